This is an optimization exercise on Yosys and OpenROAD, whose aim is small area, not a production implementation. The RTL was checked by simulation tests, not by an equivalence proof against the original design. The runs stand in the order in which they began. Some may have run side by side, so a run need not build on the results above it, and the first need not be the original design. Not every run is shown, and edits may drop behaviour that the tests do not exercise. Power is estimated from default activity; no workload was simulated.

**flow/design.v**
```verilog
module dual_port_ram #(
  parameter DATA_WIDTH = 8,
  parameter ADDR_WIDTH = 6
)(
  input logic clk,
  input logic rst,
  input logic [DATA_WIDTH-1 : 0] data1,
  input logic [ADDR_WIDTH-1 : 0] addr1,
  input logic enable1,
  input logic [DATA_WIDTH-1 : 0] data2,
  input logic [ADDR_WIDTH-1 : 0] addr2,
  input logic enable2,
  output logic [DATA_WIDTH-1 : 0] q1,
  output logic [DATA_WIDTH-1 : 0] q2
);
  logic [DATA_WIDTH-1 : 0] ram[0 : 2**(ADDR_WIDTH)-1];
  always@(posedge clk) begin
    if(rst) begin
      q1 <= 0;
      q2 <= 0;
    end else begin
      if (enable1) begin
        ram[addr1] <= data1;
      end else begin
        q1 <= ram[addr1];
      end 
      if (enable2) begin
        ram[addr2] <= data2;
      end else begin
        q2 <= ram[addr2];
      end 
    end 
  end
endmodule
```
**flow/run.sh**
```bash
#!/bin/bash
# synth_recipe.tcl (not shown) runs the flow's synth.tcl, then flattens the netlist and writes it again
# the make line also repeats each setting of config.mk as NAME=value (left out here)
make -C /OpenROAD-flow-scripts/flow DESIGN_CONFIG=/design/flow/config.mk WORK_HOME=/design/flow/orfs CLKGATE_MAP_FILE= SYNTH_SCRIPT=/design/flow/synth_recipe.tcl finish
```
**flow/config.mk**
```make
export PLATFORM = sky130hd
export DESIGN_NAME = dual_port_ram
export DESIGN_NICKNAME = dual_port_ram
export VERILOG_FILES = /design/flow/design.v
export SDC_FILE = /design/flow/constraint.sdc
export NUM_CORES = 4
export LEC_CHECK = 0
export CAP_MARGIN = 20
export CORE_MARGIN = 2
export CORE_UTILIZATION = 30
export SLEW_MARGIN = 20
```
**flow/constraint.sdc**
```tcl
create_clock -name core_clock -period 10.0 [get_ports {clk}]
set_input_delay 2.0000 -clock core_clock [delete_from_list [all_inputs] [get_ports {clk}]]
set_output_delay 2.0000 -clock core_clock [all_outputs]
set_load 0.01 [all_outputs]
```
==> metrics.log, run 1 <==
[metrics] status: complete, no violations
[metrics] CTS tree: built
[metrics] peak supply drop: 135 uV
[metrics] hold path cells: 2
[metrics] Ys Warns: 1
[metrics] DR WL/cell: 36.4 microns
[metrics] worst clock skew: 0.0227 ns
[metrics] endpoint of the lowest-slack register-to-register path: q1[5]
[metrics] area added between synthesis and finish: 10.3%
[metrics] setup repair after global routing missed its margin: no
[metrics] RR Startpoint: ram[8][5]
[metrics] proportion of layout cells with a drive suffix above 1: 36.7%
[metrics] Placed Cells incl. Taps: 3676
[metrics] via count of the first global-routing pass: 23600
[metrics] leakage: 11.1 nW
[metrics] die boundary width: 330 microns
[metrics] fmax: 0.188 GHz
[metrics] DRC errors left: 0
[metrics] logic depth of the worst register-to-register path: 6
[metrics] synthesized netlist cell count: 2444
[metrics] Final Setup Violations: 0
[metrics] hold endpoint: q2[7]
[metrics] count of cell types in the netlist: 77
[metrics] worst-case register-to-register setup slack: 7.36 ns
[metrics] Hold Vio Cnt, Final: 0
[metrics] maximum fanout count along the critical path: 56
[metrics] primary flip-flop cell chosen by synthesis mapping: edfxtp_1
[metrics] clock latency on the worst-skew pair: 0.65 ns
[metrics] fraction of the cycle the final worst path needs: 53.1%
[metrics] clock input transition at the sequential cells of the worst setup and hold paths: 0.07 ns
[metrics] Vias/cell: 6.70
[metrics] post-route ant nets: 0
[metrics] FF+latch count, synth: 528
[metrics] starting utilization of the core area: 30.3%
[metrics] ranking of synthesized cells by area: edfxtp_1 48%, mux2_2 20%, mux4_2 4.7%
[metrics] fraction of the yosys area taken by sequential cells: 49.3%
[metrics] count of non-filler cells in the finished layout: 3786
[metrics] data required time at the worst endpoint: 10.26 ns
[metrics] count of final max-slew check failures: 0
[metrics] post-CTS setup buffer count: 0
[metrics] count of pins on the block boundary: 48
[metrics] area of the core region: 105000 sq um
[metrics] class of the tightest hold or removal check: reg -> reg
[metrics] number of violations of the max-capacitance limit: 0
[metrics] area of the die: 109000 sq um
[metrics] initial antenna violation count: 17
[metrics] final WL: 138000 microns
[metrics] Slew headroom: 17.9%
[metrics] maximum level of the CTS H-tree: 2
[metrics] crit path launch type: input port
[metrics] PwrDens: 151 nW/um^2
[metrics] Setup WS post-layout: 4.69 ns
[metrics] category of the most critical setup path: in -> reg
[metrics] via count: 25400
[metrics] Die Y: 330 microns
[metrics] number of port buffers: 47
[metrics] First DRT Iteration DRCs: 5380
[metrics] Tmin final: 5.31 ns
[metrics] global-route congestion overflow total: 0
[metrics] pin slew with the least headroom to its limit: 1.23 ns
[metrics] number of clock sinks: 528
[metrics] hold path startpoint: q2[7]
[metrics] top cell type by total area after synthesis: edfxtp_1
[metrics] post-synthesis async set-or-reset flop share: 0%
[metrics] portion of synthesized cell area occupied by the leading cell type: 48.3%
[metrics] netlist area before placement: 31800 sq um
[metrics] Hold WS: 0.637 ns
[metrics] post-cts sizing count: 0
[metrics] deepest clock path buffer count: 3
[metrics] Pre-antenna DRT Iters: 9
[metrics] hold_buf cts: 0
[metrics] number of buffers inserted during clock tree synthesis: 59
[metrics] Design Power: 5.32 mW
[metrics] first-pass GRT wire length: 190000 microns
[metrics] global router's overall resource usage: 24.6%
[metrics] number of nets in the finished design: 2380
[metrics] summed negative setup slack over all endpoints: 0 ns
[metrics] largest net degree at the start of global routing: 65
[metrics] Data arrival, critical path: 5.56 ns
[metrics] total number of placement rows: 119
[metrics] Post-DP HPWL: 86100 microns
[metrics] final weighted congestion in routability-driven placement: 1.01
[metrics] mean instance size in the synthesized netlist: 13.0 sq um
[metrics] worst setup slack before clock tree synthesis: 4.18 ns
[metrics] Root Buffer: clkbuf_16
[metrics] Worst Setup End Kind: flop
[metrics] EDFF count, synth: 512
layer usage:
layer / track usage (%) / vias up / wire [microns]
met3: 9.16 / 551 / 21600
met4: 11.6 / 16 / 8060
met1: 32.7 / 12700 / 50600
met2: 35.4 / 2455 / 57500
met5: 0 / - / 95
li1: - / 9640 / -
where the power goes:
group	switching, mW	internal, mW	leakage [nW]
combinational	0.464	0.238	5.47
sequential	0.0284	2.45	4.74
clock	0.933	1.20	0.882
total	1.43	3.89	11.1
flip-flops by register name, indices dropped and copies added (netlist names):
name,cells
q2,8
ram,512
q1,8
stage by stage:
step / utilization, % / area [sq um]
floorplan: - / 31800
global placement: 31.6 / 33300
detailed placement: 31.6 / 33300
CTS: 33.3 / 35100
global route: 33.4 / 35100
finish: 33.4 / 35100
synthesized netlist by cell type, drive strengths merged (7+ instances only):
master,number
a21oi,70
a221o,24
a221oi,131
a22o,22
a22oi,71
a31oi,7
and2,9
buf,125
clkbuf,156
dfxtp,16
edfxtp,512
inv,16
mux2,587
mux2i,93
mux4,67
nand2,103
nand3,23
nor2,106
nor2b,18
nor3,12
o2111ai,8
o211ai,11
o21ai,84
o221ai,12
o22ai,62
o2bb2ai,10
o31a,7
worst max-delay path by stage:
| stage | from | endpoint | slack [ns] | cells past startpoint |
|---|---|---|---|---|
| after floorplan | enable1 | ram[3][0] | 5.89 | 5 |
| after global placement | addr2[2] | ram[46][1] | 4.24 | 6 |
| after detailed placement | addr2[2] | ram[54][2] | 4.18 | 6 |
| after CTS | addr2[2] | ram[22][6] | 4.82 | 6 |
| after global routing | enable1 | ram[23][3] | 4.68 | 5 |
| final | addr2[2] | ram[62][7] | 4.69 | 6 |
logic make-up (layout without fill, tap and decap cells):
logic type | count (synthesis) | in the layout | share of synthesized area [%]
mux | 747 | 747 | 28.4
compound gates | 573 | 573 | 13.2
flops | 528 | 528 | 49.3
simple gates | 298 | 298 | 4.78
buf+inv | 298 | 245 | 4.31
other cells | 0 | 4 | 0
cells in the final DEF, fill, tap and decap left out, types with 6 or more instances in the layout:
| master | instances |
|---|---|
| nand3_1 | 22 |
| clkinv_2 | 7 |
| inv_1 | 11 |
| mux2_2 | 561 |
| o21ai_0 | 61 |
| a2bb2oi_1 | 6 |
| o22ai_1 | 62 |
| buf_2 | 17 |
| and3_1 | 6 |
| o31a_1 | 7 |
| nor2_2 | 30 |
| a22o_1 | 22 |
| a221oi_1 | 130 |
| nor2b_2 | 9 |
| o211ai_1 | 11 |
| nor2b_1 | 7 |
| buf_4 | 78 |
| o2111ai_1 | 8 |
| edfxtp_1 | 512 |
| clkinv_1 | 16 |
| o221ai_1 | 12 |
| nor2_1 | 69 |
| mux2i_1 | 93 |
| and2_1 | 7 |
| a22oi_1 | 71 |
| nor2_4 | 7 |
| clkdlybuf4s50_1 | 25 |
| a21oi_1 | 70 |
| mux2_1 | 26 |
| a31oi_1 | 7 |
| nand2_4 | 8 |
| clkbuf_1 | 12 |
| o2bb2ai_1 | 10 |
| clkbuf_16 | 61 |
| mux4_2 | 67 |
| a221o_1 | 24 |
| nor3_1 | 10 |
| dfxtp_1 | 16 |
| o21ai_1 | 23 |
| nand2_1 | 94 |
critical path, stage by stage:
cell and delay (ns):
buf_6 0.49, buf_4 0.74, inv_2 0.47, nor3_4 1.02
nand2_4 0.23, o21ai_0 0.49
area by class of cell:
class	count	area, sq um
fill	10300	70100
sequential	528	15700
multi-input combinational	1618	14800
tap	1391	1740
clock buffer	73	1570
timing repair buffer	124	960
clock inverter	31	251
inverter	17	63.8
antenna	4	10.0
==> run 2: changes to the inputs <==
==> flow/design.v (replaced) <==
module dpram_wbit (
  input  logic s1, a1,
  input  logic s2, a2,
  input  logic h,  q,
  output logic n
);
  assign n = ~((s1 & a1) | (s2 & a2) | (h & q));
endmodule
module dpram_rsel3 (
  input  logic a, qa,
  input  logic b, qb,
  input  logic c, qc,
  output logic n
);
  assign n = ~((a & qa) | (b & qb) | (c & qc));
endmodule
module dpram_rsel2 (
  input  logic a, qa,
  input  logic b, qb,
  output logic n
);
  assign n = ~((a & qa) | (b & qb));
endmodule
module dpram_pre3 (
  input  logic [2:0] a,
  input  logic       en,
  output logic [7:0] n
);
  always_comb
    for (int i = 0; i < 8; i++)
      n[i] = ~(en & (a == 3'(i)));
endmodule
module dpram_nor2 (
  input  logic a, b,
  output logic y
);
  assign y = ~(a | b);
endmodule
module dual_port_ram #(
  parameter DATA_WIDTH = 8,
  parameter ADDR_WIDTH = 6
)(
  input logic clk,
  input logic rst,
  input logic [DATA_WIDTH-1 : 0] data1,
  input logic [ADDR_WIDTH-1 : 0] addr1,
  input logic enable1,
  input logic [DATA_WIDTH-1 : 0] data2,
  input logic [ADDR_WIDTH-1 : 0] addr2,
  input logic enable2,
  output logic [DATA_WIDTH-1 : 0] q1,
  output logic [DATA_WIDTH-1 : 0] q2
);
  localparam DEPTH = 64;
  localparam N3 = 20;           
  logic [DATA_WIDTH-1 : 0] ram [0 : DEPTH-1];
  logic [DATA_WIDTH-1 : 0] ram_n [0 : DEPTH-1];
  logic we1, we2, nrst;
  assign nrst = ~rst;
  assign we2  = enable2 & nrst;
  assign we1  = enable1 & nrst & ~(enable2 & (addr1 == addr2));
  logic [7:0] lo1_n, lo2_n, rhi1_n, rhi2_n, whi1_n, whi2_n;
  dpram_pre3 u_lo1  (.a(addr1[2:0]), .en(1'b1), .n(lo1_n));
  dpram_pre3 u_lo2  (.a(addr2[2:0]), .en(1'b1), .n(lo2_n));
  dpram_pre3 u_rhi1 (.a(addr1[5:3]), .en(1'b1), .n(rhi1_n));
  dpram_pre3 u_rhi2 (.a(addr2[5:3]), .en(1'b1), .n(rhi2_n));
  dpram_pre3 u_whi1 (.a(addr1[5:3]), .en(we1),  .n(whi1_n));
  dpram_pre3 u_whi2 (.a(addr2[5:3]), .en(we2),  .n(whi2_n));
  logic [DEPTH-1:0] r1, r2, s1, s2, h;
  for (genvar w = 0; w < DEPTH; w++) begin : g_line
    dpram_nor2 u_r1 (.a(rhi1_n[w/8]), .b(lo1_n[w%8]), .y(r1[w]));
    dpram_nor2 u_r2 (.a(rhi2_n[w/8]), .b(lo2_n[w%8]), .y(r2[w]));
    dpram_nor2 u_s1 (.a(whi1_n[w/8]), .b(lo1_n[w%8]), .y(s1[w]));
    dpram_nor2 u_s2 (.a(whi2_n[w/8]), .b(lo2_n[w%8]), .y(s2[w]));
    dpram_nor2 u_h  (.a(s1[w]),       .b(s2[w]),      .y(h[w]));
  end
  logic ph;
  always_ff @(posedge clk) begin
    if (ph) ph <= 1'b0;
    else    ph <= 1'b1;
  end
  logic [DATA_WIDTH-1:0] a1, a2;
  assign a1 = data1 ^ {DATA_WIDTH{ph}};
  assign a2 = data2 ^ {DATA_WIDTH{ph}};
  for (genvar w = 0; w < DEPTH; w++) begin : g_word
    for (genvar b = 0; b < DATA_WIDTH; b++) begin : g_bit
      dpram_wbit u_wbit (
        .s1(s1[w]), .a1(a1[b]),
        .s2(s2[w]), .a2(a2[b]),
        .h(h[w]),   .q(ram[w][b]),
        .n(ram_n[w][b])
      );
    end
  end
  always_ff @(posedge clk) begin
    for (int w = 0; w < DEPTH; w++)
      ram[w] <= ram_n[w];
  end
  logic [DATA_WIDTH-1:0] g1 [0 : N3+1];
  logic [DATA_WIDTH-1:0] g2 [0 : N3+1];
  for (genvar b = 0; b < DATA_WIDTH; b++) begin : g_rbit
    for (genvar g = 0; g < N3; g++) begin : g_grp
      dpram_rsel3 u_r1 (
        .a(r1[3*g]),   .qa(ram[3*g][b]),
        .b(r1[3*g+1]), .qb(ram[3*g+1][b]),
        .c(r1[3*g+2]), .qc(ram[3*g+2][b]),
        .n(g1[g][b])
      );
      dpram_rsel3 u_r2 (
        .a(r2[3*g]),   .qa(ram[3*g][b]),
        .b(r2[3*g+1]), .qb(ram[3*g+1][b]),
        .c(r2[3*g+2]), .qc(ram[3*g+2][b]),
        .n(g2[g][b])
      );
    end
    for (genvar g = 0; g < 2; g++) begin : g_grp2
      dpram_rsel2 u_r1 (
        .a(r1[3*N3+2*g]),   .qa(ram[3*N3+2*g][b]),
        .b(r1[3*N3+2*g+1]), .qb(ram[3*N3+2*g+1][b]),
        .n(g1[N3+g][b])
      );
      dpram_rsel2 u_r2 (
        .a(r2[3*N3+2*g]),   .qa(ram[3*N3+2*g][b]),
        .b(r2[3*N3+2*g+1]), .qb(ram[3*N3+2*g+1][b]),
        .n(g2[N3+g][b])
      );
    end
  end
  logic [DATA_WIDTH-1:0] rd1, rd2;
  always_comb begin
    rd1 = '1;
    rd2 = '1;
    for (int g = 0; g < N3+2; g++) begin
      rd1 = rd1 & g1[g];
      rd2 = rd2 & g2[g];
    end
    rd1 = ~rd1 ^ {DATA_WIDTH{ph}};
    rd2 = ~rd2 ^ {DATA_WIDTH{ph}};
  end
  always_ff @(posedge clk) begin
    if (rst) begin
      q1 <= '0;
      q2 <= '0;
    end else begin
      if (!enable1) q1 <= rd1;
      if (!enable2) q2 <= rd2;
    end
  end
endmodule
--- a/flow/config.mk
+++ b/flow/config.mk
@@ -10,2 +10,4 @@
 export CORE_UTILIZATION = 30
 export SLEW_MARGIN = 20
+export SYNTH_HIERARCHICAL = 1
+export SYNTH_MINIMUM_KEEP_SIZE = 0
==> run 2 against run 1 <==
Still clean on timing, DRC and antenna. Wire length is 16% lower. Register-to-register slack worse by 0.55 ns. Final area is 24% lower. Cell count is 16% lower. Sequential power is 8.1% higher. Critical path type unchanged. Critical endpoint is now q1[1]. Largest cell class is now multi-input combinational cells.
==> metrics.log, run 2 <==
[metrics] status: complete, no violations (unchanged)
[metrics] hold path startpoint: ram[37][0] (was q2[7])
[metrics] max FFs per register: 512 (unchanged)
[metrics] post-cts sizing count: 0 (unchanged)
[metrics] Tmin final: 5.94 ns (was 5.31 ns)
[metrics] pin slew with the least headroom to its limit: 1.25 ns (was 1.23 ns)
[metrics] most numerous cell types in the synthesized netlist: 832 x a222oi_1, 529 x dfxtp_1, 320 x nor2_1, 87 x nand4_1, 48 x nand2_1 (was 561 x mux2_2, 512 x edfxtp_1, 156 x clkbuf_1, 130 x a221oi_1, 94 x nand2_1)
[metrics] most instantiated library cell after synthesis: a222oi_1 (was mux2_2)
[metrics] via count of the first global-routing pass: 23600 (about the same)
[metrics] post-route ant nets: 0 (unchanged)
[metrics] final weighted congestion in routability-driven placement: 1.00 (was 1.01)
[metrics] count of pins on the block boundary: 48 (unchanged)
[metrics] Hold Vio Cnt, Final: 0 (unchanged)
[metrics] area added between synthesis and finish: 18.6% (was 10.3%)
[metrics] most common cell after layout, fill and taps aside: a222oi_1 (was mux2_2)
[metrics] worst clock skew: 0.0133 ns (was 0.0227 ns)
[metrics] Ys Warns: 13 (was 1)
[metrics] fraction of the yosys area taken by sequential cells: 47.2% (was 49.3%)
[metrics] data required time at the worst endpoint: 10.54 ns (was 10.26 ns)
[metrics] primary flip-flop cell chosen by synthesis mapping: dfxtp_1 (was edfxtp_1)
[metrics] first-pass GRT wire length: 163000 microns (was 190000 microns)
[metrics] final WL: 115000 microns (was 138000 microns)
[metrics] number of violations of the max-capacitance limit: 0 (unchanged)
[metrics] total number of placement rows: 100 (was 119)
[metrics] number of nets in the finished design: 2186 (was 2380)
[metrics] synthesized netlist cell count: 1993 (was 2444)
[metrics] xor-xnor portion of the synthesized cell area: 0.860% (was 0%)
[metrics] area of the die: 76900 sq um (was 109000 sq um)
[metrics] post-synthesis async set-or-reset flop share: 0% (unchanged)
[metrics] Pre-antenna DRT Iters: 17 (was 9)
[metrics] clock latency on the worst-skew pair: 0.63 ns (was 0.65 ns)
[metrics] peak supply drop: 124 uV (was 135 uV)
[metrics] Vias/cell: 8.14 (was 6.70)
[metrics] category of the most critical setup path: in -> reg (unchanged)
[metrics] Data arrival, critical path: 6.47 ns (was 5.56 ns)
[metrics] worst setup slack before clock tree synthesis: 3.72 ns (was 4.18 ns)
[metrics] setup repair after global routing missed its margin: no (unchanged)
[metrics] number of clock sinks: 529 (was 528)
[metrics] Die Y: 277 microns (was 330 microns)
[metrics] FF+latch count, synth: 529 (was 528)
[metrics] mean instance size in the synthesized netlist: 11.2 sq um (was 13.0 sq um)
[metrics] EDFF count, synth: 0 (was 512)
[metrics] initial antenna violation count: 4 (was 17)
[metrics] logic depth of the worst register-to-register path: 3 (was 6)
[metrics] maximum fanout count along the critical path: 17 (was 56)
[metrics] hold_buf cts: 0 (unchanged)
[metrics] proportion of layout cells with a drive suffix above 1: 7.91% (was 36.7%)
[metrics] portion of synthesized cell area occupied by the leading cell type: 47.2% (was 48.3%)
[metrics] number of port buffers: 47 (unchanged)
[metrics] mux contribution to synthesized area: 0% (was 28.4%)
[metrics] Post-DP HPWL: 71200 microns (was 86100 microns)
[metrics] Slew headroom: 16.8% (was 17.9%)
[metrics] crit path launch type: input port (unchanged)
[metrics] count of cell types in the netlist: 24 (was 77)
[metrics] Setup WS post-layout: 4.06 ns (was 4.69 ns)
[metrics] count of final max-slew check failures: 0 (unchanged)
[metrics] endpoint of the lowest-slack register-to-register path: ram[62][1] (was q1[5])
[metrics] post-synthesis share of cell area spent on and, or, nand and nor gates: 11.8% (was 4.78%)
[metrics] via count: 25800 (was 25400)
[metrics] hold path cells: 1 (was 2)
[metrics] post-CTS setup buffer count: 0 (unchanged)
[metrics] post-layout utilization of the core: 35.8% (was 33.4%)
[metrics] hold endpoint: ram[37][0] (was q2[7])
[metrics] summed negative setup slack over all endpoints: 0 ns (unchanged)
[metrics] CTS tree: built (unchanged)
[metrics] synthesized-area fraction occupied by ao, oa, aoi and oai cells: 39.9% (was 13.2%)
[metrics] count of non-filler cells in the finished layout: 3170 (was 3786)
[metrics] RR Startpoint: ph (was ram[8][5])
[metrics] largest net degree at the start of global routing: 65 (unchanged)
[metrics] Placed Cells incl. Taps: 3065 (was 3676)
[metrics] Root Buffer: clkbuf_16 (unchanged)
[metrics] number of buffers inserted during clock tree synthesis: 56 (was 59)
[metrics] leakage: 8.38 nW (was 11.1 nW)
[metrics] DRC errors left: 0 (unchanged)
[metrics] area of the core region: 74200 sq um (was 105000 sq um)
[metrics] top register by number of flip-flops: ram (unchanged)
[metrics] starting utilization of the core area: 30.2% (was 30.3%)
[metrics] global router's overall resource usage: 28.0% (was 24.6%)
[metrics] fraction of the cycle the final worst path needs: 59.4% (was 53.1%)
[metrics] First DRT Iteration DRCs: 8994 (was 5380)
[metrics] DR WL/cell: 36.4 microns (about the same)
[metrics] top cell type by total area after synthesis: dfxtp_1 (was edfxtp_1)
[metrics] class of the tightest hold or removal check: reg -> reg (unchanged)
[metrics] ranking of synthesized cells by area: dfxtp_1 47%, a222oi_1 37%, nor2_1 5.4% (was edfxtp_1 48%, mux2_2 20%, mux4_2 4.7%)
[metrics] netlist area before placement: 22400 sq um (was 31800 sq um)
[metrics] maximum level of the CTS H-tree: 2 (unchanged)
[metrics] post-synthesis share of cell area spent on full adders, half adders and majority gates: 0% (unchanged)
[metrics] deepest clock path buffer count: 3 (unchanged)
[metrics] highest-count cells in the layout ignoring fill and taps: 832 x a222oi_1, 528 x dfxtp_1, 320 x nor2_1, 87 x nand4_1, 57 x clkbuf_16 (was 561 x mux2_2, 512 x edfxtp_1, 130 x a221oi_1, 94 x nand2_1, 93 x mux2i_1)
[metrics] worst-case register-to-register setup slack: 6.81 ns (was 7.36 ns)
[metrics] main combinational cell family by area after synthesis: compound AO/OA/AOI/OAI gates (was multiplexers)
[metrics] PwrDens: 200 nW/um^2 (was 151 nW/um^2)
[metrics] Worst Setup End Kind: flop (unchanged)
[metrics] global-route congestion overflow total: 0 (unchanged)
[metrics] clock input transition at the sequential cells of the worst setup and hold paths: 0.06 ns (was 0.07 ns)
[metrics] fmax: 0.168 GHz (was 0.188 GHz)
[metrics] Final Setup Violations: 0 (unchanged)
[metrics] die boundary width: 277 microns (was 330 microns)
[metrics] largest registers in the final layout: ram x512, q1 x8, q2 x8 (unchanged)
-- run 2: worst max path at each step --
stage / start / end / slack [ns] / cells after the start
CTS: addr2[4] / ram[35][4] / 4.34 / 9
global placement: addr2[4] / ram[32][1] / 3.87 / 9
finish: addr1[4] / q1[1] / 4.06 / 8
floorplan: data1[7] / ram[0][7] / 5.33 / 2
global route: addr2[5] / ram[42][2] / 4.03 / 9
detailed placement: addr2[5] / ram[37][1] / 3.72 / 9
-- run 2: modules after synthesis, one instance, submodules excluded --
module	copies in the design	cells inside	area (sq um)	flops+latches
dpram_rsel3	320	1	10.0	0
dpram_wbit	512	1	10.0	0
dpram_rsel2	32	1	12.5	0
dpram_pre3	6	8	76.3	0
dual_port_ram	1	761	12000	529
dpram_nor2	320	1	3.75	0
-- run 2: through the flow --
stage          hold WS (ns)  power (mW)  instance area, sq um
3_5_place_dp          0.475        3.17                 24700
5_1_grt               0.499        5.43                 26600
4_1_cts               0.484        5.27                 26600
2_1_floorplan         0.456        2.87                 22500
6_report              0.491        5.31                 26600
3_3_place_gp          0.463        3.13                 24700
-- run 2: metal layers --
| layer | track usage (%) | vias to the layer above | part of all wire [%] |
|---|---|---|---|
| met5 | 0 | - | 0.050 |
| met4 | 17.0 | 8 | 7.0 |
| met3 | 7.03 | 543 | 14 |
| met2 | 42.9 | 2529 | 43 |
| met1 | 35.2 | 12500 | 36 |
| li1 | - | 10200 | - |
-- run 2: worst max-delay path, cell delays in order --
cell	delay, ns
clkdlybuf4s50_1	0.73
nand4b_1	0.72
nor2_1	0.29
a222oi_1	0.90
nand4_1	0.40
or4_1	0.75
or4_1	0.55
o2111ai_1	0.10
-- run 2: power by group --
group	internal [mW]	switching, mW	leakage [nW]
Combinational	0.219	0.269	2.76
Clock	1.22	0.916	0.904
Sequential	2.39	0.292	4.71
-- run 2: logic make-up after synthesis --
group | after synthesis
other cells | 1
xor+xnor | 22
simple gates | 536
compound gates | 896
flops | 529
buf+inv | 9
-- run 2: layout make-up --
type / instances / area, sq um
Multi-Input combinational cell: 1486 / 12200
Fill cell: 7266 / 47600
Clock buffer: 82 / 1610
Sequential cell: 529 / 10600
Antenna cell: 1 / 2.50
Tap cell: 969 / 1210
Inverter: 1 / 3.75
Timing Repair Buffer: 80 / 718
Clock inverter: 22 / 244
==> run 3: changes to the inputs <==
==> flow/design.v (replaced) <==
module dpram_wbit (
  input  logic s1, a1,
  input  logic s2, a2,
  input  logic h,  q,
  output logic n
);
  assign n = ~((s1 & a1) | (s2 & a2) | (h & q));
endmodule
module dpram_rsel3 (
  input  logic a, qa,
  input  logic b, qb,
  input  logic c, qc,
  output logic n
);
  assign n = ~((a & qa) | (b & qb) | (c & qc));
endmodule
module dpram_rsel1 (
  input  logic a, qa,
  output logic n
);
  assign n = ~(a & qa);
endmodule
module dpram_hold (
  input  logic hi1_n, lo1_n,
  input  logic hi2_n, lo2_n,
  output logic h
);
  assign h = (hi1_n | lo1_n) & (hi2_n | lo2_n);
endmodule
module dpram_pre3 (
  input  logic [2:0] a,
  input  logic       en,
  output logic [7:0] n
);
  always_comb
    for (int i = 0; i < 8; i++)
      n[i] = ~(en & (a == 3'(i)));
endmodule
module dpram_pre3n (
  input  logic [2:0] a,
  output logic [7:0] n
);
  always_comb
    for (int i = 0; i < 8; i++)
      n[i] = ~(a == 3'(i));
endmodule
module dpram_nor2 (
  input  logic a, b,
  output logic y
);
  assign y = ~(a | b);
endmodule
module dual_port_ram #(
  parameter DATA_WIDTH = 8,
  parameter ADDR_WIDTH = 6
)(
  input logic clk,
  input logic rst,
  input logic [DATA_WIDTH-1 : 0] data1,
  input logic [ADDR_WIDTH-1 : 0] addr1,
  input logic enable1,
  input logic [DATA_WIDTH-1 : 0] data2,
  input logic [ADDR_WIDTH-1 : 0] addr2,
  input logic enable2,
  output logic [DATA_WIDTH-1 : 0] q1,
  output logic [DATA_WIDTH-1 : 0] q2
);
  localparam DEPTH = 64;
  localparam N3 = 21;           
  logic [DATA_WIDTH-1 : 0] ram [0 : DEPTH-1];
  logic [DATA_WIDTH-1 : 0] ram_n [0 : DEPTH-1];
  logic we1, we2;
  assign we2 = enable2 & ~rst;
  assign we1 = enable1 & ~rst & ~(enable2 & (addr1 == addr2));
  logic [7:0] lo1_n, lo2_n, hi1_n, hi2_n;
  dpram_pre3n u_lo1 (.a(addr1[2:0]), .n(lo1_n));
  dpram_pre3n u_lo2 (.a(addr2[2:0]), .n(lo2_n));
  dpram_pre3n u_hi1 (.a(addr1[5:3]), .n(hi1_n));
  dpram_pre3n u_hi2 (.a(addr2[5:3]), .n(hi2_n));
  logic [7:0] whi1_n, whi2_n;
  dpram_pre3 u_whi1 (.a(addr1[5:3]), .en(we1), .n(whi1_n));
  dpram_pre3 u_whi2 (.a(addr2[5:3]), .en(we2), .n(whi2_n));
  logic [DEPTH-1:0] r1, r2, h;
  for (genvar w = 0; w < DEPTH; w++) begin : g_line
    dpram_nor2 u_r1 (.a(hi1_n[w/8]), .b(lo1_n[w%8]), .y(r1[w]));
    dpram_nor2 u_r2 (.a(hi2_n[w/8]), .b(lo2_n[w%8]), .y(r2[w]));
    dpram_hold u_h  (.hi1_n(whi1_n[w/8]), .lo1_n(lo1_n[w%8]),
                     .hi2_n(whi2_n[w/8]), .lo2_n(lo2_n[w%8]), .h(h[w]));
  end
  logic ph;
  always_ff @(posedge clk) begin
    if (ph) ph <= 1'b0;
    else    ph <= 1'b1;
  end
  logic [DATA_WIDTH-1:0] a1, a2;
  assign a1 = (data1 ^ {DATA_WIDTH{ph}}) & {DATA_WIDTH{we1}};
  assign a2 = (data2 ^ {DATA_WIDTH{ph}}) & {DATA_WIDTH{we2}};
  for (genvar w = 0; w < DEPTH; w++) begin : g_word
    for (genvar b = 0; b < DATA_WIDTH; b++) begin : g_bit
      dpram_wbit u_wbit (
        .s1(r1[w]), .a1(a1[b]),
        .s2(r2[w]), .a2(a2[b]),
        .h(h[w]),   .q(ram[w][b]),
        .n(ram_n[w][b])
      );
    end
  end
  always_ff @(posedge clk) begin
    for (int w = 0; w < DEPTH; w++)
      ram[w] <= ram_n[w];
  end
  logic [DATA_WIDTH-1:0] g1 [0 : N3];
  logic [DATA_WIDTH-1:0] g2 [0 : N3];
  for (genvar b = 0; b < DATA_WIDTH; b++) begin : g_rbit
    for (genvar g = 0; g < N3; g++) begin : g_grp
      dpram_rsel3 u_r1 (
        .a(r1[3*g]),   .qa(ram[3*g][b]),
        .b(r1[3*g+1]), .qb(ram[3*g+1][b]),
        .c(r1[3*g+2]), .qc(ram[3*g+2][b]),
        .n(g1[g][b])
      );
      dpram_rsel3 u_r2 (
        .a(r2[3*g]),   .qa(ram[3*g][b]),
        .b(r2[3*g+1]), .qb(ram[3*g+1][b]),
        .c(r2[3*g+2]), .qc(ram[3*g+2][b]),
        .n(g2[g][b])
      );
    end
    dpram_rsel1 u_r1 (.a(r1[DEPTH-1]), .qa(ram[DEPTH-1][b]), .n(g1[N3][b]));
    dpram_rsel1 u_r2 (.a(r2[DEPTH-1]), .qa(ram[DEPTH-1][b]), .n(g2[N3][b]));
  end
  logic [DATA_WIDTH-1:0] rd1, rd2;
  always_comb begin
    rd1 = '1;
    rd2 = '1;
    for (int g = 0; g < N3+1; g++) begin
      rd1 = rd1 & g1[g];
      rd2 = rd2 & g2[g];
    end
    rd1 = ~rd1 ^ {DATA_WIDTH{ph}};
    rd2 = ~rd2 ^ {DATA_WIDTH{ph}};
  end
  always_ff @(posedge clk) begin
    if (rst) begin
      q1 <= '0;
      q2 <= '0;
    end else begin
      if (!enable1) q1 <= rd1;
      if (!enable2) q2 <= rd2;
    end
  end
endmodule
==> flow/flow/run.sh (new file) <==
#!/bin/bash
# The standard layout, with two changes: the port buffers are the smallest
# buffer cell, and clock tree synthesis inserts no dummy loads.
set -euo pipefail
bash standard.sh \
  "BUFFER_PORTS_ARGS=-buffer_cell sky130_fd_sc_hd__buf_1" \
  "CTS_ARGS=-sink_clustering_enable -repair_clock_nets -sink_clustering_size 16 -sink_clustering_max_diameter 60 -buf_list sky130_fd_sc_hd__clkbuf_8 -dont_use_dummy_load" \
  finish > standard.log 2>&1
==> flow/standard.sh (new file) <==
#!/bin/bash
# synth_recipe.tcl (not shown) runs the flow's synth.tcl, then flattens the netlist and writes it again
# the make line also repeats each setting of config.mk as NAME=value (left out here)
make -C /OpenROAD-flow-scripts/flow DESIGN_CONFIG=/design/flow/config.mk WORK_HOME=/design/flow/orfs CLKGATE_MAP_FILE= SYNTH_SCRIPT=/design/flow/synth_recipe.tcl "${@:-finish}"
--- a/flow/config.mk
+++ b/flow/config.mk
@@ -8,5 +8,9 @@
 export CAP_MARGIN = 20
 export CORE_MARGIN = 2
-export CORE_UTILIZATION = 30
+export CORE_UTILIZATION = 45
+export CTS_BUF_LIST = sky130_fd_sc_hd__clkbuf_8
+export CTS_CLUSTER_DIAMETER = 60
+export CTS_CLUSTER_SIZE = 16
+export PLACE_DENSITY = 0.62
 export SLEW_MARGIN = 20
 export SYNTH_HIERARCHICAL = 1
removed: flow/run.sh
==> run 3 against run 2 <==
Non-clock buffer count increased by 68. Count of clock-buffer cells in the layout is 39 lower. Via count is 5.1% lower. Largest power group unchanged.
==> metrics.log, run 3 <==
[metrics] post-synthesis async set-or-reset flop share: 0% (unchanged)
[metrics] count of final max-slew check failures: 0 (unchanged)
[metrics] PwrDens: 189 nW/um^2 (was 200 nW/um^2)
[metrics] Slew headroom: 8.48% (was 16.8%)
[metrics] via count: 24500 (was 25800)
[metrics] post-placement cell area: 23900 sq um (was 24700 sq um)
[metrics] Placed Cells incl. Taps: 2680 (was 3065)
[metrics] top cell type by total area after synthesis: dfxtp_1 (unchanged)
[metrics] worst clock skew: 0.0487 ns (was 0.0133 ns)
[metrics] most prevalent standard cell on the critical path: or4_1 (unchanged)
[metrics] Ys Warns: 14 (was 13)
[metrics] data required time at the worst endpoint: 10.58 ns (was 10.54 ns)
[metrics] cells along the critical path: buf_1 -> nand3b_1 -> nor2_1 -> a222oi_1 -> nand4_1 -> or4_1 -> or4_1 -> o2111ai_1 (was clkdlybuf4s50_1 -> nand4b_1 -> nor2_1 -> a222oi_1 -> nand4_1 -> or4_1 -> or4_1 -> o2111ai_1)
[metrics] EDFF count, synth: 0 (unchanged)
[metrics] area added between synthesis and finish: 11.5% (was 18.6%)
[metrics] Die Y: 226 microns (was 277 microns)
[metrics] maximum fanout count along the critical path: 16 (was 17)
[metrics] synthesized netlist cell count: 1883 (was 1993)
[metrics] fraction of the cycle the final worst path needs: 57.3% (was 59.4%)
[metrics] post-CTS setup buffer count: 0 (unchanged)
[metrics] DRC errors left: 0 (unchanged)
[metrics] top register by number of flip-flops: ram (unchanged)
[metrics] RR Startpoint: ram[51][0] (was ph)
[metrics] fraction of the yosys area taken by sequential cells: 47.9% (was 47.2%)
[metrics] gate family responsible for the most delay along the worst path: simple AND/OR/NAND/NOR gates (unchanged)
[metrics] netlist area before placement: 22100 sq um (was 22400 sq um)
[metrics] setup repair after global routing missed its margin: no (unchanged)
[metrics] number of clock sinks: 529 (unchanged)
[metrics] sequential cell area in the final layout: 10600 sq um (about the same)
[metrics] global-route congestion overflow total: 0 (unchanged)
[metrics] fillers: 4507 (was 7266)
[metrics] fmax: 0.174 GHz (was 0.168 GHz)
[metrics] hold path startpoint: ram[63][3] (was ram[37][0])
[metrics] Root Buffer: clkbuf_8 (was clkbuf_16)
[metrics] number of violations of the max-capacitance limit: 0 (unchanged)
[metrics] summed negative setup slack over all endpoints: 0 ns (unchanged)
[metrics] final WL: 101000 microns (was 115000 microns)
[metrics] global router's overall resource usage: 37.5% (was 28.0%)
[metrics] maximum level of the CTS H-tree: 2 (unchanged)
[metrics] count of pins on the block boundary: 48 (unchanged)
[metrics] clock input transition at the sequential cells of the worst setup and hold paths: 0.10 ns (was 0.06 ns)
[metrics] number of buffers inserted during clock tree synthesis: 43 (was 56)
[metrics] DR WL/cell: 36.8 microns (was 36.4 microns)
[metrics] Critical Path Start: addr2[0] (was addr1[4])
[metrics] delay of the slowest cell on the worst path: 1.02 ns (was 0.90 ns)
[metrics] most instantiated library cell after synthesis: a222oi_1 (unchanged)
[metrics] largest registers in the final layout: ram x512, q1 x8, q2 x8 (unchanged)
[metrics] FF+latch count, synth: 529 (unchanged)
[metrics] mean instance size in the synthesized netlist: 11.7 sq um (was 11.2 sq um)
[metrics] primary flip-flop cell chosen by synthesis mapping: dfxtp_1 (unchanged)
[metrics] Pre-antenna DRT Iters: 17 (unchanged)
[metrics] post-layout utilization of the core: 50.6% (was 35.8%)
[metrics] count of buffering cells on the critical path with inverters included: 1 (unchanged)
[metrics] most common cell after layout, fill and taps aside: a222oi_1 (unchanged)
[metrics] via count of the first global-routing pass: 21500 (was 23600)
[metrics] status: complete, no violations (unchanged)
[metrics] area of the die: 50900 sq um (was 76900 sq um)
[metrics] Hold Vio Cnt, Final: 0 (unchanged)
[metrics] CTS tree: built (unchanged)
[metrics] category of the most critical setup path: in -> reg (unchanged)
[metrics] Vias/cell: 8.96 (was 8.14)
[metrics] pin slew with the least headroom to its limit: 1.37 ns (was 1.25 ns)
[metrics] crit path launch type: input port (unchanged)
[metrics] Post-DP HPWL: 62800 microns (was 71200 microns)
[metrics] First DRT Iteration DRCs: 8586 (was 8994)
[metrics] deepest clock path buffer count: 3 (unchanged)
[metrics] critical path's slowest cell: nand3b_1 (was a222oi_1)
[metrics] die boundary width: 226 microns (was 277 microns)
[metrics] count of non-filler cells in the finished layout: 2735 (was 3170)
[metrics] hold_buf cts: 0 (unchanged)
[metrics] Final Setup Violations: 0 (unchanged)
[metrics] number of port buffers: 47 (unchanged)
[metrics] total number of placement rows: 81 (was 100)
[metrics] first-pass GRT wire length: 146000 microns (was 163000 microns)
[metrics] highest-count cells in the layout ignoring fill and taps: 848 x a222oi_1, 529 x dfxtp_1, 101 x nor2_1, 100 x buf_4, 83 x nand4_1 (was 832 x a222oi_1, 528 x dfxtp_1, 320 x nor2_1, 87 x nand4_1, 57 x clkbuf_16)
[metrics] starting utilization of the core area: 45.4% (was 30.2%)
[metrics] largest net degree at the start of global routing: 65 (unchanged)
[metrics] portion of synthesized cell area occupied by the leading cell type: 47.9% (was 47.2%)
[metrics] number of nets in the finished design: 2099 (was 2186)
[metrics] peak supply drop: 142 uV (was 124 uV)
[metrics] ranking of synthesized cells by area: dfxtp_1 48%, a222oi_1 38%, o22a_1 2.5% (was dfxtp_1 47%, a222oi_1 37%, nor2_1 5.4%)
[metrics] clock latency on the worst-skew pair: 0.68 ns (was 0.63 ns)
[metrics] final weighted congestion in routability-driven placement: 0.980 (was 1.00)
[metrics] proportion of layout cells with a drive suffix above 1: 9.39% (was 7.91%)
[metrics] area of the core region: 48700 sq um (was 74200 sq um)
[metrics] post-cts sizing count: 0 (unchanged)
[metrics] leakage: 7.70 nW (was 8.38 nW)
[metrics] Data arrival, critical path: 6.32 ns (was 6.47 ns)
[metrics] class of the tightest hold or removal check: reg -> reg (unchanged)
[metrics] Hold WS: 0.488 ns (was 0.491 ns)
[metrics] Worst Setup End Kind: flop (unchanged)
[metrics] Tmin final: 5.73 ns (was 5.94 ns)
[metrics] max FFs per register: 512 (unchanged)
[metrics] area of all placed cells without fillers: 24700 sq um (was 26600 sq um)
[metrics] count of cell types in the netlist: 31 (was 24)
[metrics] most numerous cell types in the synthesized netlist: 848 x a222oi_1, 529 x dfxtp_1, 144 x nor2_1, 83 x nand4_1, 64 x o22a_1 (was 832 x a222oi_1, 529 x dfxtp_1, 320 x nor2_1, 87 x nand4_1, 48 x nand2_1)
[metrics] initial antenna violation count: 9 (was 4)
[metrics] post-route ant nets: 0 (unchanged)
[metrics] area taken by multi-input logic gates: 11700 sq um (was 12200 sq um)
## run 3: modules after synthesis (local to each module, per instance)
module         flip-flops and latches  area (sq um)
dual_port_ram                     529         12100
dpram_rsel3                         0          10.0
dpram_rsel1                         0          3.75
dpram_nor2                          0          3.75
dpram_hold                          0          8.76
dpram_wbit                          0          10.0
dpram_pre3                          0          76.3
dpram_pre3n                         0          60.1
## run 3: power by group
| part | switching, mW | leakage (nW) | internal (mW) |
|---|---|---|---|
| Sequential | 0.362 | 4.63 | 2.54 |
| Clock | 0.714 | 0.309 | 0.386 |
| Combinational | 0.327 | 2.77 | 0.321 |
## run 3: path summary, 6_finish.rpt
path	slack, ns	depth (start not counted)	end
setup / recovery	4.27	8	q2[5]
setup reg to reg	7.06	5	q1[0]
hold reg to reg	0.49	1	ram[63][3]
hold / removal	0.49	1	ram[63][3]
## run 3: kinds of logic (layout without fill, tap and decap cells)
| family | Yosys count | in the layout | share of synthesized area, % |
|---|---|---|---|
| flip-flops | 529 | 529 | 47.9 |
| other | 0 | 6 | 0 |
| AND/OR/NAND/NOR | 375 | 375 | 9.05 |
| buffers and inverters | 12 | 194 | 0.232 |
| AO/OA/AOI/OAI | 945 | 945 | 42.0 |
| XOR/XNOR | 22 | 22 | 0.871 |
## run 3: cell type report
class	instances	share of cell area (%)
flip-flops and latches	529	42.9
inverters	3	0.0457
diodes	6	0.0609
multi-input cells	1342	47.4
repair buffers	148	3.82
clock buffers	43	2.40
well taps	664	3.37
## run 3: layer usage
| metal | vias to the layer above | wire (microns) | GRT usage [%] |
|---|---|---|---|
| met1 | 12000 | 37500 | 50.4 |
| met4 | 2 | 5000 | 16.2 |
| met5 | - | 15 | 0 |
| met3 | 303 | 14000 | 8.14 |
| met2 | 2193 | 44200 | 58.0 |
| li1 | 9962 | - | - |
## run 3: per-stage QoR
step           total power, mW  setup WS (ns)
6_report                  4.65           4.27
3_5_place_dp              3.55           3.82
4_1_cts                   4.61           4.51
3_3_place_gp              3.51           3.85
5_1_grt                   4.81           4.32
2_1_floorplan             3.26           4.95
==> run 4: changes to the inputs <==
==> flow/flow/run.sh (replaced) <==
#!/bin/bash
# The standard layout, with two changes: the port buffers are the smallest
# buffer cell, and clock tree synthesis inserts no dummy loads.
set -euo pipefail
bash standard.sh \
  "BUFFER_PORTS_ARGS=-buffer_cell sky130_fd_sc_hd__buf_1" \
  "CTS_ARGS=-sink_clustering_enable -repair_clock_nets -sink_clustering_size 12 -sink_clustering_max_diameter 50 -buf_list sky130_fd_sc_hd__clkbuf_8 -dont_use_dummy_load" \
  finish > standard.log 2>&1
--- a/flow/config.mk
+++ b/flow/config.mk
@@ -10,6 +10,6 @@
 export CORE_UTILIZATION = 45
 export CTS_BUF_LIST = sky130_fd_sc_hd__clkbuf_8
-export CTS_CLUSTER_DIAMETER = 60
-export CTS_CLUSTER_SIZE = 16
+export CTS_CLUSTER_DIAMETER = 50
+export CTS_CLUSTER_SIZE = 12
 export PLACE_DENSITY = 0.62
 export SLEW_MARGIN = 20
==> run 4 against run 3 <==
Still clean. Area after synthesis unchanged. First-iteration DRC count fell by 2.0%. Utilization grew 0.36 points. Hold slack got worse by 0.0056 ns. Setup slack better by 0.46 ns. Final area increased by 0.71%. Critical path depth increased by 1. Count of clock-buffer cells in the layout up 13. Fmax is 8.6% higher. Synthesized cell count is the same. Clock skew grew 0.0020 ns. Power grew 3.1%. Largest cell class unchanged.
==> metrics.log, run 4 <==
[metrics] status: complete, no violations (unchanged)
[metrics] Post-DP HPWL: 62800 microns (unchanged)
[metrics] Design Power: 4.80 mW (was 4.65 mW)
[metrics] post-route ant nets: 0 (unchanged)
[metrics] area added between synthesis and finish: 12.3% (was 11.5%)
[metrics] gate family responsible for the most delay along the worst path: simple AND/OR/NAND/NOR gates (unchanged)
[metrics] Pre-antenna DRT Iters: 17 (unchanged)
[metrics] Flop pwr share: 60.6% (was 62.4%)
[metrics] global-route congestion overflow total: 0 (unchanged)
[metrics] post-synthesis share of cell area spent on full adders, half adders and majority gates: 0% (unchanged)
[metrics] mux contribution to synthesized area: 0% (unchanged)
[metrics] primary flip-flop cell chosen by synthesis mapping: dfxtp_1 (unchanged)
[metrics] portion of synthesized cell area occupied by the leading cell type: 47.9% (unchanged)
[metrics] die boundary width: 226 microns (unchanged)
[metrics] post-synthesis async set-or-reset flop share: 0% (unchanged)
[metrics] initial antenna violation count: 9 (unchanged)
[metrics] most prevalent standard cell on the critical path: or4_1 (unchanged)
[metrics] synthesized-area fraction occupied by ao, oa, aoi and oai cells: 42.0% (unchanged)
[metrics] starting utilization of the core area: 45.4% (unchanged)
[metrics] share of total power consumed by net switching: 29.9% (was 30.2%)
[metrics] top cell type by total area after synthesis: dfxtp_1 (unchanged)
[metrics] post-CTS setup buffer count: 0 (unchanged)
[metrics] area of the core region: 48700 sq um (unchanged)
[metrics] final weighted congestion in routability-driven placement: 0.980 (unchanged)
[metrics] max FFs per register: 512 (unchanged)
[metrics] post-synthesis share of cell area spent on and, or, nand and nor gates: 9.05% (unchanged)
[metrics] count of final max-slew check failures: 0 (unchanged)
[metrics] Tmin final: 5.28 ns (was 5.73 ns)
[metrics] xor-xnor portion of the synthesized cell area: 0.871% (unchanged)
[metrics] design internal power: 3.36 mW (was 3.25 mW)
[metrics] crit path launch type: input port (unchanged)
[metrics] synthesized netlist cell count: 1883 (unchanged)
[metrics] Final Setup Violations: 0 (unchanged)
[metrics] first-pass GRT wire length: 147000 microns (was 146000 microns)
[metrics] Hold Vio Cnt, Final: 0 (unchanged)
[metrics] area of the die: 50900 sq um (unchanged)
[metrics] number of nets in the finished design: 2111 (was 2099)
[metrics] setup repair after global routing missed its margin: no (unchanged)
[metrics] leakage: 7.79 nW (was 7.70 nW)
[metrics] clock input transition at the sequential cells of the worst setup and hold paths: 0.05 ns (was 0.10 ns)
[metrics] Combinational Power Share: 13.5% (was 13.9%)
[metrics] main combinational cell family by area after synthesis: compound AO/OA/AOI/OAI gates (unchanged)
[metrics] post-cts sizing count: 0 (unchanged)
[metrics] via count: 24600 (was 24500)
[metrics] cells along the critical path: buf_1 -> nand3b_1 -> buf_8 -> nor2_1 -> a222oi_1 -> nand4_1 -> or4_1 -> or4_1 -> o2111ai_1 (was buf_1 -> nand3b_1 -> nor2_1 -> a222oi_1 -> nand4_1 -> or4_1 -> or4_1 -> o2111ai_1)
[metrics] delay of the slowest cell on the worst path: 0.73 ns (was 1.02 ns)
[metrics] Root Buffer: clkbuf_8 (unchanged)
[metrics] netlist area before placement: 22100 sq um (unchanged)
[metrics] class of the tightest hold or removal check: reg -> reg (unchanged)
[metrics] fraction of the yosys area taken by sequential cells: 47.9% (unchanged)
[metrics] most instantiated library cell after synthesis: a222oi_1 (unchanged)
[metrics] ranking of synthesized cells by area: dfxtp_1 48%, a222oi_1 38%, o22a_1 2.5% (unchanged)
[metrics] DRC errors left: 0 (unchanged)
[metrics] First DRT Iteration DRCs: 8412 (was 8586)
[metrics] proportion of layout cells with a drive suffix above 1: 9.92% (was 9.39%)
[metrics] data required time at the worst endpoint: 10.62 ns (was 10.58 ns)
[metrics] mean instance size in the synthesized netlist: 11.7 sq um (unchanged)
[metrics] count of cell types in the netlist: 31 (unchanged)
[metrics] Worst Setup End Kind: flop (unchanged)
[metrics] deepest clock path buffer count: 3 (unchanged)
[metrics] highest-count cells in the layout ignoring fill and taps: 848 x a222oi_1, 529 x dfxtp_1, 101 x nor2_1, 98 x buf_4, 83 x nand4_1 (was 848 x a222oi_1, 529 x dfxtp_1, 101 x nor2_1, 100 x buf_4, 83 x nand4_1)
[metrics] fraction of the cycle the final worst path needs: 52.8% (was 57.3%)
[metrics] maximum level of the CTS H-tree: 2 (unchanged)
[metrics] Data arrival, critical path: 5.90 ns (was 6.32 ns)
[metrics] sw power: 1.44 mW (was 1.40 mW)
[metrics] Ys Warns: 14 (unchanged)
[metrics] top register by number of flip-flops: ram (unchanged)
[metrics] peak supply drop: 133 uV (was 142 uV)
[metrics] via count of the first global-routing pass: 21700 (was 21500)
[metrics] Die Y: 226 microns (unchanged)
[metrics] summed negative setup slack over all endpoints: 0 ns (unchanged)
[metrics] most numerous cell types in the synthesized netlist: 848 x a222oi_1, 529 x dfxtp_1, 144 x nor2_1, 83 x nand4_1, 64 x o22a_1 (unchanged)
[metrics] EDFF count, synth: 0 (unchanged)
[metrics] power share of the clock group: 25.9% (was 23.6%)
[metrics] global router's overall resource usage: 37.6% (was 37.5%)
[metrics] largest net degree at the start of global routing: 65 (unchanged)
[metrics] most common cell after layout, fill and taps aside: a222oi_1 (unchanged)
[metrics] pin slew with the least headroom to its limit: 1.19 ns (was 1.37 ns)
[metrics] hold_buf cts: 0 (unchanged)
[metrics] clock latency on the worst-skew pair: 0.71 ns (was 0.68 ns)
[metrics] DR WL/cell: 36.7 microns (was 36.8 microns)
[metrics] area of all placed cells without fillers: 24800 sq um (was 24700 sq um)
[metrics] largest registers in the final layout: ram x512, q1 x8, q2 x8 (unchanged)
[metrics] count of buffering cells on the critical path with inverters included: 2 (was 1)
[metrics] worst clock skew: 0.0507 ns (was 0.0487 ns)
[metrics] final WL: 101000 microns (about the same)
[metrics] total number of placement rows: 81 (unchanged)
[metrics] CTS tree: built (unchanged)
[metrics] post-placement cell area: 23900 sq um (unchanged)
[metrics] Slew headroom: 20.2% (was 8.48%)
[metrics] PwrDens: 193 nW/um^2 (was 189 nW/um^2)
[metrics] number of buffers inserted during clock tree synthesis: 56 (was 43)
[metrics] count of pins on the block boundary: 48 (unchanged)
[metrics] Vias/cell: 8.97 (was 8.96)
[metrics] number of violations of the max-capacitance limit: 0 (unchanged)
[metrics] FF+latch count, synth: 529 (unchanged)
[metrics] maximum fanout count along the critical path: 16 (unchanged)
[metrics] number of clock sinks: 529 (unchanged)
[metrics] critical path's slowest cell: a222oi_1 (was nand3b_1)
[metrics] fmax: 0.189 GHz (was 0.174 GHz)
[metrics] number of port buffers: 47 (unchanged)
[metrics] category of the most critical setup path: in -> reg (unchanged)
[run 4: cell counts after synthesis]
No cell type changed its count.
[run 4: power groups by stage]
| stage | Combinational, mW | Clock, mW | Sequential [mW] |
|---|---|---|---|
| global placement | 0.605 | 0 | 2.90 |
| finish | 0.648 | 1.24 | 2.91 |
| floorplan | 0.439 | 0 | 2.82 |
| CTS | 0.630 | 1.25 | 2.88 |
| detailed placement | 0.630 | 0 | 2.92 |
| global route | 0.689 | 1.34 | 2.94 |
[run 4: routing by layer]
| layer | routed length, microns | track usage (%) |
|---|---|---|
| met2 | 44300 | 58.1 |
| met5 | 91 | 0 |
| met3 | 14100 | 8.24 |
| met1 | 37400 | 50.3 |
| met4 | 4920 | 16.6 |
[run 4: cell families (layout without fill, tap and decap cells)]
family                 after synthesis  after routing
AO/OA/AOI/OAI                      945            945
flip-flops                         529            529
AND/OR/NAND/NOR                    375            375
XOR/XNOR                            22             22
buffers and inverters               12            206
other                                0              6
[run 4: layout make-up]
cell class	instances	area, sq um
Antenna cell	6	15.0
Clock buffer	56	771
Fill cell	4507	23900
Inverter	3	11.3
Multi-Input combinational cell	1342	11700
Sequential cell	529	10600
Tap cell	664	831
Timing Repair Buffer	147	938
[run 4: path summary, 6_finish.rpt]
| check | endpoint | depth (start not counted) | slack, ns | start |
|---|---|---|---|---|
| hold / removal | ram[25][2] | 1 | 0.48 | ram[25][2] |
| setup / recovery | q1[5] | 9 | 4.72 | addr1[0] |
| hold reg to reg | ram[25][2] | 1 | 0.48 | ram[25][2] |
| setup reg to reg | q1[1] | 5 | 7.14 | ram[51][1] |
[run 4: stage by stage]
step / std cells / utilization [%] / hold slack [ns] / setup slack (ns)
3_3_place_gp: 2680 / 49.1 / 0.463 / 3.85
3_5_place_dp: 2680 / 49.1 / 0.474 / 3.82
6_report: 2747 / 50.9 / 0.482 / 4.72
2_1_floorplan: 1883 / - / 0.456 / 4.95
5_1_grt: 2744 / 50.9 / 0.497 / 4.62
4_1_cts: 2736 / 50.7 / 0.482 / 4.53
[run 4: modules after synthesis, one instance, submodules excluded]
| module | times used | area, sq um | flip-flops and latches | cells inside |
|---|---|---|---|---|
| dpram_hold | 64 | 8.76 | 0 | 1 |
| dual_port_ram | 1 | 12100 | 529 | 779 |
| dpram_rsel1 | 16 | 3.75 | 0 | 1 |
| dpram_nor2 | 128 | 3.75 | 0 | 1 |
| dpram_pre3n | 4 | 60.1 | 0 | 8 |
| dpram_rsel3 | 336 | 10.0 | 0 | 1 |
| dpram_wbit | 512 | 10.0 | 0 | 1 |
| dpram_pre3 | 2 | 76.3 | 0 | 8 |
[run 4: worst register-to-register path: stages, from the launching register on]
cell and delay (ns):
dfxtp_1 0.34, a222oi_1 0.77, nand4_1 0.38, or4_1 0.67
or4_1 0.53, o2111ai_1 0.10
==> run 5: changes to the inputs <==
--- a/flow/design.v
+++ b/flow/design.v
@@ -5,5 +5,5 @@
   output logic n
 );
-  assign n = ~((s1 & a1) | (s2 & a2) | (h & q));
+  assign n = ~((s1 & a1) | (s2 & a2) | (h & ~q));
 endmodule
 module dpram_rsel3 (
@@ -88,12 +88,7 @@
                      .hi2_n(whi2_n[w/8]), .lo2_n(lo2_n[w%8]), .h(h[w]));
   end
-  logic ph;
-  always_ff @(posedge clk) begin
-    if (ph) ph <= 1'b0;
-    else    ph <= 1'b1;
-  end
   logic [DATA_WIDTH-1:0] a1, a2;
-  assign a1 = (data1 ^ {DATA_WIDTH{ph}}) & {DATA_WIDTH{we1}};
-  assign a2 = (data2 ^ {DATA_WIDTH{ph}}) & {DATA_WIDTH{we2}};
+  assign a1 = ~data1 & {DATA_WIDTH{we1}};
+  assign a2 = ~data2 & {DATA_WIDTH{we2}};
   for (genvar w = 0; w < DEPTH; w++) begin : g_word
     for (genvar b = 0; b < DATA_WIDTH; b++) begin : g_bit
@@ -138,6 +133,6 @@
       rd2 = rd2 & g2[g];
     end
-    rd1 = ~rd1 ^ {DATA_WIDTH{ph}};
-    rd2 = ~rd2 ^ {DATA_WIDTH{ph}};
+    rd1 = ~rd1;
+    rd2 = ~rd2;
   end
   always_ff @(posedge clk) begin
==> flow/run.sh (new file) <==
#!/bin/bash
# synth_recipe.tcl (not shown) runs the flow's synth.tcl, then flattens the netlist and writes it again
# the make line also repeats each setting of config.mk as NAME=value (left out here)
make -C /OpenROAD-flow-scripts/flow DESIGN_CONFIG=/design/flow/config.mk WORK_HOME=/design/flow/orfs CLKGATE_MAP_FILE= SYNTH_SCRIPT=/design/flow/synth_recipe.tcl finish
--- a/flow/config.mk
+++ b/flow/config.mk
@@ -10,6 +10,6 @@
 export CORE_UTILIZATION = 45
 export CTS_BUF_LIST = sky130_fd_sc_hd__clkbuf_8
-export CTS_CLUSTER_DIAMETER = 50
-export CTS_CLUSTER_SIZE = 12
+export CTS_CLUSTER_DIAMETER = 60
+export CTS_CLUSTER_SIZE = 16
 export PLACE_DENSITY = 0.62
 export SLEW_MARGIN = 20
removed: flow/flow/run.sh
removed: flow/standard.sh
==> run 5 against run 4 <==
First-iteration DRC count grew 15%. Via count grew 6.4%. Global-route usage shrank 0.52 points. Critical path type unchanged. Highest routed layer unchanged.
==> metrics.log, run 5 <==
[metrics] PwrDens: 181 nW/um^2 (was 193 nW/um^2)
[metrics] deepest clock path buffer count: 3 (unchanged)
[metrics] hold endpoint: ram[34][0] (was ram[25][2])
[metrics] Pre-antenna DRT Iters: 17 (unchanged)
[metrics] largest registers in the final layout: ram x512, q1 x8, q2 x8 (unchanged)
[metrics] largest net degree at the start of global routing: 65 (unchanged)
[metrics] category of the most critical setup path: in -> reg (unchanged)
[metrics] initial antenna violation count: 4 (was 9)
[metrics] die boundary width: 234 microns (was 226 microns)
[metrics] portion of synthesized cell area occupied by the leading cell type: 44.6% (was 47.9%)
[metrics] data required time at the worst endpoint: 10.54 ns (was 10.62 ns)
[metrics] area of the core region: 52300 sq um (was 48700 sq um)
[metrics] Slew headroom: 17.3% (was 20.2%)
[metrics] post-cts sizing count: 0 (unchanged)
[metrics] number of clock sinks: 528 (was 529)
[metrics] primary flip-flop cell chosen by synthesis mapping: dfxtp_1 (unchanged)
[metrics] clock latency on the worst-skew pair: 0.68 ns (was 0.71 ns)
[metrics] netlist area before placement: 23700 sq um (was 22100 sq um)
[metrics] count of pins on the block boundary: 48 (unchanged)
[metrics] Die Y: 234 microns (was 226 microns)
[metrics] pin slew with the least headroom to its limit: 1.24 ns (was 1.19 ns)
[metrics] count of final max-slew check failures: 0 (unchanged)
[metrics] number of nets in the finished design: 2542 (was 2111)
[metrics] hold path cells: 2 (was 1)
[metrics] post-route ant nets: 0 (unchanged)
[metrics] proportion of layout cells with a drive suffix above 1: 8.20% (was 9.92%)
[metrics] most numerous cell types in the synthesized netlist: 848 x a222oi_1, 529 x inv_1, 528 x dfxtp_1, 152 x nor2_1, 66 x nand4_1 (was 848 x a222oi_1, 529 x dfxtp_1, 144 x nor2_1, 83 x nand4_1, 64 x o22a_1)
[metrics] via count: 26200 (was 24600)
[metrics] most instantiated library cell after synthesis: a222oi_1 (unchanged)
[metrics] summed negative setup slack over all endpoints: 0 ns (unchanged)
[metrics] crit path launch type: input port (unchanged)
[metrics] most common cell after layout, fill and taps aside: a222oi_1 (unchanged)
[metrics] status: complete, no violations (unchanged)
[metrics] final weighted congestion in routability-driven placement: 0.943 (was 0.980)
[metrics] Final Setup Violations: 0 (unchanged)
[metrics] maximum level of the CTS H-tree: 2 (unchanged)
[metrics] Placed Cells incl. Taps: 3146 (was 2680)
[metrics] worst clock skew: 0.0355 ns (was 0.0507 ns)
[metrics] count of cell types in the netlist: 30 (was 31)
[metrics] clock input transition at the sequential cells of the worst setup and hold paths: 0.09 ns (was 0.05 ns)
[metrics] post-CTS setup buffer count: 0 (unchanged)
[metrics] highest-count cells in the layout ignoring fill and taps: 848 x a222oi_1, 532 x inv_1, 528 x dfxtp_1, 111 x nor2_1, 83 x buf_4 (was 848 x a222oi_1, 529 x dfxtp_1, 101 x nor2_1, 98 x buf_4, 83 x nand4_1)
[metrics] fraction of the yosys area taken by sequential cells: 44.6% (was 47.9%)
[metrics] Data arrival, critical path: 6.14 ns (was 5.90 ns)
[metrics] global router's overall resource usage: 37.1% (was 37.6%)
[metrics] hold_buf cts: 0 (unchanged)
[metrics] Ys Warns: 14 (unchanged)
[metrics] logic depth of the worst register-to-register path: 4 (was 5)
[metrics] setup repair after global routing missed its margin: no (unchanged)
[metrics] DR WL/cell: 33.2 microns (was 36.7 microns)
[metrics] starting utilization of the core area: 45.3% (was 45.4%)
[metrics] max FFs per register: 512 (unchanged)
[metrics] Hold Vio Cnt, Final: 0 (unchanged)
[metrics] DRC errors left: 0 (unchanged)
[metrics] area added between synthesis and finish: 13.2% (was 12.3%)
[metrics] number of violations of the max-capacitance limit: 0 (unchanged)
[metrics] peak supply drop: 78.1 uV (was 133 uV)
[metrics] FF+latch count, synth: 528 (was 529)
[metrics] mean instance size in the synthesized netlist: 10.1 sq um (was 11.7 sq um)
[metrics] First DRT Iteration DRCs: 9633 (was 8412)
[metrics] Tmin final: 5.60 ns (was 5.28 ns)
[metrics] fillers: 4750 (was 4507)
[metrics] Vias/cell: 8.13 (was 8.97)
[metrics] Design Power: 4.86 mW (was 4.80 mW)
[metrics] area of the die: 54600 sq um (was 50900 sq um)
[metrics] count of non-filler cells in the finished layout: 3225 (was 2747)
[metrics] Worst Setup End Kind: flop (unchanged)
[metrics] synthesized netlist cell count: 2339 (was 1883)
[metrics] fraction of the cycle the final worst path needs: 56.0% (was 52.8%)
[metrics] worst setup slack before clock tree synthesis: 4.01 ns (was 3.82 ns)
[metrics] total number of placement rows: 84 (was 81)
[metrics] fmax: 0.179 GHz (was 0.189 GHz)
[metrics] Root Buffer: clkbuf_8 (unchanged)
[metrics] top register by number of flip-flops: ram (unchanged)
[metrics] number of port buffers: 47 (unchanged)
[metrics] number of buffers inserted during clock tree synthesis: 44 (was 56)
[metrics] ranking of synthesized cells by area: dfxtp_1 45%, a222oi_1 36%, inv_1 8.4% (was dfxtp_1 48%, a222oi_1 38%, o22a_1 2.5%)
[metrics] leakage: 12.2 nW (was 7.79 nW)
[metrics] Post-DP HPWL: 65200 microns (was 62800 microns)
[metrics] final WL: 107000 microns (was 101000 microns)
[metrics] first-pass GRT wire length: 153000 microns (was 147000 microns)
[metrics] via count of the first global-routing pass: 23000 (was 21700)
[metrics] CTS tree: built (unchanged)
[metrics] Setup WS post-layout: 4.40 ns (was 4.72 ns)
[metrics] RR Startpoint: ram[39][6] (was ram[51][1])
[metrics] hold path startpoint: ram[34][0] (was ram[25][2])
[metrics] top cell type by total area after synthesis: dfxtp_1 (unchanged)
[metrics] class of the tightest hold or removal check: reg -> reg (unchanged)
[metrics] EDFF count, synth: 0 (unchanged)
[metrics] post-synthesis async set-or-reset flop share: 0% (unchanged)
[metrics] post-layout utilization of the core: 51.3% (was 50.9%)
[metrics] global-route congestion overflow total: 0 (unchanged)
[metrics] endpoint of the lowest-slack register-to-register path: q2[6] (was q1[1])
[metrics] maximum fanout count along the critical path: 17 (was 16)
[metrics] worst-case register-to-register setup slack: 7.52 ns (was 7.14 ns)
[run 5: cell types whose count changed after synthesis, sizes merged, moves of 16 or more]
cell / change
o2111ai: -16
or4: -32
nor4: +16
nand2: -48
o21ai: -16
nand3: +16
xnor2: -16
a221oi: +16
nand4b: +16
nand4: -17
inv: +526
[run 5: per-stage QoR]
stage | hold slack (ns) | cell area (sq um)
floorplan | 0.469 | 23700
global placement | 0.475 | 25700
detailed placement | 0.482 | 25800
CTS | 0.495 | 26700
global route | 0.511 | 26800
finish | 0.499 | 26800
[run 5: worst max path at each step]
stage          startpoint    endpoint  slack, ns  depth (start not counted)
6_report         addr2[3]  ram[27][1]       4.40                          7
5_1_grt           enable1  ram[40][6]       4.40                          6
4_1_cts               rst  ram[27][1]       4.73                          6
3_5_place_dp     addr2[3]  ram[27][1]       4.01                          7
3_3_place_gp          rst  ram[40][0]       4.21                          6
2_1_floorplan         rst   ram[0][0]       3.54                          5
[run 5: critical path, cell delays in order]
cell	delay, ns
clkdlybuf4s50_1	0.85
xnor2_1	0.32
and4_1	0.48
a21oi_1	0.66
nand4b_1	0.77
o22a_1	0.64
a222oi_1	0.39
[run 5: kinds of logic (layout without fill, tap and decap cells)]
kind of cell	after synthesis	after routing	share of synthesized area (%)
flops	528	528	44.6
other cells	0	1	0
buf+inv	536	733	8.58
xor+xnor	6	6	0.222
compound gates	937	937	39.0
simple gates	332	332	7.58
[run 5: modules after synthesis (local to each module, per instance)]
module	flip-flops and latches	area, sq um	copies in the design	cells inside
dual_port_ram	528	11800	1	723
dpram_pre3	0	76.3	2	8
dpram_pre3n	0	60.1	4	8
dpram_wbit	0	13.8	512	2
dpram_rsel3	0	10.0	336	1
dpram_hold	0	8.76	64	1
dpram_nor2	0	3.75	128	1
dpram_rsel1	0	3.75	16	1
[run 5: cell type report]
type                            instances  area (sq um)  share of cell area [%]
Inverter                              529          1990                    7.40
Sequential cell                       528         10600                    39.4
Timing Repair Buffer                  132          1120                    4.16
Tap cell                              688           861                    3.21
Antenna cell                            1          2.50                 0.00932
Clock inverter                         19           216                   0.807
Clock buffer                           53           729                    2.72
Multi-Input combinational cell       1275         11400                    42.3
[run 5: per-layer routing]
layer / track usage, % / routed length (microns) / share of wire [%] / vias to the layer above
li1: - / - / - / 10800
met1: 50.7 / 39000 / 36 / 12600
met2: 53.7 / 44600 / 42 / 2451
met3: 11.6 / 17900 / 17 / 355
met4: 15.2 / 5470 / 5.1 / 8
met5: 0 / 56 / 0.052 / -
[run 5: power by group]
group | internal [mW] | switching [mW]
Clock | 0.593 | 0.793
Combinational | 0.346 | 0.427
Sequential | 2.43 | 0.269
Total | 3.37 | 1.49
==> run 6: changes to the inputs <==
--- a/flow/design.v
+++ b/flow/design.v
@@ -5,5 +5,5 @@
   output logic n
 );
-  assign n = ~((s1 & a1) | (s2 & a2) | (h & ~q));
+  assign n = ~((s1 & a1) | (s2 & a2) | (h & q));
 endmodule
 module dpram_rsel3 (
@@ -20,11 +20,4 @@
 );
   assign n = ~(a & qa);
-endmodule
-module dpram_hold (
-  input  logic hi1_n, lo1_n,
-  input  logic hi2_n, lo2_n,
-  output logic h
-);
-  assign h = (hi1_n | lo1_n) & (hi2_n | lo2_n);
 endmodule
 module dpram_pre3 (
@@ -73,27 +66,32 @@
   assign we2 = enable2 & ~rst;
   assign we1 = enable1 & ~rst & ~(enable2 & (addr1 == addr2));
-  logic [7:0] lo1_n, lo2_n, hi1_n, hi2_n;
-  dpram_pre3n u_lo1 (.a(addr1[2:0]), .n(lo1_n));
-  dpram_pre3n u_lo2 (.a(addr2[2:0]), .n(lo2_n));
-  dpram_pre3n u_hi1 (.a(addr1[5:3]), .n(hi1_n));
-  dpram_pre3n u_hi2 (.a(addr2[5:3]), .n(hi2_n));
-  logic [7:0] whi1_n, whi2_n;
-  dpram_pre3 u_whi1 (.a(addr1[5:3]), .en(we1), .n(whi1_n));
-  dpram_pre3 u_whi2 (.a(addr2[5:3]), .en(we2), .n(whi2_n));
-  logic [DEPTH-1:0] r1, r2, h;
+  logic [7:0] lo1_n, lo2_n, hi1_n, hi2_n, whi1_n, whi2_n;
+  dpram_pre3n u_lo1  (.a(addr1[2:0]), .n(lo1_n));
+  dpram_pre3n u_lo2  (.a(addr2[2:0]), .n(lo2_n));
+  dpram_pre3n u_hi1  (.a(addr1[5:3]), .n(hi1_n));
+  dpram_pre3n u_hi2  (.a(addr2[5:3]), .n(hi2_n));
+  dpram_pre3  u_whi1 (.a(addr1[5:3]), .en(we1), .n(whi1_n));
+  dpram_pre3  u_whi2 (.a(addr2[5:3]), .en(we2), .n(whi2_n));
+  logic [DEPTH-1:0] r1, r2, s1, s2, h;
   for (genvar w = 0; w < DEPTH; w++) begin : g_line
-    dpram_nor2 u_r1 (.a(hi1_n[w/8]), .b(lo1_n[w%8]), .y(r1[w]));
-    dpram_nor2 u_r2 (.a(hi2_n[w/8]), .b(lo2_n[w%8]), .y(r2[w]));
-    dpram_hold u_h  (.hi1_n(whi1_n[w/8]), .lo1_n(lo1_n[w%8]),
-                     .hi2_n(whi2_n[w/8]), .lo2_n(lo2_n[w%8]), .h(h[w]));
+    dpram_nor2 u_r1 (.a(hi1_n[w/8]),  .b(lo1_n[w%8]), .y(r1[w]));
+    dpram_nor2 u_r2 (.a(hi2_n[w/8]),  .b(lo2_n[w%8]), .y(r2[w]));
+    dpram_nor2 u_s1 (.a(whi1_n[w/8]), .b(lo1_n[w%8]), .y(s1[w]));
+    dpram_nor2 u_s2 (.a(whi2_n[w/8]), .b(lo2_n[w%8]), .y(s2[w]));
+    dpram_nor2 u_h  (.a(s1[w]),       .b(s2[w]),      .y(h[w]));
+  end
+  logic ph;
+  always_ff @(posedge clk) begin
+    if (ph) ph <= 1'b0;
+    else    ph <= 1'b1;
   end
   logic [DATA_WIDTH-1:0] a1, a2;
-  assign a1 = ~data1 & {DATA_WIDTH{we1}};
-  assign a2 = ~data2 & {DATA_WIDTH{we2}};
+  assign a1 = data1 ^ {DATA_WIDTH{ph}};
+  assign a2 = data2 ^ {DATA_WIDTH{ph}};
   for (genvar w = 0; w < DEPTH; w++) begin : g_word
     for (genvar b = 0; b < DATA_WIDTH; b++) begin : g_bit
       dpram_wbit u_wbit (
-        .s1(r1[w]), .a1(a1[b]),
-        .s2(r2[w]), .a2(a2[b]),
+        .s1(s1[w]), .a1(a1[b]),
+        .s2(s2[w]), .a2(a2[b]),
         .h(h[w]),   .q(ram[w][b]),
         .n(ram_n[w][b])
@@ -133,6 +131,6 @@
       rd2 = rd2 & g2[g];
     end
-    rd1 = ~rd1;
-    rd2 = ~rd2;
+    rd1 = ~rd1 ^ {DATA_WIDTH{ph}};
+    rd2 = ~rd2 ^ {DATA_WIDTH{ph}};
   end
   always_ff @(posedge clk) begin
==> flow/flow/run.sh (new file) <==
#!/bin/bash
# The standard layout, with two changes: the port buffers are the smallest
# buffer cell, and clock tree synthesis inserts no dummy loads.
set -euo pipefail
bash standard.sh \
  "BUFFER_PORTS_ARGS=-buffer_cell sky130_fd_sc_hd__buf_1" \
  "CTS_ARGS=-sink_clustering_enable -repair_clock_nets -sink_clustering_size 16 -sink_clustering_max_diameter 60 -buf_list sky130_fd_sc_hd__clkbuf_8 -dont_use_dummy_load" \
  finish > standard.log 2>&1
==> flow/standard.sh (new file) <==
#!/bin/bash
# synth_recipe.tcl (not shown) runs the flow's synth.tcl, then flattens the netlist and writes it again
# the make line also repeats each setting of config.mk as NAME=value (left out here)
make -C /OpenROAD-flow-scripts/flow DESIGN_CONFIG=/design/flow/config.mk WORK_HOME=/design/flow/orfs CLKGATE_MAP_FILE= SYNTH_SCRIPT=/design/flow/synth_recipe.tcl "${@:-finish}"
removed: flow/run.sh
==> run 6 against run 5 <==
Final area down 9.3%. Fmax down 3.9%. Clock skew up 0.047 ns. Still clean on timing, DRC and antenna. Register-to-register slack worse by 0.62 ns. Critical path depth up 2. Utilization down 1.3 points. Via count down 2.0%. First-iteration DRC count up 4.3%. Largest power group unchanged. Critical path type unchanged. Non-clock buffer count down 50. Power down 1.3%. Die area down 6.4%.
==> metrics.log, run 6 <==
[metrics] first-pass GRT wire length: 159000 microns (was 153000 microns)
[metrics] CTS tree: built (unchanged)
[metrics] clock latency on the worst-skew pair: 0.70 ns (was 0.68 ns)
[metrics] largest registers in the final layout: ram x512, q1 x8, q2 x8 (unchanged)
[metrics] leakage: 7.67 nW (was 12.2 nW)
[metrics] sw power: 1.54 mW (was 1.49 mW)
[metrics] delay of the slowest cell on the worst path: 0.90 ns (was 0.85 ns)
[metrics] Hold WS: 0.488 ns (was 0.499 ns)
[metrics] worst clock skew: 0.0829 ns (was 0.0355 ns)
[metrics] status: complete, no violations (unchanged)
[metrics] data required time at the worst endpoint: 10.56 ns (was 10.54 ns)
[metrics] global router's overall resource usage: 42.1% (was 37.1%)
[metrics] post-cts sizing count: 0 (unchanged)
[metrics] share of total power consumed by net switching: 32.0% (was 30.6%)
[metrics] most common cell after layout, fill and taps aside: a222oi_1 (unchanged)
[metrics] Combinational Power Share: 14.3% (was 15.9%)
[metrics] mean instance size in the synthesized netlist: 11.1 sq um (was 10.1 sq um)
[metrics] pin slew with the least headroom to its limit: 1.33 ns (was 1.24 ns)
[metrics] via count of the first global-routing pass: 22600 (was 23000)
[metrics] post-route ant nets: 0 (unchanged)
[metrics] via count: 25700 (was 26200)
[metrics] FF+latch count, synth: 529 (was 528)
[metrics] design internal power: 3.26 mW (was 3.37 mW)
[metrics] final weighted congestion in routability-driven placement: 1.10 (was 0.943)
[metrics] Flop pwr share: 62.3% (was 55.6%)
[metrics] number of buffers inserted during clock tree synthesis: 45 (was 44)
[metrics] synthesized netlist cell count: 1992 (was 2339)
[metrics] cells along the critical path: buf_1 -> xnor2_1 -> nand4_1 -> nor4_1 -> nor3b_1 -> nand4bb_1 -> nor2_1 -> nor2_1 -> a222oi_1 (was clkdlybuf4s50_1 -> xnor2_1 -> and4_1 -> a21oi_1 -> nand4b_1 -> o22a_1 -> a222oi_1)
[metrics] post-synthesis async set-or-reset flop share: 0% (unchanged)
[metrics] count of buffering cells on the critical path with inverters included: 1 (unchanged)
[metrics] largest net degree at the start of global routing: 65 (unchanged)
[metrics] fillers: 4457 (was 4750)
[metrics] summed negative setup slack over all endpoints: 0 ns (unchanged)
[metrics] PwrDens: 197 nW/um^2 (was 181 nW/um^2)
[metrics] ranking of synthesized cells by area: dfxtp_1 48%, a222oi_1 38%, nor2_1 5.4% (was dfxtp_1 45%, a222oi_1 36%, inv_1 8.4%)
[metrics] highest-count cells in the layout ignoring fill and taps: 848 x a222oi_1, 528 x dfxtp_1, 320 x nor2_1, 83 x nand4_1, 64 x nand2_1 (was 848 x a222oi_1, 532 x inv_1, 528 x dfxtp_1, 111 x nor2_1, 83 x buf_4)
[metrics] maximum fanout count along the critical path: 17 (unchanged)
[metrics] proportion of layout cells with a drive suffix above 1: 4.78% (was 8.20%)
[metrics] number of violations of the max-capacitance limit: 0 (unchanged)
[metrics] First DRT Iteration DRCs: 10000 (was 9633)
[metrics] class of the tightest hold or removal check: reg -> reg (unchanged)
[metrics] most prevalent standard cell on the critical path: nor2_1
[metrics] area added between synthesis and finish: 9.85% (was 13.2%)
[metrics] Root Buffer: clkbuf_8 (unchanged)
[metrics] hold_buf cts: 0 (unchanged)
[metrics] fmax: 0.172 GHz (was 0.179 GHz)
[metrics] most numerous cell types in the synthesized netlist: 848 x a222oi_1, 529 x dfxtp_1, 320 x nor2_1, 83 x nand4_1, 64 x nand2_1 (was 848 x a222oi_1, 529 x inv_1, 528 x dfxtp_1, 152 x nor2_1, 66 x nand4_1)
[metrics] primary flip-flop cell chosen by synthesis mapping: dfxtp_1 (unchanged)
[metrics] Slew headroom: 11.6% (was 17.3%)
[metrics] Worst Setup End Kind: flop (unchanged)
[metrics] deepest clock path buffer count: 3 (unchanged)
[metrics] fraction of the yosys area taken by sequential cells: 47.8% (was 44.6%)
[metrics] portion of synthesized cell area occupied by the leading cell type: 47.8% (was 44.6%)
[metrics] power share of the clock group: 23.4% (was 28.5%)
[metrics] Data arrival, critical path: 6.38 ns (was 6.14 ns)
[metrics] gate family responsible for the most delay along the worst path: simple AND/OR/NAND/NOR gates (was compound AO/OA/AOI/OAI gates)
[metrics] maximum level of the CTS H-tree: 2 (unchanged)
[metrics] category of the most critical setup path: in -> reg (unchanged)
[metrics] fraction of the cycle the final worst path needs: 58.2% (was 56.0%)
[metrics] EDFF count, synth: 0 (unchanged)
[metrics] count of final max-slew check failures: 0 (unchanged)
[metrics] Tmin final: 5.82 ns (was 5.60 ns)
[metrics] setup repair after global routing missed its margin: no (unchanged)
[metrics] initial antenna violation count: 8 (was 4)
[metrics] global-route congestion overflow total: 0 (unchanged)
[metrics] crit path launch type: input port (unchanged)
[metrics] Vias/cell: 9.25 (was 8.13)
[metrics] Hold Vio Cnt, Final: 0 (unchanged)
[metrics] area of the die: 51100 sq um (was 54600 sq um)
[metrics] Die Y: 226 microns (was 234 microns)
[metrics] DR WL/cell: 40.5 microns (was 33.2 microns)
[metrics] final WL: 113000 microns (was 107000 microns)
[metrics] netlist area before placement: 22200 sq um (was 23700 sq um)
[metrics] number of nets in the finished design: 2145 (was 2542)
[metrics] number of clock sinks: 529 (was 528)
[metrics] Final Setup Violations: 0 (unchanged)
[metrics] DRC errors left: 0 (unchanged)
[metrics] starting utilization of the core area: 45.5% (was 45.3%)
[metrics] count of pins on the block boundary: 48 (unchanged)
[metrics] most instantiated library cell after synthesis: a222oi_1 (unchanged)
[metrics] total number of placement rows: 81 (was 84)
[metrics] clock input transition at the sequential cells of the worst setup and hold paths: 0.09 ns (about the same)
[metrics] Ys Warns: 14 (unchanged)
[metrics] top register by number of flip-flops: ram (unchanged)
[metrics] area of the core region: 48700 sq um (was 52300 sq um)
[metrics] critical path's slowest cell: nand4bb_1 (was clkdlybuf4s50_1)
[metrics] post-CTS setup buffer count: 0 (unchanged)
[metrics] count of cell types in the netlist: 26 (was 30)
[metrics] die boundary width: 226 microns (was 234 microns)
[metrics] peak supply drop: 120 uV (was 78.1 uV)
[metrics] number of port buffers: 47 (unchanged)
[metrics] max FFs per register: 512 (unchanged)
[metrics] Post-DP HPWL: 70200 microns (was 65200 microns)
[metrics] top cell type by total area after synthesis: dfxtp_1 (unchanged)
[metrics] Pre-antenna DRT Iters: 17 (unchanged)
[metrics] worst-case register-to-register setup slack: 6.90 ns (was 7.52 ns)
==> run 6: cell types whose count changed after synthesis, moves of 14 or more <==
cell,before,now
nand4_1,66,83
o2111ai_1,0,16
nor4_1,15,1
o22a_1,64,0
nand4b_1,21,6
or4_1,0,32
nor2_1,152,320
nand3_1,20,4
a221oi_1,15,0
nand2_1,16,64
o21ai_0,0,16
xor2_1,3,19
inv_1,529,0
==> run 6: through the flow <==
| step | area [sq um] | total power, mW | utilization (%) | cells | worst slack (ns) |
|---|---|---|---|---|---|
| floorplan | 22200 | 3.26 | - | 1992 | 5.33 |
| global placement | 23700 | 3.62 | 48.6 | 2729 | 3.87 |
| detailed placement | 23700 | 3.65 | 48.6 | 2729 | 3.77 |
| CTS | 24300 | 4.72 | 49.9 | 2774 | 4.42 |
| global route | 24300 | 4.92 | 49.9 | 2775 | 4.00 |
| finish | 24400 | 4.80 | 50.0 | 2777 | 4.18 |
==> run 6: path summary, 6_finish.rpt <==
| path | from | to | cells past startpoint |
|---|---|---|---|
| worst min register to register | ram[13][5] | ram[13][5] | 1 |
| worst max register to register | ph | ram[6][5] | 3 |
| worst max-delay path | addr2[4] | ram[37][7] | 9 |
| worst min-delay path | ram[13][5] | ram[13][5] | 1 |
==> run 6: kinds of logic after synthesis <==
group	Yosys count	share of synthesized area, %
buffers and inverters	9	0.192
and+or+nand+nor	552	11.9
DFF	529	47.8
xor gates and xnor gates	22	0.869
AOI/OAI and AO/OA	880	39.3
==> run 6: power groups by stage <==
stage / logic (mW) / clock network, mW / registers, mW
floorplan: 0.439 / 0 / 2.83
global placement: 0.635 / 0 / 2.98
detailed placement: 0.661 / 0 / 2.99
CTS: 0.660 / 1.12 / 2.95
global route: 0.717 / 1.20 / 3.00
finish: 0.688 / 1.12 / 2.99
==> run 6: cell type report <==
class	instances	area (sq um)	share of cell area (%)
timing repair buffer	82	459	1.89
inverter	1	3.75	0.0154
clock buffer	45	619	2.54
multi-input combinational	1454	11800	48.6
tap	664	831	3.41
sequential	529	10600	43.5
antenna	2	5.00	0.0206
==> run 6: per-layer routing <==
| metal | vias to the layer above | track usage [%] | wire length [microns] | share of wire (%) |
|---|---|---|---|---|
| met5 | - | 0 | 52 | 0.046 |
| met4 | 6 | 23.9 | 8620 | 7.7 |
| met3 | 599 | 11.2 | 18000 | 16 |
| met2 | 2686 | 64.1 | 47500 | 42 |
| met1 | 12400 | 54.0 | 38400 | 34 |
| li1 | 10000 | - | - | - |
==> run 6: per-module statistics from Yosys, one instance, submodules excluded <==
module / times used / flip-flops and latches / cells / area (sq um)
dpram_nor2: 320 / 0 / 1 / 3.75
dual_port_ram: 1 / 529 / 760 / 12000
dpram_pre3n: 4 / 0 / 8 / 60.1
dpram_rsel1: 16 / 0 / 1 / 3.75
dpram_rsel3: 336 / 0 / 1 / 10.0
dpram_pre3: 2 / 0 / 8 / 76.3
dpram_wbit: 512 / 0 / 1 / 10.0
==> run 7: changes to the inputs <==
--- a/flow/design.v
+++ b/flow/design.v
@@ -37,4 +37,22 @@
     for (int i = 0; i < 8; i++)
       n[i] = ~(a == 3'(i));
+endmodule
+module dpram_rtree #(parameter N = 22) (
+  input  logic [N-1:0] g,
+  output logic         t
+);
+  assign t = ~&g;
+endmodule
+module dpram_xor2 (
+  input  logic a, b,
+  output logic y
+);
+  assign y = a ^ b;
+endmodule
+module dpram_qsel (
+  input  logic ld, x, hold, q,
+  output logic d
+);
+  assign d = (ld & x) | (hold & q);
 endmodule
 module dpram_nor2 (
@@ -123,23 +141,28 @@
     dpram_rsel1 u_r2 (.a(r2[DEPTH-1]), .qa(ram[DEPTH-1][b]), .n(g2[N3][b]));
   end
-  logic [DATA_WIDTH-1:0] rd1, rd2;
-  always_comb begin
-    rd1 = '1;
-    rd2 = '1;
-    for (int g = 0; g < N3+1; g++) begin
-      rd1 = rd1 & g1[g];
-      rd2 = rd2 & g2[g];
-    end
-    rd1 = ~rd1 ^ {DATA_WIDTH{ph}};
-    rd2 = ~rd2 ^ {DATA_WIDTH{ph}};
+  logic ld1, ld2, hold1, hold2;
+  assign ld1   = ~enable1 & ~rst;
+  assign ld2   = ~enable2 & ~rst;
+  assign hold1 =  enable1 & ~rst;
+  assign hold2 =  enable2 & ~rst;
+  logic [DATA_WIDTH-1:0] t1, t2, d1, d2;
+  for (genvar b = 0; b < DATA_WIDTH; b++) begin : g_out
+    logic [N3:0] c1, c2;
+    always_comb
+      for (int g = 0; g <= N3; g++) begin
+        c1[g] = g1[g][b];
+        c2[g] = g2[g][b];
+      end
+    dpram_rtree #(.N(N3+1)) u_t1 (.g(c1), .t(t1[b]));
+    dpram_rtree #(.N(N3+1)) u_t2 (.g(c2), .t(t2[b]));
+    logic x1, x2;
+    dpram_xor2 u_x1 (.a(t1[b]), .b(ph), .y(x1));
+    dpram_xor2 u_x2 (.a(t2[b]), .b(ph), .y(x2));
+    dpram_qsel u_q1 (.ld(ld1), .x(x1), .hold(hold1), .q(q1[b]), .d(d1[b]));
+    dpram_qsel u_q2 (.ld(ld2), .x(x2), .hold(hold2), .q(q2[b]), .d(d2[b]));
   end
   always_ff @(posedge clk) begin
-    if (rst) begin
-      q1 <= '0;
-      q2 <= '0;
-    end else begin
-      if (!enable1) q1 <= rd1;
-      if (!enable2) q2 <= rd2;
-    end
+    q1 <= d1;
+    q2 <= d2;
   end
 endmodule
==> run 7 against run 6 <==
Final area shrank 0.88%. Clock skew shrank 0.018 ns. Count of clock-buffer cells in the layout shrank 1. Highest routed layer unchanged. Clock power is essentially flat. Sequential power is essentially flat. Wire length shrank 2.0%. Largest cell class unchanged. Power shrank 0.62%. Still clean on timing, DRC and antenna. Critical path type unchanged.
==> metrics.log, run 7 <==
[metrics] status: complete, no violations (unchanged)
[metrics] Hold Vio Cnt, Final: 0 (unchanged)
[metrics] top register by number of flip-flops: ram (unchanged)
[metrics] class of the tightest hold or removal check: reg -> reg (unchanged)
[metrics] hold_buf cts: 0 (unchanged)
[metrics] DRC errors left: 0 (unchanged)
[metrics] most instantiated library cell after synthesis: a222oi_1 (unchanged)
[metrics] max FFs per register: 512 (unchanged)
[metrics] fraction of the yosys area taken by sequential cells: 48.1% (was 47.8%)
[metrics] mean instance size in the synthesized netlist: 11.4 sq um (was 11.1 sq um)
[metrics] setup repair after global routing missed its margin: no (unchanged)
[metrics] highest-count cells in the layout ignoring fill and taps: 848 x a222oi_1, 528 x dfxtp_1, 322 x nor2_1, 83 x nand4_1, 47 x buf_1 (was 848 x a222oi_1, 528 x dfxtp_1, 320 x nor2_1, 83 x nand4_1, 64 x nand2_1)
[metrics] pin slew with the least headroom to its limit: 1.27 ns (was 1.33 ns)
[metrics] final WL: 110000 microns (was 113000 microns)
[metrics] post-synthesis async set-or-reset flop share: 0% (unchanged)
[metrics] area of the core region: 48600 sq um (was 48700 sq um)
[metrics] category of the most critical setup path: in -> reg (unchanged)
[metrics] Data arrival, critical path: 6.05 ns (was 6.38 ns)
[metrics] Die Y: 225 microns (was 226 microns)
[metrics] CTS tree: built (unchanged)
[metrics] maximum fanout count along the critical path: 10 (was 17)
[metrics] Ys Warns: 14 (unchanged)
[metrics] portion of synthesized cell area occupied by the leading cell type: 48.1% (was 47.8%)
[metrics] fillers: 4412 (was 4457)
[metrics] Tmin final: 5.51 ns (was 5.82 ns)
[metrics] via count: 25100 (was 25700)
[metrics] number of buffers inserted during clock tree synthesis: 44 (was 45)
[metrics] top cell type by total area after synthesis: dfxtp_1 (unchanged)
[metrics] maximum level of the CTS H-tree: 2 (unchanged)
[metrics] post-route ant nets: 0 (unchanged)
[metrics] Setup WS post-layout: 4.49 ns (was 4.18 ns)
[metrics] fraction of the cycle the final worst path needs: 55.1% (was 58.2%)
[metrics] FF+latch count, synth: 529 (unchanged)
[metrics] starting utilization of the core area: 45.2% (was 45.5%)
[metrics] post-CTS setup buffer count: 0 (unchanged)
[metrics] Final Setup Violations: 0 (unchanged)
[metrics] leakage: 7.55 nW (was 7.67 nW)
[metrics] netlist area before placement: 22000 sq um (was 22200 sq um)
[metrics] logic depth of the worst register-to-register path: 6 (was 3)
[metrics] First DRT Iteration DRCs: 9641 (was 10000)
[metrics] area of the die: 50700 sq um (was 51100 sq um)
[metrics] crit path launch type: input port (unchanged)
[metrics] global router's overall resource usage: 41.5% (was 42.1%)
[metrics] endpoint of the lowest-slack register-to-register path: q1[2] (was ram[6][5])
[metrics] gate family responsible for the most delay along the worst path: simple AND/OR/NAND/NOR gates (unchanged)
[metrics] die boundary width: 225 microns (was 226 microns)
[metrics] RR Startpoint: ram[3][2] (was ph)
[metrics] most common cell after layout, fill and taps aside: a222oi_1 (unchanged)
[metrics] clock latency on the worst-skew pair: 0.69 ns (was 0.70 ns)
[metrics] CP Depth: 10 (was 9)
[metrics] cells along the critical path: buf_1 -> nand3b_1 -> buf_4 -> nor2_1 -> a222oi_1 -> nand4_1 -> nor4_1 -> nand4_1 -> xor2_1 -> a22o_1 (was buf_1 -> xnor2_1 -> nand4_1 -> nor4_1 -> nor3b_1 -> nand4bb_1 -> nor2_1 -> nor2_1 -> a222oi_1)
[metrics] area added between synthesis and finish: 9.68% (was 9.85%)
[metrics] proportion of layout cells with a drive suffix above 1: 4.80% (was 4.78%)
[metrics] Root Buffer: clkbuf_8 (unchanged)
[metrics] deepest clock path buffer count: 3 (unchanged)
[metrics] worst setup slack before clock tree synthesis: 4.34 ns (was 3.77 ns)
[metrics] number of nets in the finished design: 2097 (was 2145)
[metrics] Slew headroom: 15.4% (was 11.6%)
[metrics] capturing instance or port of the critical path: q1[2] (was ram[37][7])
[metrics] initial antenna violation count: 4 (was 8)
[metrics] Vias/cell: 9.33 (was 9.25)
[metrics] number of port buffers: 47 (unchanged)
[metrics] count of pins on the block boundary: 48 (unchanged)
[metrics] Worst Setup End Kind: flop (unchanged)
[metrics] Pre-antenna DRT Iters: 22 (was 17)
[metrics] global-route congestion overflow total: 0 (unchanged)
[metrics] first-pass GRT wire length: 157000 microns (was 159000 microns)
[metrics] peak supply drop: 119 uV (was 120 uV)
[metrics] clock input transition at the sequential cells of the worst setup and hold paths: 0.10 ns (was 0.09 ns)
[metrics] sequential cell area in the final layout: 10600 sq um (unchanged)
[metrics] total number of placement rows: 81 (unchanged)
[metrics] final weighted congestion in routability-driven placement: 1.03 (was 1.10)
[metrics] antenna diode count: 0 (was 2)
[metrics] number of clock sinks: 529 (unchanged)
[metrics] via count of the first global-routing pass: 22200 (was 22600)
[metrics] synthesized netlist cell count: 1936 (was 1992)
[metrics] most prevalent standard cell on the critical path: nand4_1 (was nor2_1)
[metrics] primary flip-flop cell chosen by synthesis mapping: dfxtp_1 (unchanged)
[metrics] worst-case register-to-register setup slack: 6.86 ns (was 6.90 ns)
[metrics] number of violations of the max-capacitance limit: 0 (unchanged)
[metrics] worst clock skew: 0.0653 ns (was 0.0829 ns)
[metrics] fmax: 0.181 GHz (was 0.172 GHz)
[metrics] Critical Path Start: addr1[0] (was addr2[4])
[metrics] most numerous cell types in the synthesized netlist: 848 x a222oi_1, 529 x dfxtp_1, 322 x nor2_1, 83 x nand4_1, 35 x xor2_1 (was 848 x a222oi_1, 529 x dfxtp_1, 320 x nor2_1, 83 x nand4_1, 64 x nand2_1)
[metrics] count of cell types in the netlist: 22 (was 26)
[metrics] largest registers in the final layout: ram x512, q1 x8, q2 x8 (unchanged)
[metrics] Hold WS: 0.494 ns (was 0.488 ns)
[metrics] count of buffering cells on the critical path with inverters included: 2 (was 1)
[metrics] summed negative setup slack over all endpoints: 0 ns (unchanged)
[metrics] EDFF count, synth: 0 (unchanged)
[metrics] area taken by multi-input logic gates: 11700 sq um (was 11800 sq um)
[metrics] delay of the slowest cell on the worst path: 0.88 ns (was 0.90 ns)
[metrics] post-cts sizing count: 0 (unchanged)
[metrics] critical path's slowest cell: nor4_1 (was nand4bb_1)
[metrics] PwrDens: 198 nW/um^2 (was 197 nW/um^2)
[metrics] Post-DP HPWL: 69900 microns (was 70200 microns)
[metrics] data required time at the worst endpoint: 10.54 ns (was 10.56 ns)
[metrics] largest net degree at the start of global routing: 65 (unchanged)
[metrics] DR WL/cell: 41.1 microns (was 40.5 microns)
[metrics] count of final max-slew check failures: 0 (unchanged)
[metrics] ranking of synthesized cells by area: dfxtp_1 48%, a222oi_1 39%, nor2_1 5.5% (was dfxtp_1 48%, a222oi_1 38%, nor2_1 5.4%)
run 7: cell types whose count changed after synthesis, moves of 6 or more:
cell	delta
nand2_1	-48
or4_1	-32
a22o_1	+16
and4_1	+16
o2111ai_1	-16
o21ai_0	-16
xor2_1	+16
nor4_1	+15
clkbuf_1	-6
run 7: per-layer routing:
metal / global-route usage [%] / part of all wire [%] / up-vias
met3: 11.3 / 16 / 444
met1: 56.5 / 37 / 12100
li1: - / - / 9850
met5: 0 / 0.049 / -
met4: 20.3 / 6.0 / 8
met2: 60.6 / 42 / 2608
run 7: where the power goes:
part	switching (mW)	total (mW)	internal (mW)
clock	0.718	1.11	0.393
combinational	0.362	0.680	0.318
sequential	0.442	2.98	2.54
total	1.52	4.77	3.25
run 7: kinds of logic (layout without fill, tap and decap cells):
logic type	count (synthesis)	in the layout	share of synthesized area [%]
compound gates	865	865	39.3
xor+xnor	38	38	1.51
buf+inv	3	130	0.102
flops	529	529	48.1
simple gates	501	501	11.0
run 7: cell type report:
class,count,area share (%)
timing repair buffer,85,1.91
multi-input combinational,1404,48.4
tap,622,3.22
sequential,529,43.9
clock buffer,44,2.51
inverter,1,0.0156
run 7: how the worst min path moves through the flow:
stage                     from          to  cells after the start
finish                   q1[7]       q1[7]                      1
global route        ram[18][0]  ram[18][0]                      1
CTS                 ram[11][6]  ram[11][6]                      1
detailed placement       q1[7]       q1[7]                      1
global placement    ram[18][7]  ram[18][7]                      1
floorplan            ram[0][0]   ram[0][0]                      1
run 7: stage by stage:
stage	instance area, sq um	cells	power, mW	utilization [%]
2_1_floorplan	22000	1936	3.26	-
3_5_place_dp	23500	2641	3.64	48.4
5_1_grt	24100	2685	4.89	49.6
3_3_place_gp	23500	2641	3.62	48.4
6_report	24100	2685	4.77	49.6
4_1_cts	24100	2685	4.70	49.6
run 7: Yosys stat by module, one instance, submodules excluded, a selection:
| module | flip-flops and latches | area (sq um) |
|---|---|---|
| dpram_pre3n | 0 | 60.1 |
| dpram_wbit | 0 | 10.0 |
| dpram_rsel3 | 0 | 10.0 |
| dpram_xor2 | 0 | 8.76 |
| dpram_qsel | 0 | 8.76 |
| dpram_nor2 | 0 | 3.75 |
| dpram_rsel1 | 0 | 3.75 |
==> run 8: changes to the inputs <==
--- a/flow/design.v
+++ b/flow/design.v
@@ -5,5 +5,5 @@
   output logic n
 );
-  assign n = ~((s1 & a1) | (s2 & a2) | (h & q));
+  assign n = ~((s1 & a1) | (s2 & a2) | (h & ~q));
 endmodule
 module dpram_rsel3 (
@@ -43,10 +43,4 @@
 );
   assign t = ~&g;
-endmodule
-module dpram_xor2 (
-  input  logic a, b,
-  output logic y
-);
-  assign y = a ^ b;
 endmodule
 module dpram_qsel (
@@ -99,12 +93,7 @@
     dpram_nor2 u_h  (.a(s1[w]),       .b(s2[w]),      .y(h[w]));
   end
-  logic ph;
-  always_ff @(posedge clk) begin
-    if (ph) ph <= 1'b0;
-    else    ph <= 1'b1;
-  end
   logic [DATA_WIDTH-1:0] a1, a2;
-  assign a1 = data1 ^ {DATA_WIDTH{ph}};
-  assign a2 = data2 ^ {DATA_WIDTH{ph}};
+  assign a1 = ~data1;
+  assign a2 = ~data2;
   for (genvar w = 0; w < DEPTH; w++) begin : g_word
     for (genvar b = 0; b < DATA_WIDTH; b++) begin : g_bit
@@ -156,9 +145,6 @@
     dpram_rtree #(.N(N3+1)) u_t1 (.g(c1), .t(t1[b]));
     dpram_rtree #(.N(N3+1)) u_t2 (.g(c2), .t(t2[b]));
-    logic x1, x2;
-    dpram_xor2 u_x1 (.a(t1[b]), .b(ph), .y(x1));
-    dpram_xor2 u_x2 (.a(t2[b]), .b(ph), .y(x2));
-    dpram_qsel u_q1 (.ld(ld1), .x(x1), .hold(hold1), .q(q1[b]), .d(d1[b]));
-    dpram_qsel u_q2 (.ld(ld2), .x(x2), .hold(hold2), .q(q2[b]), .d(d2[b]));
+    dpram_qsel u_q1 (.ld(ld1), .x(t1[b]), .hold(hold1), .q(q1[b]), .d(d1[b]));
+    dpram_qsel u_q2 (.ld(ld2), .x(t2[b]), .hold(hold2), .q(q2[b]), .d(d2[b]));
   end
   always_ff @(posedge clk) begin
==> run 8 against run 7 <==
Still clean on timing, DRC and antenna. Die area increased by 7.4%. Setup slack improved by 0.30 ns. Sequential power decreased by 6.7%. Critical path depth decreased by 2. Synthesized cell count increased by 25%. Hold slack improved by 0.010 ns. Area after synthesis increased by 7.5%. Flip-flop and latch count decreased by 1. Count of clock-buffer cells in the layout increased by 2.
==> metrics.log, run 8 <==
[metrics] status: complete, no violations (unchanged)
[metrics] area added between synthesis and finish: 8.45% (was 9.68%)
[metrics] maximum fanout count along the critical path: 17 (was 10)
[metrics] post-CTS setup buffer count: 0 (unchanged)
[metrics] deepest clock path buffer count: 3 (unchanged)
[metrics] count of non-filler cells in the finished layout: 3251 (was 2685)
[metrics] Combinational Power Share: 16.8% (was 14.3%)
[metrics] crit path launch type: input port (unchanged)
[metrics] post-cts sizing count: 0 (unchanged)
[metrics] number of nets in the finished design: 2591 (was 2097)
[metrics] fraction of the cycle the final worst path needs: 52.1% (was 55.1%)
[metrics] count of final max-slew check failures: 0 (unchanged)
[metrics] mean instance size in the synthesized netlist: 9.75 sq um (was 11.4 sq um)
[metrics] count of pins on the block boundary: 48 (unchanged)
[metrics] synthesized netlist cell count: 2428 (was 1936)
[metrics] PwrDens: 184 nW/um^2 (was 198 nW/um^2)
[metrics] Root Buffer: clkbuf_8 (unchanged)
[metrics] Tmin final: 5.21 ns (was 5.51 ns)
[metrics] pin slew with the least headroom to its limit: 1.33 ns (was 1.27 ns)
[metrics] Die Y: 233 microns (was 225 microns)
[metrics] Placed Cells incl. Taps: 3198 (was 2641)
[metrics] top cell type by total area after synthesis: dfxtp_1 (unchanged)
[metrics] portion of synthesized cell area occupied by the leading cell type: 44.7% (was 48.1%)
[metrics] clock input transition at the sequential cells of the worst setup and hold paths: 0.10 ns (about the same)
[metrics] number of buffers inserted during clock tree synthesis: 46 (was 44)
[metrics] Post-DP HPWL: 72700 microns (was 69900 microns)
[metrics] top register by number of flip-flops: ram (unchanged)
[metrics] peak supply drop: 120 uV (was 119 uV)
[metrics] critical path's slowest cell: nor4_1 (unchanged)
[metrics] RR Startpoint: ram[15][3] (was ram[3][2])
[metrics] final WL: 119000 microns (was 110000 microns)
[metrics] DR WL/cell: 36.6 microns (was 41.1 microns)
[metrics] sw power: 1.54 mW (was 1.52 mW)
[metrics] endpoint of the lowest-slack register-to-register path: q1[3] (was q1[2])
[metrics] most numerous cell types in the synthesized netlist: 848 x a222oi_1, 528 x dfxtp_1, 528 x inv_1, 322 x nor2_1, 83 x nand4_1 (was 848 x a222oi_1, 529 x dfxtp_1, 322 x nor2_1, 83 x nand4_1, 35 x xor2_1)
[metrics] highest-count cells in the layout ignoring fill and taps: 848 x a222oi_1, 528 x dfxtp_1, 512 x inv_1, 322 x nor2_1, 83 x nand4_1 (was 848 x a222oi_1, 528 x dfxtp_1, 322 x nor2_1, 83 x nand4_1, 47 x buf_1)
[metrics] largest net degree at the start of global routing: 65 (unchanged)
[metrics] Final Setup Violations: 0 (unchanged)
[metrics] largest registers in the final layout: ram x512, q1 x8, q2 x8 (unchanged)
[metrics] data required time at the worst endpoint: 10.62 ns (was 10.54 ns)
[metrics] Pre-antenna DRT Iters: 17 (was 22)
[metrics] final weighted congestion in routability-driven placement: 0.992 (was 1.03)
[metrics] Flop pwr share: 59.0% (was 62.4%)
[metrics] Ys Warns: 14 (unchanged)
[metrics] ranking of synthesized cells by area: dfxtp_1 45%, a222oi_1 36%, inv_1 8.4% (was dfxtp_1 48%, a222oi_1 39%, nor2_1 5.5%)
[metrics] CTS tree: built (unchanged)
[metrics] most common cell after layout, fill and taps aside: a222oi_1 (unchanged)
[metrics] leakage: 11.8 nW (was 7.55 nW)
[metrics] most prevalent standard cell on the critical path: nand4_1 (unchanged)
[metrics] number of port buffers: 47 (unchanged)
[metrics] power share of the clock group: 24.2% (was 23.3%)
[metrics] most instantiated library cell after synthesis: a222oi_1 (unchanged)
[metrics] design internal power: 3.18 mW (was 3.25 mW)
[metrics] area of the core region: 52200 sq um (was 48600 sq um)
[metrics] primary flip-flop cell chosen by synthesis mapping: dfxtp_1 (unchanged)
[metrics] number of violations of the max-capacitance limit: 0 (unchanged)
[metrics] max FFs per register: 512 (unchanged)
[metrics] first-pass GRT wire length: 167000 microns (was 157000 microns)
[metrics] clock latency on the worst-skew pair: 0.72 ns (was 0.69 ns)
[metrics] Hold Vio Cnt, Final: 0 (unchanged)
[metrics] hold path startpoint: ram[20][3] (was q1[7])
[metrics] post-route ant nets: 0 (unchanged)
[metrics] count of cell types in the netlist: 20 (was 22)
[metrics] cells along the critical path: buf_1 -> or3b_1 -> nor2_1 -> a222oi_1 -> nand4_1 -> nor4_1 -> nand4_1 -> a22o_1 (was buf_1 -> nand3b_1 -> buf_4 -> nor2_1 -> a222oi_1 -> nand4_1 -> nor4_1 -> nand4_1 -> xor2_1 -> a22o_1)
[metrics] Critical Path Start: addr1[4] (was addr1[0])
[metrics] maximum level of the CTS H-tree: 2 (unchanged)
[metrics] starting utilization of the core area: 45.3% (was 45.2%)
[metrics] category of the most critical setup path: in -> reg (unchanged)
[metrics] Data arrival, critical path: 5.83 ns (was 6.05 ns)
[metrics] setup repair after global routing missed its margin: no (unchanged)
[metrics] proportion of layout cells with a drive suffix above 1: 3.83% (was 4.80%)
[metrics] via count of the first global-routing pass: 24200 (was 22200)
[metrics] fraction of the yosys area taken by sequential cells: 44.7% (was 48.1%)
[metrics] die boundary width: 233 microns (was 225 microns)
[metrics] fmax: 0.192 GHz (was 0.181 GHz)
[metrics] total number of placement rows: 84 (was 81)
[metrics] worst-case register-to-register setup slack: 7.20 ns (was 6.86 ns)
[metrics] initial antenna violation count: 9 (was 4)
[metrics] fillers: 4910 (was 4412)
[metrics] share of total power consumed by net switching: 32.7% (was 31.9%)
[metrics] area of the die: 54400 sq um (was 50700 sq um)
[metrics] First DRT Iteration DRCs: 9685 (was 9641)
[metrics] global router's overall resource usage: 41.6% (was 41.5%)
[metrics] post-synthesis async set-or-reset flop share: 0% (unchanged)
[metrics] hold_buf cts: 0 (unchanged)
[metrics] number of clock sinks: 528 (was 529)
[metrics] netlist area before placement: 23700 sq um (was 22000 sq um)
[metrics] global-route congestion overflow total: 0 (unchanged)
[metrics] logic depth of the worst register-to-register path: 5 (was 6)
[metrics] Vias/cell: 8.23 (was 9.33)
[metrics] EDFF count, synth: 0 (unchanged)
[metrics] Worst Setup End Kind: flop (unchanged)
[metrics] DRC errors left: 0 (unchanged)
[metrics] class of the tightest hold or removal check: reg -> reg (unchanged)
[metrics] Slew headroom: 11.7% (was 15.4%)
[metrics] FF+latch count, synth: 528 (was 529)
[metrics] capturing instance or port of the critical path: q1[3] (was q1[2])
[metrics] summed negative setup slack over all endpoints: 0 ns (unchanged)
[metrics] worst clock skew: 0.0891 ns (was 0.0653 ns)
[metrics] via count: 26800 (was 25100)
[metrics] delay of the slowest cell on the worst path: 0.91 ns (was 0.88 ns)
run 8: cell count changes after synthesis:
cell,previous run,this run
buf_6,1,0
inv_1,1,528
xor2_1,35,3
dfxtp_1,529,528
buf_4,1,0
run 8: cells by family (layout without fill, tap and decap cells):
| logic type | count (synthesis) | after routing | synth area share [%] |
|---|---|---|---|
| buf+inv | 528 | 657 | 8.37 |
| flops | 528 | 528 | 44.7 |
| other cells | 0 | 6 | 0 |
| simple gates | 501 | 501 | 10.2 |
| compound gates | 865 | 865 | 36.5 |
| xor+xnor | 6 | 6 | 0.222 |
run 8: layout make-up:
cell class              instances  area (sq um)  share of cell area, %
diodes                          6          15.0                 0.0585
multi-input cells            1372         11100                   43.3
repair buffers                 83           490                   1.91
well taps                     688           861                   3.35
flip-flops and latches        528         10600                   41.2
clock buffers                  46           633                   2.47
inverters                     528          1980                   7.72
run 8: worst max-delay path: cells and delay by family:
kind	cells	cell delay (ns)
AND/OR/NAND/NOR	5	2.51
buffers and inverters	1	0.52
AO/OA/AOI/OAI	2	0.78
run 8: power groups by stage:
stage | clock network [mW] | logic (mW) | registers (mW)
6_report | 1.14 | 0.795 | 2.78
5_1_grt | 1.22 | 0.836 | 2.80
4_1_cts | 1.14 | 0.760 | 2.76
3_5_place_dp | 0 | 0.756 | 2.80
3_3_place_gp | 0 | 0.733 | 2.79
2_1_floorplan | 0 | 0.503 | 2.66
run 8: per-stage QoR:
stage	setup slack (ns)	utilization (%)	hold WS, ns	total power [mW]	cell area [sq um]
final	4.79	49.1	0.504	4.72	25700
after global placement	4.39	47.8	0.481	3.53	25000
after CTS	5.18	49.1	0.500	4.66	25600
after detailed placement	4.44	47.8	0.488	3.56	25000
after global routing	4.86	49.1	0.511	4.85	25700
after floorplan	5.81	-	0.469	3.16	23700
run 8: worst min-delay path by stage:
stage | depth (start not counted) | slack, ns | endpoint
floorplan | 2 | 0.47 | ram[10][0]
global placement | 2 | 0.48 | ram[26][6]
detailed placement | 2 | 0.49 | ram[14][5]
CTS | 2 | 0.50 | ram[10][1]
global route | 2 | 0.51 | ram[40][3]
finish | 2 | 0.50 | ram[20][3]
run 8: per-layer routing:
layer / wire length, microns / up-vias / share of wire (%) / track usage, %
li1: - / 10800 / - / -
met1: 43700 / 12900 / 37 / 54.8
met2: 50500 / 2485 / 42 / 61.9
met3: 16800 / 513 / 14 / 9.55
met4: 7830 / 6 / 6.6 / 25.2
met5: 35 / - / 0.029 / 0
run 8: Yosys stat by module, one instance, submodules excluded, a selection:
module / flops+latches / cells inside / cell area [sq um]
dual_port_ram: 528 / 556 / 10700
dpram_nor2: 0 / 1 / 3.75
dpram_qsel: 0 / 1 / 8.76
dpram_rsel1: 0 / 1 / 3.75
dpram_rsel3: 0 / 1 / 10.0
dpram_pre3: 0 / 8 / 76.3
dpram_wbit: 0 / 2 / 13.8
dpram_pre3n: 0 / 8 / 60.1

[what the ideal ports hide]
No port has a modelled driver above. Below, the same layouts with a new extraction and two added sets of constraints.
Step 1 (the two cells are an assumption about what drives the block):
set clk [get_ports {clk}]
set_driving_cell -lib_cell sky130_fd_sc_hd__clkbuf_16 $clk
set_driving_cell -lib_cell sky130_fd_sc_hd__buf_2 [delete_from_list [all_inputs] $clk]
Step 2, shift: input delay + t, output delay - t, t = (earliest + latest rising clock arrival at the registers) / 2. This alone moves slack from input paths to output paths.
a / b / c = ideal ports / drivers / drivers and shift; a / b = the first two.
| run | shift t [ns] | setup WS [ns] | hold slack, ns | worst setup path after step 2 | latest minus earliest clock arrival (ns) |
|---|---|---|---|---|---|
| run 1 | 0.708 | 4.694 / 4.676 / 3.968 | 0.637 / 0.637 / 0.637 | input to register | 0.024 / 0.024 |
| run 2 | 0.689 | 4.063 / 4.098 / 3.410 | 0.491 / 0.491 / 0.491 | input to register | 0.016 / 0.015 |
| run 3 | 0.720 | 4.266 / 4.287 / 3.567 | 0.488 / 0.488 / 0.488 | input to register | 0.057 / 0.057 |
| run 4 | 0.746 | 4.722 / 4.746 / 3.999 | 0.482 / 0.482 / 0.482 | input to register | 0.064 / 0.065 |
| run 5 | 0.724 | 4.402 / 4.438 / 3.714 | 0.499 / 0.499 / 0.499 | input to register | 0.037 / 0.037 |
| run 6 | 0.714 | 4.176 / 4.167 / 3.453 | 0.488 / 0.488 / 0.488 | input to register | 0.084 / 0.084 |
| run 7 | 0.717 | 4.488 / 4.509 / 3.792 | 0.494 / 0.494 / 0.494 | input to register | 0.066 / 0.066 |
| run 8 | 0.736 | 4.792 / 4.780 / 4.045 | 0.504 / 0.504 / 0.504 | input to register | 0.093 / 0.093 |
After both steps setup and hold are still met in every run listed. The setup slack of run 8, which loses most, moves by -0.012 ns with the drivers and by -0.747 ns with both steps.
